From an optimization exercise on the open Yosys and OpenROAD flow, aimed at small area; shortcuts taken in it are not production practice.
RTL that was checked went through simulation tests only; none was proved equivalent to the original.
Runs are listed by start time; runs that overlapped did not see each other's results, and the first one shown may already differ from the original design.
Some runs may be left out. An edit can pass the tests and still lose a function that they never use.
For runs 5 to 7, only the layout was checked, not whether the RTL still works.
Power is estimated from default activity; no workload was simulated.

`flow/config.mk`:
```
export PLATFORM = sky130hd
export DESIGN_NAME = mtm_Alu
export DESIGN_NICKNAME = mtm_Alu
export VERILOG_FILES = /design/flow/design.v
export SDC_FILE = /design/flow/constraint.sdc
export NUM_CORES = 4
export LEC_CHECK = 0
export CAP_MARGIN = 20
export CORE_MARGIN = 2
export CORE_UTILIZATION = 40
export PLACE_DENSITY = 0.6
export SLEW_MARGIN = 20
```
`flow/design.v`:
```
module mtm_Alu_deserializer (
  input wire clk,
  input wire rst_n,
  input wire sin,
  output reg [31:0] A,
  output reg [31:0] B,
  output reg [7:0] CTL
);
localparam IDLE = 2'd0;
localparam LOAD = 2'd1;
localparam DATA_ERR = 2'd2;
localparam STOP = 2'd3;
reg [7:0] bit_counter;
reg [1:0] state;
reg [98:0] OUT;
reg [7:0] bit_counter_v;
reg [1:0] state_v;
reg [3:0] CRC_v;
reg [98:0] OUT_v;
reg [7:0] CTL_v;
reg [31:0] A_v;
reg [31:0] B_v;
always @(posedge clk) begin
  state_v = state;
  bit_counter_v = bit_counter;
  CRC_v = 4'b0000;
  OUT_v = OUT;
  CTL_v = CTL;
  A_v = A;
  B_v = B;
  if (!rst_n) begin
    state_v = IDLE;
    bit_counter_v = 0;
    CTL_v = 8'b11111111;
    OUT_v = 99'b111111111111111111111111111111111111111111111111111111111111111111111111111111111111111111111111111;
  end
  else begin
    case(state_v)
      IDLE: begin
        if (sin == 0) begin
          bit_counter_v = 97;
          state_v = LOAD;
          OUT_v = {OUT_v,sin};
        end
        else begin
          state_v = IDLE;
        end
      end
      LOAD: begin
        if (bit_counter_v % 11 == 10 && sin == 1) begin
          state_v = LOAD;
        end
        else if (bit_counter_v == 9 && sin == 0) begin
          state_v = DATA_ERR;
          bit_counter_v = 9;
          CTL_v = 8'b11001001;
        end
        else if (bit_counter_v != 9 && bit_counter_v % 11 == 9 && sin == 1) begin
          state_v = DATA_ERR;
          bit_counter_v = 9;
          CTL_v = 8'b11001001;
        end
        else if (bit_counter_v % 11 == 0 && sin == 0) begin
          state_v = DATA_ERR;
          bit_counter_v = 0;
          CTL_v = 8'b11001001;
        end
        else if (bit_counter_v == 0 && sin == 1) begin
          OUT_v = {OUT_v,sin};
          CRC_v = nextCRC4_D68({OUT_v[96:89],OUT_v[85:78],OUT_v[74:67],OUT_v[63:56],OUT_v[52:45],OUT_v[41:34],OUT_v[30:23],OUT_v[19:12],1'b1,OUT_v[7:5]},4'b0000);
          bit_counter_v = 2;
          if (CRC_v == OUT_v[4:1]) begin
            A_v = {OUT_v[96:89],OUT_v[85:78],OUT_v[74:67],OUT_v[63:56]};
            B_v = {OUT_v[52:45],OUT_v[41:34],OUT_v[30:23],OUT_v[19:12]};
            CTL_v = OUT_v[8:1];
            state_v = STOP;
          end
          else begin
            CTL_v = 8'b10100101;
            state_v = DATA_ERR;
          end
        end
        else begin
          OUT_v = {OUT_v,sin};
          bit_counter_v = bit_counter_v - 1;
        end
      end
      DATA_ERR: begin
        if (bit_counter_v > 0) begin
          bit_counter_v = bit_counter_v - 1;
        end
        else begin
          state_v = IDLE;
          CTL_v = 8'b11111111;
        end
      end
      STOP: begin
        if (bit_counter_v > 0) begin
          bit_counter_v = bit_counter_v - 1;
        end
        else begin
          A_v = 32'b11111111111111111111111111111111;
          B_v = 32'b11111111111111111111111111111111;
          CTL_v = 32'b11111111;
          state_v = IDLE;
        end
      end
      endcase
    end
  state <= state_v;
  bit_counter <= bit_counter_v;
  OUT <= OUT_v;
  CTL <= CTL_v;
  A <= A_v;
  B <= B_v;
end
function [3:0] nextCRC4_D68;
  input [67:0] Data;
  input [3:0] crc;
  reg [67:0] d;
  reg [3:0] c;
  reg [3:0] newcrc;
begin
  d = Data;
  c = crc;
  newcrc[0] = d[66] ^ d[64] ^ d[63] ^ d[60] ^ d[56] ^ d[55] ^ d[54] ^ d[53] ^ d[51] ^ d[49] ^ d[48] ^ d[45] ^ d[41] ^ d[40] ^ d[39] ^ d[38] ^ d[36] ^ d[34] ^ d[33] ^ d[30] ^ d[26] ^ d[25] ^ d[24] ^ d[23] ^ d[21] ^ d[19] ^ d[18] ^ d[15] ^ d[11] ^ d[10] ^ d[9] ^ d[8] ^ d[6] ^ d[4] ^ d[3] ^ d[0] ^ c[0] ^ c[2];
  newcrc[1] = d[67] ^ d[66] ^ d[65] ^ d[63] ^ d[61] ^ d[60] ^ d[57] ^ d[53] ^ d[52] ^ d[51] ^ d[50] ^ d[48] ^ d[46] ^ d[45] ^ d[42] ^ d[38] ^ d[37] ^ d[36] ^ d[35] ^ d[33] ^ d[31] ^ d[30] ^ d[27] ^ d[23] ^ d[22] ^ d[21] ^ d[20] ^ d[18] ^ d[16] ^ d[15] ^ d[12] ^ d[8] ^ d[7] ^ d[6] ^ d[5] ^ d[3] ^ d[1] ^ d[0] ^ c[1] ^ c[2] ^ c[3];
  newcrc[2] = d[67] ^ d[66] ^ d[64] ^ d[62] ^ d[61] ^ d[58] ^ d[54] ^ d[53] ^ d[52] ^ d[51] ^ d[49] ^ d[47] ^ d[46] ^ d[43] ^ d[39] ^ d[38] ^ d[37] ^ d[36] ^ d[34] ^ d[32] ^ d[31] ^ d[28] ^ d[24] ^ d[23] ^ d[22] ^ d[21] ^ d[19] ^ d[17] ^ d[16] ^ d[13] ^ d[9] ^ d[8] ^ d[7] ^ d[6] ^ d[4] ^ d[2] ^ d[1] ^ c[0] ^ c[2] ^ c[3];
  newcrc[3] = d[67] ^ d[65] ^ d[63] ^ d[62] ^ d[59] ^ d[55] ^ d[54] ^ d[53] ^ d[52] ^ d[50] ^ d[48] ^ d[47] ^ d[44] ^ d[40] ^ d[39] ^ d[38] ^ d[37] ^ d[35] ^ d[33] ^ d[32] ^ d[29] ^ d[25] ^ d[24] ^ d[23] ^ d[22] ^ d[20] ^ d[18] ^ d[17] ^ d[14] ^ d[10] ^ d[9] ^ d[8] ^ d[7] ^ d[5] ^ d[3] ^ d[2] ^ c[1] ^ c[3];
  nextCRC4_D68 = newcrc;
end
endfunction
    endmodule
module mtm_Alu_core(
  input wire clk,
  input wire rst_n,
  input wire [31:0] A,
  input wire [31:0] B,
  input wire [7:0] CTL,
  output reg [31:0] C,
  output reg [7:0] CTL_out
  );
wire [2:0] OP;
assign OP = CTL[6:4];
localparam  AND = 3'b000;
localparam OR = 3'b001;
localparam ADD = 3'b100;
localparam SUB = 3'b101;
reg cr,of,zr,neg;
reg cr_v,of_v,zr_v,neg_v;
reg [31:0] C_v;
reg [7:0] CTL_out_v;
always @(posedge clk) begin
  cr_v = cr; of_v = of; zr_v = zr; neg_v = neg;
  C_v = C;
  CTL_out_v = CTL_out;
  if (!rst_n) begin
    cr_v = 0; of_v = 0; zr_v = 0; neg_v = 0;
    CTL_out_v = 8'b11111111;
    C_v = 0;
  end
  else if (CTL[7] == 0) begin
    case(OP)
      AND: begin
        C_v = A & B;
        CTL_out_v = {1'b0,cr_v,of_v,zr_v,neg_v,nextCRC3_D36({C_v,1'b0,cr_v,of_v,zr_v,neg_v},4'b0000)};
      end
      OR: begin
        C_v = A | B;
        CTL_out_v = {1'b0,cr_v,of_v,zr_v,neg_v,nextCRC3_D36({C_v,1'b0,cr_v,of_v,zr_v,neg_v},4'b0000)};
      end
      ADD: begin
        {cr_v,C_v} = A + B;
        zr_v = (C_v == 0);
        of_v = ((A[31] == 0 && B[31] == 0 && C_v[31] == 1) || (A[31] == 1 && B[31] == 1 && C_v[31] == 0));
        neg_v = (C_v[31] == 1);
        CTL_out_v = {1'b0,cr_v,of_v,zr_v,neg_v,nextCRC3_D36({C_v,1'b0,cr_v,of_v,zr_v,neg_v},4'b0000)};
      end
      SUB: begin
        {cr_v,C_v} = A - B;
        zr_v = (C_v == 0);
        of_v = ((A[31] == 0 && B[31] == 0 && C_v[31] == 1) || (A[31] == 1 && B[31] == 1 && C_v[31] == 0));
        neg_v = (A < B);
        CTL_out_v = {1'b0,cr_v,of_v,zr_v,neg_v,nextCRC3_D36({C_v,1'b0,cr_v,of_v,zr_v,neg_v},4'b0000)};
      end
      default: begin
        CTL_out_v = 8'b10010011;
      end
    endcase
    end
    else if( CTL == 8'b10100101 || CTL == 8'b11001001) begin
      CTL_out_v = CTL;
    end
    else begin
    cr_v = 0;  
    of_v = 0;
    zr_v = 0;
    neg_v = 0;
    CTL_out_v = 8'b11111111;
    end
  cr <= cr_v; of <= of_v; zr <= zr_v; neg <= neg_v;
  C <= C_v;
  CTL_out <= CTL_out_v;
end
function [2:0] nextCRC3_D36;
  input [35:0] Data;
  input [2:0] crc;
  reg [35:0] d;
  reg [2:0] c;
  reg [2:0] newcrc;
begin
  d = Data;
  c = crc;
  newcrc[0] = d[35] ^ d[32] ^ d[31] ^ d[30] ^ d[28] ^ d[25] ^ d[24] ^ d[23] ^ d[21] ^ d[18] ^ d[17] ^ d[16] ^ d[14] ^ d[11] ^ d[10] ^ d[9] ^ d[7] ^ d[4] ^ d[3] ^ d[2] ^ d[0] ^ c[2];
  newcrc[1] = d[35] ^ d[33] ^ d[30] ^ d[29] ^ d[28] ^ d[26] ^ d[23] ^ d[22] ^ d[21] ^ d[19] ^ d[16] ^ d[15] ^ d[14] ^ d[12] ^ d[9] ^ d[8] ^ d[7] ^ d[5] ^ d[2] ^ d[1] ^ d[0] ^ c[0] ^ c[2];
  newcrc[2] = d[34] ^ d[31] ^ d[30] ^ d[29] ^ d[27] ^ d[24] ^ d[23] ^ d[22] ^ d[20] ^ d[17] ^ d[16] ^ d[15] ^ d[13] ^ d[10] ^ d[9] ^ d[8] ^ d[6] ^ d[3] ^ d[2] ^ d[1] ^ c[1];
  nextCRC3_D36 = newcrc;
end
endfunction
endmodule
module mtm_Alu_serializer(
  input  wire clk,    
  input  wire rst_n,
  input wire [31:0] C,
  input wire [7:0] CTL_out,
  output reg sout
  );
  localparam IDLE = 4'd0;   
  localparam SERIAL_C = 4'd1;
  localparam SERIAL_CTL = 4'd2;
  localparam BEGIN = 4'd3;  
  localparam BEGIN_2 = 4'd4;   
  localparam FINISH = 4'd5;    
  localparam NEXT = 4'd6;
  reg [7:0] bit_counter;
  reg [7:0] byte_counter;
  reg [2:0] state;
  reg [31:0] C_nxt;
  reg [7:0] CTL_nxt;
  reg [7:0] bit_counter_v;
  reg [7:0] byte_counter_v;
  reg [2:0] state_v;
  reg [31:0] C_nxt_v;
  reg [7:0] CTL_nxt_v;
  reg sout_v;
  always @(posedge clk) begin
    bit_counter_v = bit_counter;
    byte_counter_v = byte_counter;
    state_v = state;
    C_nxt_v = C_nxt;
    CTL_nxt_v = CTL_nxt;
    sout_v = sout;
    if (!rst_n) begin
      state_v = IDLE;
      bit_counter_v = 0;
      byte_counter_v = 0;
      CTL_nxt_v = 0;
      C_nxt_v = 0;
      sout_v = 1;
    end
    else begin
      case(state_v)
        IDLE: begin
          if (CTL_out[7] == 0) begin
            state_v = BEGIN;
            C_nxt_v = C;
            CTL_nxt_v = CTL_out;
            byte_counter_v = 5;
            bit_counter_v = 31;
          end
          else if (CTL_out[7:0] == 8'b11001001 || CTL_out[7:0] == 8'b10010011 || CTL_out[7:0] == 8'b10100101) begin
            state_v = BEGIN;
            C_nxt_v = C;
            CTL_nxt_v = CTL_out;
            byte_counter_v = 1;
          end
          else begin
            sout_v = 1;
          end
        end
        BEGIN: begin
          state_v = BEGIN_2;
          sout_v = 0;
          end
        BEGIN_2: begin
          if (byte_counter_v > 1) begin
            sout_v = 0;
            state_v = SERIAL_C;
          end
          else begin
            sout_v = 1;
            state_v = SERIAL_CTL;
            bit_counter_v = 7;
          end
        end
        SERIAL_C: begin
          if ((bit_counter_v+1)% 8 == 1) begin
            sout_v = C_nxt_v[bit_counter_v];
            state_v = FINISH;
            byte_counter_v = byte_counter_v - 1;
            bit_counter_v = bit_counter_v - 1;
          end
          else begin
            sout_v = C_nxt_v[bit_counter_v];
            bit_counter_v = bit_counter_v - 1;
          end
        end
        SERIAL_CTL: begin
          if (bit_counter_v == 0) begin
            sout_v = CTL_nxt_v[bit_counter_v];
            state_v = FINISH;
            byte_counter_v = byte_counter_v - 1;
          end
          else begin
            sout_v = CTL_nxt_v[bit_counter_v];
            bit_counter_v = bit_counter_v - 1;
          end
        end
        FINISH: begin
          sout_v = 1;
          if (byte_counter_v == 0) begin
            state_v = IDLE;
            end
            else
          state_v = BEGIN;
          end
      endcase
    end
    bit_counter <= bit_counter_v;
    byte_counter <= byte_counter_v;
    state <= state_v;
    C_nxt <= C_nxt_v;
    CTL_nxt <= CTL_nxt_v;
    sout <= sout_v;
  end
endmodule
module mtm_Alu (
    input  wire clk,    
    input  wire rst_n,  
    input  wire sin,    
    output wire sout    
);
wire [31:0] A;
wire [31:0] B;
wire [31:0] C;
wire [7:0] CTL;
wire [7:0] CTL_out;
mtm_Alu_deserializer u_mtm_Alu_deserializer(
  .clk    (clk),
  .rst_n  (rst_n),
  .sin (sin),
  .A (A),
  .B  (B),
  .CTL(CTL)
);
mtm_Alu_core u_mtm_Alu_core(
  .clk    (clk),
  .rst_n  (rst_n),
  .A (A),
  .B  (B),
  .CTL(CTL),
  .C(C),
  .CTL_out(CTL_out)
);
mtm_Alu_serializer u_mtm_Alu_serializer(
  .clk(clk),
  .rst_n(rst_n),
  .C(C),
  .CTL_out(CTL_out),
  .sout(sout)
);
endmodule
```
`flow/constraint.sdc`:
```
create_clock -name core_clock -period 10.0 [get_ports {clk}]
set_input_delay 2.0000 -clock core_clock [delete_from_list [all_inputs] [get_ports {clk}]]
set_output_delay 2.0000 -clock core_clock [all_outputs]
set_load 0.01 [all_outputs]
```
`flow/run.sh`:
```
#!/bin/bash
# synth_recipe.tcl (not shown) runs the flow's synth.tcl, then flattens the netlist and writes it again
# the make line also repeats each setting of config.mk as NAME=value (left out here)
make -C /OpenROAD-flow-scripts/flow DESIGN_CONFIG=/design/flow/config.mk WORK_HOME=/design/flow/orfs CLKGATE_MAP_FILE= SYNTH_SCRIPT=/design/flow/synth_recipe.tcl finish
```
==> impl_metrics.env, run 1 <==
export IMPL_row_count=82
export IMPL_r2r_end="u_mtm_Alu_deserializer.OUT[16]$_SDFFE_PN1P_"
export IMPL_status="timing/DRC/antenna clean"
export IMPL_yosys_area_share_simple_pct=18.0
export IMPL_reg2reg_from="u_mtm_Alu_deserializer.bit_counter[5]$_SDFFE_PN0P_"
export IMPL_end_kind="flip-flop"
export IMPL_grt_first_pass_wirelength_um=91100
export IMPL_cts_buffer_depth=3
export IMPL_mostFrequentLayoutCells="nand2_1, xnor2_1, dfxtp_1, a21oi_1, nor2_1"
export IMPL_grt_max_degree=105
export IMPL_cts_resized=0
export IMPL_avgSynthCellArea_um2=8.57
export IMPL_die_area_um2=52200
export IMPL_synthXorXnorAreaFrac_pct=13.0
export IMPL_yosys_area_share_adder_pct=6.91
export IMPL_cts_hold_buf=0
export IMPL_cts_tree="built"
export IMPL_first_pass_iters=7
export IMPL_syn_to_final_growth_pct=7.37
export IMPL_max_freq_mhz=109
export IMPL_synth_top_family_by_area="simple AND/OR/NAND/NOR gates"
export IMPL_worstMarginPinSlew_ns=1.12
export IMPL_ios=4
export IMPL_r2r_slack_ns=0.85
export IMPL_crit_slowest_cell="dfxtp_1"
export IMPL_min_period_ns=9.15
export IMPL_slew_violations=0
export IMPL_cts_made_buffers=31
export IMPL_ir_worst_vdd_mv=0.201
export IMPL_holdPathStages=2
export IMPL_track_usage_pct=21.7
export IMPL_yosysWarnings=3
export IMPL_clock_sinks=282
export IMPL_final_nets=2378
export IMPL_hold_viol_final=0
export IMPL_ys_seq_area_share_pct=31.2
export IMPL_port_buffers=3
export IMPL_die_w_um=228
export IMPL_drive_above_1_share_pct=6.12
export IMPL_worst_path_largest_cell_delay_ns=0.78
export IMPL_finalWorstSetupSlack_ns=0.854
export IMPL_initial_core_util_pct=40.3
export IMPL_clock_skew_final_ns=0.0139
export IMPL_cp_arrival_ns=9.56
export IMPL_cts_clk_slew_worst_paths_ns=0.06
export IMPL_n_fill_cell=4937
export IMPL_drc_errors=0
export IMPL_startpoint_type="flip-flop"
export IMPL_min_path_type="flip-flop to flip-flop"
export IMPL_vias=16600
export IMPL_root_buffer="clkbuf_16"
export IMPL_final_setup_viol_count=0
export IMPL_drt_iter0_drc=1320
export IMPL_synth_cell_type_count=91
export IMPL_synthesis_area_um2=20100
export IMPL_synth_nets=2463
export IMPL_critPathKind="flip-flop to flip-flop"
export IMPL_layout_commonest_cell="nand2_1"
export IMPL_synth_ff_type="dfxtp_1"
export IMPL_holdPathEnd="u_mtm_Alu_serializer.CTL_nxt[6]$_SDFFE_PN0P_"
export IMPL_timing_final_crit_share_pct=91.5
export IMPL_final_cell_count_no_fill=2962
export IMPL_p_leak_nw=8.11
export IMPL_required_ns=10.41
export IMPL_power_density_nw_per_um2=222
export IMPL_post_drt_wl_per_cell_um=19.4
export IMPL_netlist_instances=2350
export IMPL_min_from="u_mtm_Alu_serializer.CTL_nxt[6]$_SDFFE_PN0P_"
export IMPL_via_per_inst=5.59
export IMPL_ant_nets=0
export IMPL_synthMuxAreaShare_pct=9.68
export IMPL_p_total_mw=4.80
export IMPL_regArea_um2=6290
export IMPL_dp_cells=2904
export IMPL_coreArea_um2=50000
export IMPL_maxCapViolCount=0
export IMPL_maxSlewHeadroom_pct=25.4
export IMPL_gp_congestion=1.02
export IMPL_synth_compound_area_share_pct=15.7
export IMPL_overflow=0
export IMPL_dp_slack_ns=0.998
export IMPL_dp_hpwl_um=44200
export IMPL_fin_tns_setup_ns=0
export IMPL_rsz0062_at_grt="no"
export IMPL_grt_pass1_vias=15700
export IMPL_synth_edf_count=64
export IMPL_crit_top_cell="ha_1"
export IMPL_die_h_um=228
export IMPL_wirelength_um=57600
export IMPL_multi_input_area_um2=12800
export IMPL_synth_seq_cells=282
export IMPL_worst_path_max_fanout=47
export IMPL_synthArstFlopShare_pct=0
export IMPL_postCtsSetupBuffers=0
export IMPL_worstRegToRegCells=28
export IMPL_htree_levels=1
export IMPL_antenna_found_initial=0
export IMPL_clock_latency_ns=0.59
## through the flow
| stage | instance area (µm²) | util (%) | hold slack (ns) |
|---|---|---|---|
| 2_1_floorplan | 20100 | - | 0.429 |
| 5_1_grt | 21600 | 43.3 | 0.468 |
| 3_5_place_dp | 20600 | 41.3 | 0.442 |
| 4_1_cts | 21600 | 43.3 | 0.451 |
| 6_report | 21600 | 43.3 | 0.449 |
| 3_3_place_gp | 20600 | 41.2 | 0.441 |
## logic make-up (layout without fill, tap and decap cells)
family          count (synthesis)  in the layout
compound gates                482            482
xor+xnor                      292            292
fa+ha+maj                     110            110
buf+inv                       274            213
flops                         282            282
mux                           159            159
other cells                     0              1
simple gates                  751            751
## per-layer routing
metal,vias to the layer above,GRT usage [%],wire (µm)
li1,8013,-,-
met1,7941,30.0,26400
met2,493,35.6,26400
met3,111,2.32,2780
met4,0,6.80,2010
met5,-,0,0
## worst max path at each step
stage,startpoint,end
after floorplan,u_mtm_Alu_deserializer.bit_counter[5]$_SDFFE_PN0P_,u_mtm_Alu_deserializer.A[0]$_SDFFCE_PP1P_
after global placement,u_mtm_Alu_deserializer.bit_counter[5]$_SDFFE_PN0P_,u_mtm_Alu_deserializer.A[5]$_SDFFCE_PP1P_
after detailed placement,u_mtm_Alu_deserializer.bit_counter[5]$_SDFFE_PN0P_,u_mtm_Alu_deserializer.B[7]$_SDFFCE_PP1P_
after CTS,u_mtm_Alu_deserializer.bit_counter[5]$_SDFFE_PN0P_,u_mtm_Alu_deserializer.B[4]$_SDFFCE_PP1P_
after global routing,u_mtm_Alu_deserializer.bit_counter[6]$_SDFFE_PN0P_,u_mtm_Alu_deserializer.OUT[16]$_SDFFE_PN1P_
final,u_mtm_Alu_deserializer.bit_counter[5]$_SDFFE_PN0P_,u_mtm_Alu_deserializer.OUT[16]$_SDFFE_PN1P_
## critical path, delay by kind of cell (launching register included)
kind | cells | cell delay, ns
buffers and inverters | 3 | 0.73
xor gates and xnor gates | 1 | 0.27
muxes | 3 | 0.76
adders and majority gates | 3 | 0.83
AOI/OAI and AO/OA | 11 | 3.51
DFF | 1 | 0.78
and+or+nand+nor | 7 | 2.07
## cell type report
type,count,share of cell area [%]
diodes,1,0.0116
clock buffers,41,3.90
clock inverters,16,0.718
inverters,137,2.38
multi-input cells,1794,59.2
flip-flops and latches,282,29.1
well taps,672,3.89
repair buffers,19,0.799
## synthesized netlist by cell type, types with 7 or more instances
| cell type | number | share of area (%) |
|---|---|---|
| o211ai_1 | 14 | 0.52 |
| a21oi_1 | 170 | 4.2 |
| xnor2_1 | 239 | 10 |
| o21bai_1 | 17 | 0.63 |
| a21o_1 | 14 | 0.52 |
| nor2_1 | 146 | 2.7 |
| mux2_2 | 16 | 0.89 |
| nand4_1 | 14 | 0.43 |
| o31ai_1 | 9 | 0.34 |
| ha_1 | 108 | 6.7 |
| or4_1 | 10 | 0.37 |
| o22ai_1 | 7 | 0.22 |
| a2111oi_0 | 8 | 0.35 |
| nand2b_1 | 87 | 2.7 |
| or2_2 | 7 | 0.22 |
| nand2_1 | 284 | 5.3 |
| edfxtp_1 | 64 | 9.5 |
| nor3b_1 | 7 | 0.26 |
| xor2_1 | 48 | 2.1 |
| mux4_2 | 27 | 3.0 |
| dfxtp_1 | 218 | 22 |
| nand3b_1 | 8 | 0.30 |
| a211o_1 | 8 | 0.35 |
| a31oi_1 | 14 | 0.43 |
| a22oi_1 | 8 | 0.30 |
| and3_1 | 11 | 0.34 |
| buf_1 | 10 | 0.19 |
| nand3_1 | 28 | 0.70 |
| o21ai_0 | 76 | 1.9 |
| nor3_1 | 51 | 1.3 |
| nor2b_1 | 35 | 1.1 |
| inv_1 | 135 | 2.5 |
| a211oi_1 | 42 | 1.6 |
| buf_2 | 8 | 0.20 |
| a221oi_1 | 8 | 0.35 |
| clkbuf_1 | 112 | 2.1 |
| o21a_1 | 10 | 0.37 |
| or3_1 | 14 | 0.43 |
| nor4_1 | 16 | 0.50 |
| mux2i_1 | 116 | 5.8 |
| and2_1 | 9 | 0.28 |
## flip-flops by register name, summed over array words and instances (netlist names)
name / cells
u_mtm_Alu_deserializer.OUT: 96
u_mtm_Alu_core.C: 32
u_mtm_Alu_deserializer.A: 32
u_mtm_Alu_deserializer.B: 32
u_mtm_Alu_serializer.C_nxt: 32
u_mtm_Alu_core.CTL_out: 8
u_mtm_Alu_deserializer.CTL: 8
u_mtm_Alu_deserializer.bit_counter: 8
u_mtm_Alu_serializer.CTL_nxt: 8
u_mtm_Alu_serializer.bit_counter: 8
u_mtm_Alu_serializer.byte_counter: 8
u_mtm_Alu_serializer.state: 3
u_mtm_Alu_deserializer.state: 2
u_mtm_Alu_core.cr: 1
u_mtm_Alu_core.neg: 1
u_mtm_Alu_core.of: 1
u_mtm_Alu_core.zr: 1
u_mtm_Alu_serializer.sout: 1
## power breakdown
group / switching [mW] / internal, mW
logic: 1.37 / 0.953
clock network: 0.475 / 0.647
registers: 0.136 / 1.22
==> run 2: changes to the inputs <==
==> flow/design.v (replaced) <==
module mtm_Alu_deserializer (
  input  wire        clk,
  input  wire        rst_n,
  input  wire        sin,
  output reg  [31:0] A,
  output reg  [2:0]  op,
  output wire        shift_b,
  output wire        load_c,
  output reg  [2:0]  kind
);
localparam IDLE = 2'd0;
localparam LOAD = 2'd1;
localparam DERR = 2'd2;
localparam STOP = 2'd3;
reg [1:0] state;
reg [3:0] q;       
reg [3:0] k;       
reg [3:0] crc;
reg       msb;
reg       echo;
wire payload = (state == LOAD) && (q >= 4'd2) && (q <= 4'd9);
wire ctlpkt  = (k == 4'd8);
assign shift_b = payload && (k[3:2] == 2'b01);
assign load_c  = (state == LOAD) && ctlpkt && (q == 4'd10);
wire d  = (ctlpkt && q == 4'd2) ? 1'b1 : sin;
wire fb = crc[3] ^ d;
always @(*) begin
  kind = 3'd0;
  if (state == DERR)
    kind = 3'd2;
  else if (state == STOP) begin
    if (crc != 4'd0)
      kind = 3'd3;
    else if (!msb)
      kind = (op[1] == 1'b0) ? 3'd1 : 3'd4;
    else if (echo)
      kind = op[2] ? 3'd2 : 3'd3;
  end
end
always @(posedge clk) begin
  if (!rst_n) begin
    state <= IDLE;
  end
  else begin
    case (state)
      IDLE: begin
        if (!sin) begin
          state <= LOAD;
          q <= 4'd1;
          k <= 4'd0;
          crc <= 4'd0;
        end
      end
      LOAD: begin
        if (q == 4'd0) begin
          if (!sin) q <= 4'd1;
        end
        else if (q == 4'd1) begin
          if (sin != ctlpkt) begin
            state <= DERR;
            q <= 4'd9;
          end
          else
            q <= 4'd2;
        end
        else if (q == 4'd10) begin
          if (!sin) begin
            state <= DERR;
            q <= 4'd0;
          end
          else if (ctlpkt) begin
            state <= STOP;
            q <= 4'd2;
          end
          else begin
            q <= 4'd0;
            k <= k + 4'd1;
          end
        end
        else begin
          q <= q + 4'd1;
          crc <= {crc[2], crc[1], crc[0] ^ fb, fb};
          if (k[3:2] == 2'b00)
            A <= {A[30:0], sin};
          if (ctlpkt) begin
            if (q == 4'd2) msb <= sin;
            if (q >= 4'd3 && q <= 4'd5) op <= {op[1:0], sin};
            if (q == 4'd6)
              echo <= msb && ((op == 3'b010 && crc == 4'b0101) ||
                              (op == 3'b100 && crc == 4'b1001));
          end
        end
      end
      default: begin
        if (q != 4'd0)
          q <= q - 4'd1;
        else
          state <= IDLE;
      end
    endcase
  end
end
endmodule
module mtm_Alu_core(
  input  wire        clk,
  input  wire        sin,
  input  wire [31:0] A,
  input  wire [2:0]  op,
  input  wire        shift_b,
  input  wire        load_c,
  input  wire        shift_c,
  output reg  [31:0] B,
  output reg         cr,
  output reg         of,
  output reg         zr,
  output reg         neg
);
wire        arith = op[2];
wire        sub   = op[0];
wire [32:0] sum   = {1'b0, A} + {1'b0, sub ? ~B : B} + {32'd0, sub};
wire [31:0] C     = arith ? sum[31:0] : (sub ? (A | B) : (A & B));
wire        bw    = sum[32] ^ sub;
always @(posedge clk) begin
  if (load_c) begin
    B   <= C;
    cr  <= arith && bw;
    of  <= arith && (A[31] == B[31]) && (sum[31] != A[31]);
    neg <= arith && (sub ? bw : sum[31]);
    zr  <= arith;
  end
  else begin
    if (shift_b || shift_c)
      B <= {B[30:0], sin};
    if (shift_c && B[31])
      zr <= 1'b0;
  end
end
endmodule
module mtm_Alu_serializer(
  input  wire       clk,
  input  wire       rst_n,
  input  wire [2:0] kind,
  input  wire       cbit,
  input  wire       cr,
  input  wire       of,
  input  wire       zr,
  input  wire       neg,
  output wire       shift_c,
  output reg        sout
);
reg       busy;
reg [3:0] sq;      
reg [2:0] sk;      
reg [2:0] code;
reg [2:0] crc;
reg       se;      
wire dbit = busy && (sq >= 4'd2) && (sq <= 4'd9);
assign shift_c = dbit && !sk[2];
reg [7:0] ctl;
always @(*) begin
  case (code)
    3'd2:    ctl = 8'b11001001;
    3'd3:    ctl = 8'b10100101;
    3'd4:    ctl = 8'b10010011;
    default: ctl = {1'b0, cr, of, zr, neg, crc[2], crc[2], crc[2]};
  endcase
end
reg bitv;
always @(*) begin
  if (!sk[2])
    bitv = cbit;
  else
    bitv = ctl[4'd9 - sq];
end
wire fb = crc[2] ^ bitv;
always @(posedge clk) begin
  if (!rst_n) begin
    busy <= 1'b0;
    se   <= 1'b1;
    sout <= 1'b1;
  end
  else begin
    sout <= se;
    if (!busy) begin
      se <= 1'b1;
      if (kind != 3'd0) begin
        busy <= 1'b1;
        sq   <= 4'd0;
        sk   <= (kind == 3'd1) ? 3'd0 : 3'd4;
        code <= kind;
        crc  <= 3'd0;
      end
    end
    else if (sq == 4'd0) begin
      se <= 1'b0;
      sq <= 4'd1;
    end
    else if (sq == 4'd1) begin
      se <= sk[2];
      sq <= 4'd2;
    end
    else if (sq == 4'd10) begin
      se <= 1'b1;
      if (sk[2])
        busy <= 1'b0;
      else begin
        sk <= sk + 3'd1;
        sq <= 4'd0;
      end
    end
    else begin
      se <= bitv;
      sq <= sq + 4'd1;
      if (sk != 3'd0 || sq != 4'd2)
        crc <= {crc[1], crc[0] ^ fb, fb};
    end
  end
end
endmodule
module mtm_Alu (
    input  wire clk,    
    input  wire rst_n,  
    input  wire sin,    
    output wire sout    
);
wire [31:0] A;
wire [31:0] B;
wire [2:0]  op;
wire        shift_b;
wire        load_c;
wire [2:0]  kind;
wire        shift_c;
wire        cr, of, zr, neg;
mtm_Alu_deserializer u_mtm_Alu_deserializer(
  .clk    (clk),
  .rst_n  (rst_n),
  .sin    (sin),
  .A      (A),
  .op     (op),
  .shift_b(shift_b),
  .load_c (load_c),
  .kind   (kind)
);
mtm_Alu_core u_mtm_Alu_core(
  .clk    (clk),
  .sin    (sin),
  .A      (A),
  .op     (op),
  .shift_b(shift_b),
  .load_c (load_c),
  .shift_c(shift_c),
  .B      (B),
  .cr     (cr),
  .of     (of),
  .zr     (zr),
  .neg    (neg)
);
mtm_Alu_serializer u_mtm_Alu_serializer(
  .clk    (clk),
  .rst_n  (rst_n),
  .kind   (kind),
  .cbit   (B[31]),
  .cr     (cr),
  .of     (of),
  .zr     (zr),
  .neg    (neg),
  .shift_c(shift_c),
  .sout   (sout)
);
endmodule
==> impl_metrics.env, run 2 <==
export IMPL_status="timing/DRC/antenna clean"
export IMPL_cts_clk_slew_worst_paths_ns=0.07
export IMPL_reg2reg_from="u_mtm_Alu_deserializer.q[0]$_DFFE_PP_"
export IMPL_synthArstFlopShare_pct=0
export IMPL_syn_to_final_growth_pct=6.47
export IMPL_ir_worst_vdd_mv=0.0831
export IMPL_dp_hpwl_um=11600
export IMPL_slew_violations=0
export IMPL_synthesis_area_um2=7760
export IMPL_via_per_inst=5.48
export IMPL_final_setup_viol_count=0
export IMPL_first_pass_iters=5
export IMPL_grt_first_pass_wirelength_um=28100
export IMPL_drc_errors=0
export IMPL_netlist_instances=838
export IMPL_initial_core_util_pct=41.1
export IMPL_clock_latency_ns=0.36
export IMPL_overflow=0
export IMPL_synth_top_area_cell="edfxtp_1"
export IMPL_end_kind="flip-flop"
export IMPL_p_leak_nw=3.08
export IMPL_max_freq_mhz=269
export IMPL_fin_area_um2=8260
export IMPL_min_path_type="flip-flop to flip-flop"
export IMPL_clock_sinks=103
export IMPL_antenna_found_initial=0
export IMPL_timing_final_crit_share_pct=37.2
export IMPL_multi_input_area_um2=4440
export IMPL_postCtsSetupBuffers=0
export IMPL_reg_top3="u_mtm_Alu_core.B: 32 flops, u_mtm_Alu_deserializer.A: 32 flops"
export IMPL_htree_levels=3
export IMPL_synth_nets=889
export IMPL_regArea_um2=3040
export IMPL_n_fill_cell=1912
export IMPL_wirelength_um=16800
export IMPL_yosysWarnings=3
export IMPL_synth_cell_type_count=81
export IMPL_fin_tns_setup_ns=0
export IMPL_ys_seq_area_share_pct=39.2
export IMPL_cp_startpoint="u_mtm_Alu_deserializer.q[0]$_DFFE_PP_"
export IMPL_die_area_um2=20500
export IMPL_min_period_ns=3.72
export IMPL_drive_above_1_share_pct=5.35
export IMPL_drt_iter0_drc=413
export IMPL_layout_commonest_cell="edfxtp_1"
export IMPL_clock_skew_final_ns=0.00902
export IMPL_diodes=0
export IMPL_min_from="u_mtm_Alu_serializer.se$_SDFF_PN1_"
export IMPL_gp_congestion=0.840
export IMPL_yosysMostFrequentCell="edfxtp_1"
export IMPL_track_usage_pct=17.1
export IMPL_die_h_um=143
export IMPL_cp_arrival_ns=3.83
export IMPL_root_buffer="clkbuf_16"
export IMPL_finalWorstSetupSlack_ns=6.28
export IMPL_dpl_cell_area_um2=7990
export IMPL_mostFrequentLayoutCells="edfxtp_1, a21oi_1, nand2_1, nor2_1, o21ai_0"
export IMPL_met2_usage_pct=27.1
export IMPL_cts_resized=0
export IMPL_synth_seq_cells=103
export IMPL_ant_nets=0
export IMPL_cts_buffer_depth=2
export IMPL_yosysTopAreaCellShare_pct=37.9
export IMPL_worst_path_max_fanout=51
export IMPL_post_drt_wl_per_cell_um=15.5
export IMPL_cts_hold_buf=0
export IMPL_startpoint_type="flip-flop"
export IMPL_synth_ff_type="edfxtp_1"
export IMPL_final_nets=869
export IMPL_rsz0062_at_grt="no"
export IMPL_cts_tree="built"
export IMPL_worstMarginPinSlew_ns=0.906
export IMPL_dp_slack_ns=5.98
export IMPL_grt_use_met3_pct=2.01
export IMPL_maxSlewHeadroom_pct=39.6
export IMPL_critPathKind="flip-flop to flip-flop"
export IMPL_cts_made_buffers=9
export IMPL_use_met1_pct=24.4
export IMPL_synth_edf_count=98
export IMPL_required_ns=10.11
export IMPL_power_density_nw_per_um2=173
export IMPL_row_count=50
export IMPL_grt_pass1_vias=5594
export IMPL_coreArea_um2=18900
export IMPL_vias=5938
export IMPL_synthTopCellsByCount="edfxtp_1, a21oi_1, nand2_1"
export IMPL_ios=4
export IMPL_maxCapViolCount=0
export IMPL_port_buffers=3
export IMPL_die_w_um=143
export IMPL_grt_max_degree=68
export IMPL_avgSynthCellArea_um2=9.26
export IMPL_busiest_layer="met2"
export IMPL_ys_top_cells_by_area="edfxtp_1, ha_1, a21oi_1"
export IMPL_hold_viol_final=0
## run 2: cell count changes after synthesis, moves of 32 or more
| cell | change |
|---|---|
| nor2_1 | -78 |
| xnor2_1 | -224 |
| nor3_1 | -32 |
| mux2i_1 | -107 |
| clkbuf_1 | -86 |
| a21oi_1 | -80 |
| nand2b_1 | -81 |
| dfxtp_1 | -213 |
| edfxtp_1 | +34 |
| inv_1 | -106 |
| ha_1 | -61 |
| nand2_1 | -202 |
## run 2: final timing paths
path                                          end  slack [ns]  cells past startpoint
max reg2reg        u_mtm_Alu_core.B[27]$_DFFE_PP_        6.28                      8
min reg2reg  u_mtm_Alu_serializer.sout$_SDFF_PN1_        0.42                      1
min          u_mtm_Alu_serializer.sout$_SDFF_PN1_        0.42                      1
max                u_mtm_Alu_core.B[27]$_DFFE_PP_        6.28                      8
## run 2: cell type report
cell class,instances,area share [%]
timing repair buffer,9,0.909
clock buffer,11,2.82
multi-input combinational,666,53.8
clock inverter,5,0.409
sequential,103,36.8
inverter,29,1.32
tap,260,3.94
## run 2: worst max-delay path: stages (launching register included)
cell and delay (ns):
edfxtp_1 0.46, inv_1 0.16, ha_1 0.27, nand3b_1 0.28, or3_2 0.96, inv_1 0.68, nand2_1 0.38, nor2_1 0.19
a21oi_1 0.07
## run 2: routing by layer
metal,vias up,wire length (µm),share of wire (%)
li1,3048,-,-
met1,2808,8590,51
met2,64,7580,45
met3,18,365,2.2
met4,0,291,1.7
met5,-,0,0
## run 2: report_power, final
group / switching [mW] / internal, mW
combinational: 0.271 / 0.195
sequential: 0.0797 / 0.548
clock: 0.162 / 0.169
## run 2: through the flow
step	power [mW]	instances	util [%]	hold WS (ns)
after floorplan	0.994	838	-	0.386
after global placement	1.10	1067	42.3	0.394
after detailed placement	1.10	1067	42.3	0.406
after CTS	1.44	1083	43.7	0.423
after global routing	1.52	1083	43.7	0.448
final	1.43	1083	43.7	0.416
## run 2: cell families (layout without fill, tap and decap cells)
group           count (synthesis)  count (layout)  share of synthesized area (%)
simple gates                  262             262                           16.7
compound gates                275             275                           23.0
mux                            12              12                           1.63
flops                         103             103                           39.2
xor+xnor                       65              65                           7.51
buf+inv                        69              54                           3.61
fa+ha+maj                      52              52                           8.35
==> run 3: changes to the inputs <==
--- a/flow/design.v
+++ b/flow/design.v
@@ -7,3 +7,4 @@
   output wire        shift_b,
-  output wire        load_c,
+  output wire        alu_en,
+  output wire [1:0]  slice,
   output reg  [2:0]  kind
@@ -23,3 +24,4 @@
 assign shift_b = payload && (k[3:2] == 2'b01);
-assign load_c  = (state == LOAD) && ctlpkt && (q == 4'd10);
+assign alu_en  = payload && ctlpkt && (q >= 4'd6);
+assign slice   = {~q[1], q[0]};
 wire d  = (ctlpkt && q == 4'd2) ? 1'b1 : sin;
@@ -109,3 +111,4 @@
   input  wire        shift_b,
-  input  wire        load_c,
+  input  wire        alu_en,
+  input  wire [1:0]  slice,
   input  wire        shift_c,
@@ -117,14 +120,30 @@
 );
-wire        arith = op[2];
-wire        sub   = op[0];
-wire [32:0] sum   = {1'b0, A} + {1'b0, sub ? ~B : B} + {32'd0, sub};
-wire [31:0] C     = arith ? sum[31:0] : (sub ? (A | B) : (A & B));
-wire        bw    = sum[32] ^ sub;
+wire       arith = op[2];
+wire       inv   = op[2] & op[0];
+wire [7:0] a     = A[8*slice +: 8];
+wire [7:0] b     = B[8*slice +: 8];
+wire       cin   = (slice == 2'd0) ? inv : cr;
+wire [8:0] c;
+wire [7:0] s;
+wire [7:0] r;
+assign c[0] = cin;
+genvar i;
+generate
+  for (i = 0; i < 8; i = i + 1) begin : g_bit
+    wire bx = b[i] ^ inv;
+    assign s[i]   = a[i] ^ bx ^ c[i];
+    assign c[i+1] = (a[i] & bx) | (c[i] & (a[i] ^ bx));
+    assign r[i]   = arith ? s[i] : (op[0] ? (a[i] | b[i]) : (a[i] & b[i]));
+  end
+endgenerate
+wire last = (slice == 2'd3);
 always @(posedge clk) begin
-  if (load_c) begin
-    B   <= C;
-    cr  <= arith && bw;
-    of  <= arith && (A[31] == B[31]) && (sum[31] != A[31]);
-    neg <= arith && (sub ? bw : sum[31]);
-    zr  <= arith;
+  if (alu_en) begin
+    B[8*slice +: 8] <= r;
+    cr <= last ? (arith & (c[8] ^ inv)) : c[8];
+    if (last) begin
+      of  <= arith && (a[7] == b[7]) && (s[7] != a[7]);
+      neg <= arith && (inv ? ~c[8] : s[7]);
+      zr  <= arith;
+    end
   end
@@ -229,3 +248,4 @@
 wire        shift_b;
-wire        load_c;
+wire        alu_en;
+wire [1:0]  slice;
 wire [2:0]  kind;
@@ -240,3 +260,4 @@
   .shift_b(shift_b),
-  .load_c (load_c),
+  .alu_en (alu_en),
+  .slice  (slice),
   .kind   (kind)
@@ -249,3 +270,4 @@
   .shift_b(shift_b),
-  .load_c (load_c),
+  .alu_en (alu_en),
+  .slice  (slice),
   .shift_c(shift_c),
==> impl_metrics.env, run 3 <==
export IMPL_synth_edf_count=98
export IMPL_synth_cell_type_count=60
export IMPL_final_cell_count_no_fill=740
export IMPL_reg_top3="u_mtm_Alu_core.B: 32 flops, u_mtm_Alu_deserializer.A: 32 flops"
export IMPL_post_drt_wl_per_cell_um=17.5
export IMPL_cts_resized=0
export IMPL_die_w_um=127
export IMPL_clock_sinks=103
export IMPL_grt_first_pass_wirelength_um=21200
export IMPL_diodes=0
export IMPL_die_area_um2=16200
export IMPL_mostFrequentLayoutCells="edfxtp_1, nand2_1, a21oi_1, nor2_1, inv_1"
export IMPL_maxSlewHeadroom_pct=31.4
export IMPL_die_h_um=127
export IMPL_yosysMostFrequentCell="edfxtp_1"
export IMPL_cp_arrival_ns=5.79
export IMPL_synth_top_area_cell="edfxtp_1"
export IMPL_final_setup_viol_count=0
export IMPL_rsz0062_at_grt="no"
export IMPL_coreArea_um2=15000
export IMPL_synth_nets=583
export IMPL_track_usage_pct=16.7
export IMPL_drive_above_1_share_pct=9.96
export IMPL_cts_made_buffers=9
export IMPL_synthesis_area_um2=6080
export IMPL_end_kind="flip-flop"
export IMPL_min_period_ns=5.59
export IMPL_dp_cells=724
export IMPL_use_met1_pct=24.2
export IMPL_busiest_layer="met2"
export IMPL_avgSynthCellArea_um2=10.9
export IMPL_syn_to_final_growth_pct=7.04
export IMPL_ios=4
export IMPL_synthArstFlopShare_pct=0
export IMPL_antenna_found_initial=0
export IMPL_met2_usage_pct=25.3
export IMPL_layout_commonest_cell="edfxtp_1"
export IMPL_dp_slack_ns=4.49
export IMPL_first_pass_iters=5
export IMPL_timing_final_crit_share_pct=55.9
export IMPL_vias=4215
export IMPL_synth_seq_cells=103
export IMPL_cts_hold_buf=0
export IMPL_drc_errors=0
export IMPL_clock_latency_ns=0.36
export IMPL_critPathKind="flip-flop to flip-flop"
export IMPL_drt_iter0_drc=391
export IMPL_port_buffers=3
export IMPL_dp_hpwl_um=8900
export IMPL_startpoint_type="flip-flop"
export IMPL_overflow=0
export IMPL_maxCapViolCount=0
export IMPL_root_buffer="clkbuf_16"
export IMPL_cts_buffer_depth=2
export IMPL_synthTopCellsByCount="edfxtp_1, nand2_1, a21oi_1"
export IMPL_ant_nets=0
export IMPL_min_path_type="flip-flop to flip-flop"
export IMPL_ir_worst_vdd_mv=0.147
export IMPL_max_freq_mhz=179
export IMPL_netlist_instances=557
export IMPL_grt_pass1_vias=4017
export IMPL_ys_seq_area_share_pct=50.1
export IMPL_htree_levels=3
export IMPL_postCtsSetupBuffers=0
export IMPL_required_ns=10.20
export IMPL_grt_max_degree=69
export IMPL_final_nets=573
export IMPL_p_leak_nw=2.31
export IMPL_hold_viol_final=0
export IMPL_grt_use_met3_pct=2.30
export IMPL_synth_ff_type="edfxtp_1"
export IMPL_finalWorstSetupSlack_ns=4.41
export IMPL_cts_tree="built"
export IMPL_worst_path_max_fanout=17
export IMPL_initial_core_util_pct=40.4
export IMPL_status="timing/DRC/antenna clean"
export IMPL_slew_violations=0
export IMPL_n_fill_cell=1368
export IMPL_post_route_util_pct=43.3
export IMPL_yosysWarnings=3
export IMPL_via_per_inst=5.70
export IMPL_yosysTopAreaCellShare_pct=48.4
export IMPL_row_count=45
export IMPL_fin_tns_setup_ns=0
export IMPL_gp_congestion=0.874
export IMPL_power_density_nw_per_um2=251
export IMPL_worstMarginPinSlew_ns=1.00
export IMPL_clock_skew_final_ns=0.00891
export IMPL_cts_clk_slew_worst_paths_ns=0.07
export IMPL_ys_top_cells_by_area="edfxtp_1, mux4_2, a21oi_1"
export IMPL_wirelength_um=12900
==> run 3: cell count changes in the layout (fill, tap and decap cells not counted), sizes merged, moves of 17 or more <==
cell	change
ha	-32
o21ai	-31
xor2	-41
a21o	-17
nand2	-23
nor2	-26
a21oi	-44
==> run 3: layout make-up <==
class                      instances  area (µm²)  share of cell area [%]
clock buffer                       9         225                    3.46
inverter                          34         128                    1.96
sequential                       103        3040                    46.8
timing repair buffer              10        82.6                    1.27
tap                              188         235                    3.62
multi-input combinational        389        2750                    42.3
clock inverter                     7        40.0                   0.615
==> run 3: logic make-up after synthesis <==
logic type / after synthesis / synth area share [%]
xor+xnor: 20 / 3.11
simple gates: 179 / 14.2
fa+ha+maj: 24 / 5.91
mux: 19 / 6.50
compound gates: 147 / 15.3
buf+inv: 65 / 4.90
flops: 103 / 50.1
==> run 3: through the flow <==
stage          hold WS, ns  total power, mW  instance area (µm²)
2_1_floorplan        0.386             1.15                 6080
3_3_place_gp         0.405             1.29                 6240
3_5_place_dp         0.405             1.31                 6240
4_1_cts              0.435             1.64                 6510
5_1_grt              0.454             1.74                 6510
6_report             0.435             1.64                 6510
==> run 3: critical path: stages, from the launching register on <==
cell,delay [ns]
edfxtp_1,0.79
nand2_1,0.46
xnor2_1,0.27
fa_1,0.44
fa_1,0.39
fa_1,0.39
fa_1,0.40
fa_1,0.38
inv_1,0.08
fa_1,0.15
inv_1,0.05
fa_1,0.36
inv_1,0.09
fa_1,0.45
o21ai_0,0.44
a22oi_1,0.14
o21ai_0,0.16
==> run 3: final timing paths <==
kind                                           to                                    from  slack, ns  depth (start not counted)
min          u_mtm_Alu_serializer.sout$_SDFF_PN1_      u_mtm_Alu_serializer.se$_SDFF_PN1_       0.43                          1
min reg2reg  u_mtm_Alu_serializer.sout$_SDFF_PN1_      u_mtm_Alu_serializer.se$_SDFF_PN1_       0.43                          1
max reg2reg        u_mtm_Alu_core.B[31]$_DFFE_PP_  u_mtm_Alu_deserializer.op[2]$_DFFE_PP_       4.41                         16
max                u_mtm_Alu_core.B[31]$_DFFE_PP_  u_mtm_Alu_deserializer.op[2]$_DFFE_PP_       4.41                         16
==> run 3: power breakdown <==
| part | switching [mW] | leakage, nW | internal (mW) |
|---|---|---|---|
| Clock | 0.156 | 0.124 | 0.166 |
| Combinational | 0.426 | 1.24 | 0.277 |
| Sequential | 0.0637 | 0.940 | 0.547 |
| Total | 0.646 | 2.31 | 0.990 |
==> run 3: metal layers <==
metal | wire length (µm) | vias up
met3 | 596 | 15
met2 | 6030 | 118
met5 | 0 | -
met1 | 6100 | 2062
met4 | 208 | 0
li1 | - | 2020
==> run 4: changes to the inputs <==
--- a/flow/design.v
+++ b/flow/design.v
@@ -8,4 +8,5 @@
   output wire        alu_en,
-  output wire [1:0]  slice,
-  output reg  [2:0]  kind
+  output wire [2:0]  step,
+  output wire        req,
+  output reg  [1:0]  code
 );
@@ -16,7 +17,6 @@
 reg [1:0] state;
-reg [3:0] q;       
+reg [3:0] q;
 reg [3:0] k;       
 reg [3:0] crc;
-reg       msb;
-reg       echo;
+reg       msb;     
 wire payload = (state == LOAD) && (q >= 4'd2) && (q <= 4'd9);
@@ -24,18 +24,18 @@
 assign shift_b = payload && (k[3:2] == 2'b01);
-assign alu_en  = payload && ctlpkt && (q >= 4'd6);
-assign slice   = {~q[1], q[0]};
+assign alu_en  = ((state == LOAD) && ctlpkt && (q >= 4'd6)) || (state == STOP);
+assign step    = q[2:0];
 wire d  = (ctlpkt && q == 4'd2) ? 1'b1 : sin;
 wire fb = crc[3] ^ d;
+wire crc_ok = (crc == 4'd0);
+assign req = (state == DERR) ||
+             ((state == STOP) && !(crc_ok && msb && op == 3'b000));
 always @(*) begin
-  kind = 3'd0;
   if (state == DERR)
-    kind = 3'd2;
-  else if (state == STOP) begin
-    if (crc != 4'd0)
-      kind = 3'd3;
-    else if (!msb)
-      kind = (op[1] == 1'b0) ? 3'd1 : 3'd4;
-    else if (echo)
-      kind = op[2] ? 3'd2 : 3'd3;
-  end
+    code = 2'd1;
+  else if (!crc_ok)
+    code = 2'd2;
+  else if (!msb)
+    code = op[1] ? 2'd3 : 2'd0;
+  else
+    code = op[2] ? 2'd1 : 2'd2;
 end
@@ -62,3 +62,3 @@
             state <= DERR;
-            q <= 4'd9;
+            q <= 4'd4;
           end
@@ -70,3 +70,3 @@
             state <= DERR;
-            q <= 4'd0;
+            q <= 4'd13;
           end
@@ -74,3 +74,3 @@
             state <= STOP;
-            q <= 4'd2;
+            q <= 4'd11;
           end
@@ -89,5 +89,6 @@
             if (q >= 4'd3 && q <= 4'd5) op <= {op[1:0], sin};
-            if (q == 4'd6)
-              echo <= msb && ((op == 3'b010 && crc == 4'b0101) ||
-                              (op == 3'b100 && crc == 4'b1001));
+            if (q == 4'd6 && msb &&
+                !((op == 3'b010 && crc == 4'b0101) ||
+                  (op == 3'b100 && crc == 4'b1001)))
+              op <= 3'b000;
           end
@@ -96,6 +97,6 @@
       default: begin
-        if (q != 4'd0)
-          q <= q - 4'd1;
+        if (q == 4'd13)
+          state <= IDLE;
         else
-          state <= IDLE;
+          q <= q + 4'd1;
       end
@@ -112,3 +113,3 @@
   input  wire        alu_en,
-  input  wire [1:0]  slice,
+  input  wire [2:0]  step,
   input  wire        shift_c,
@@ -122,8 +123,11 @@
 wire       inv   = op[2] & op[0];
-wire [7:0] a     = A[8*slice +: 8];
-wire [7:0] b     = B[8*slice +: 8];
-wire       cin   = (slice == 2'd0) ? inv : cr;
-wire [8:0] c;
-wire [7:0] s;
-wire [7:0] r;
+wire [2:0] nib   = step + 3'd2;           
+wire [3:0] a     = A[4*nib +: 4];
+wire [3:0] b     = B[3:0];
+wire       first = (step == 3'd6);
+wire       last  = (step == 3'd5);
+wire       cin   = first ? inv : cr;
+wire [4:0] c;
+wire [3:0] s;
+wire [3:0] r;
 assign c[0] = cin;
@@ -131,6 +135,6 @@
 generate
-  for (i = 0; i < 8; i = i + 1) begin : g_bit
+  for (i = 0; i < 4; i = i + 1) begin : g_bit
     wire bx = b[i] ^ inv;
     assign s[i]   = a[i] ^ bx ^ c[i];
-    assign c[i+1] = (a[i] & bx) | (c[i] & (a[i] ^ bx));
+    assign c[i+1] = (a[i] & bx) | (a[i] & c[i]) | (bx & c[i]);
     assign r[i]   = arith ? s[i] : (op[0] ? (a[i] | b[i]) : (a[i] & b[i]));
@@ -138,10 +142,9 @@
 endgenerate
-wire last = (slice == 2'd3);
 always @(posedge clk) begin
   if (alu_en) begin
-    B[8*slice +: 8] <= r;
-    cr <= last ? (arith & (c[8] ^ inv)) : c[8];
+    B  <= {r, B[31:4]};
+    cr <= last ? (arith & (c[4] ^ inv)) : c[4];
     if (last) begin
-      of  <= arith && (a[7] == b[7]) && (s[7] != a[7]);
-      neg <= arith && (inv ? ~c[8] : s[7]);
+      of  <= arith && (a[3] == b[3]) && (s[3] != a[3]);
+      neg <= arith && (inv ? ~c[4] : s[3]);
       zr  <= arith;
@@ -160,3 +163,4 @@
   input  wire       rst_n,
-  input  wire [2:0] kind,
+  input  wire       req,
+  input  wire [1:0] code,
   input  wire       cbit,
@@ -169,30 +173,24 @@
 );
-reg       busy;
 reg [3:0] sq;      
-reg [2:0] sk;      
-reg [2:0] code;
+reg [2:0] sk;
 reg [2:0] crc;
 reg       se;      
-wire dbit = busy && (sq >= 4'd2) && (sq <= 4'd9);
-assign shift_c = dbit && !sk[2];
+wire idle  = (sk == 3'd7);
+wire dbit  = (sq >= 4'd2) && (sq <= 4'd9);
+assign shift_c = !sk[2] && dbit;
 reg [7:0] ctl;
 always @(*) begin
-  case (code)
-    3'd2:    ctl = 8'b11001001;
-    3'd3:    ctl = 8'b10100101;
-    3'd4:    ctl = 8'b10010011;
-    default: ctl = {1'b0, cr, of, zr, neg, crc[2], crc[2], crc[2]};
+  if (!sk[0])
+    ctl = {1'b0, cr, of, zr, neg, crc[2], crc[2], crc[2]};
+  else case (crc[1:0])
+    2'd1:    ctl = 8'b11001001;
+    2'd2:    ctl = 8'b10100101;
+    default: ctl = 8'b10010011;
   endcase
 end
-reg bitv;
-always @(*) begin
-  if (!sk[2])
-    bitv = cbit;
-  else
-    bitv = ctl[4'd9 - sq];
-end
-wire fb = crc[2] ^ bitv;
+wire bitv = sk[2] ? ctl[4'd9 - sq] : cbit;
+wire fb   = crc[2] ^ bitv;
 always @(posedge clk) begin
   if (!rst_n) begin
-    busy <= 1'b0;
+    sk   <= 3'd7;
     se   <= 1'b1;
@@ -202,10 +200,8 @@
     sout <= se;
-    if (!busy) begin
+    if (idle) begin
       se <= 1'b1;
-      if (kind != 3'd0) begin
-        busy <= 1'b1;
-        sq   <= 4'd0;
-        sk   <= (kind == 3'd1) ? 3'd0 : 3'd4;
-        code <= kind;
-        crc  <= 3'd0;
+      if (req) begin
+        sq  <= 4'd0;
+        sk  <= (code == 2'd0) ? 3'd0 : 3'd5;
+        crc <= {1'b0, code};
       end
@@ -222,8 +218,7 @@
       se <= 1'b1;
+      sq <= 4'd0;
       if (sk[2])
-        busy <= 1'b0;
-      else begin
+        sk <= 3'd7;
+      else
         sk <= sk + 3'd1;
-        sq <= 4'd0;
-      end
     end
@@ -232,3 +227,3 @@
       sq <= sq + 4'd1;
-      if (sk != 3'd0 || sq != 4'd2)
+      if ((sk != 3'd0 || sq != 4'd2) && !(sk == 3'd5))
         crc <= {crc[1], crc[0] ^ fb, fb};
@@ -249,4 +244,5 @@
 wire        alu_en;
-wire [1:0]  slice;
-wire [2:0]  kind;
+wire [2:0]  step;
+wire        req;
+wire [1:0]  code;
 wire        shift_c;
@@ -261,4 +257,5 @@
   .alu_en (alu_en),
-  .slice  (slice),
-  .kind   (kind)
+  .step   (step),
+  .req    (req),
+  .code   (code)
 );
@@ -271,3 +268,3 @@
   .alu_en (alu_en),
-  .slice  (slice),
+  .step   (step),
   .shift_c(shift_c),
@@ -282,3 +279,4 @@
   .rst_n  (rst_n),
-  .kind   (kind),
+  .req    (req),
+  .code   (code),
   .cbit   (B[31]),
==> impl_metrics.env, run 4 <==
export IMPL_synthMuxAreaShare_pct=5.86
export IMPL_clock_skew_final_ns=0.00834
export IMPL_crit_slowest_cell="edfxtp_1"
export IMPL_overflow=0
export IMPL_grt_max_degree=36
export IMPL_layout_commonest_cell="nand2_1"
export IMPL_synth_top_area_cell="edfxtp_1"
export IMPL_end_kind="flip-flop"
export IMPL_track_usage_pct=15.2
export IMPL_final_setup_viol_count=0
export IMPL_synth_cell_type_count=66
export IMPL_slew_violations=0
export IMPL_gp_congestion=0.829
export IMPL_synth_compound_area_share_pct=10.7
export IMPL_timing_final_crit_share_pct=40.0
export IMPL_busiest_layer="met2"
export IMPL_ys_seq_area_share_pct=53.4
export IMPL_use_met1_pct=21.7
export IMPL_status="timing/DRC/antenna clean"
export IMPL_clock_sinks=98
export IMPL_reg_top3="u_mtm_Alu_core.B: 32 flops, u_mtm_Alu_deserializer.A: 32 flops"
export IMPL_vias=3577
export IMPL_root_buffer="clkbuf_16"
export IMPL_drc_errors=0
export IMPL_clock_latency_ns=0.35
export IMPL_cts_resized=0
export IMPL_p_leak_nw=2.16
export IMPL_maxSlewHeadroom_pct=53.5
export IMPL_worst_path_largest_cell_delay_ns=0.75
export IMPL_yosysMostFrequentCell="nand2_1"
export IMPL_r2r_slack_ns=6.00
export IMPL_grt_pass1_vias=3442
export IMPL_crit_top_cell="fa_1"
export IMPL_cts_tree="built"
export IMPL_synthesis_area_um2=5380
export IMPL_max_freq_mhz=250
export IMPL_htree_levels=3
export IMPL_synthTopCellsByCount="nand2_1, edfxtp_1, nor2_1"
export IMPL_worst_path_max_fanout=22
export IMPL_cp_arrival_ns=4.18
export IMPL_hold_viol_final=0
export IMPL_drt_iter0_drc=168
export IMPL_met2_usage_pct=23.5
export IMPL_cts_hold_buf=0
export IMPL_crit_buf_inv=2
export IMPL_antenna_found_initial=0
export IMPL_drive_above_1_share_pct=7.14
export IMPL_ios=4
export IMPL_via_per_inst=5.37
export IMPL_min_path_type="flip-flop to flip-flop"
export IMPL_synthXorXnorAreaFrac_pct=2.12
export IMPL_power_density_nw_per_um2=213
export IMPL_final_nets=512
export IMPL_yosys_area_share_adder_pct=6.14
export IMPL_fin_tns_setup_ns=0
export IMPL_avgSynthCellArea_um2=10.8
export IMPL_synthArstFlopShare_pct=0
export IMPL_cts_made_buffers=9
export IMPL_wirelength_um=10200
export IMPL_critPathTopFamily="adder cells"
export IMPL_netlist_instances=496
export IMPL_rsz0062_at_grt="no"
export IMPL_coreArea_um2=13200
export IMPL_grt_first_pass_wirelength_um=17500
export IMPL_cp_cell_sequence="inv_1 -> ha_1 -> mux4_2 -> mux2_4 -> fa_1 -> fa_1 -> inv_1 -> fa_1 -> fa_1 -> xnor2_1 -> nor3b_1"
export IMPL_cts_clk_slew_worst_paths_ns=0.07
export IMPL_row_count=42
export IMPL_maxCapViolCount=0
export IMPL_syn_to_final_growth_pct=8.37
export IMPL_die_area_um2=14400
export IMPL_critPathKind="flip-flop to flip-flop"
export IMPL_cts_buffer_depth=2
export IMPL_dp_hpwl_um=7060
export IMPL_ys_top_cells_by_area="edfxtp_1, nand2_1, ha_1"
export IMPL_synth_nets=523
export IMPL_yosys_area_share_simple_pct=17.8
export IMPL_port_buffers=3
export IMPL_mostFrequentLayoutCells="nand2_1, edfxtp_1, nor2_1, a21oi_1"
export IMPL_ant_nets=0
export IMPL_diodes=0
export IMPL_yosysTopAreaCellShare_pct=50.8
export IMPL_startpoint_type="flip-flop"
export IMPL_yosysWarnings=3
export IMPL_synth_ff_type="edfxtp_1"
export IMPL_n_fill_cell=1234
export IMPL_worstMarginPinSlew_ns=0.698
export IMPL_synth_seq_cells=98
export IMPL_die_h_um=120
export IMPL_ir_worst_vdd_mv=0.110
export IMPL_postCtsSetupBuffers=0
export IMPL_initial_core_util_pct=40.8
export IMPL_first_pass_iters=5
export IMPL_post_drt_wl_per_cell_um=15.4
export IMPL_grt_use_met3_pct=2.28
export IMPL_synth_top_family_by_area="simple AND/OR/NAND/NOR gates"
export IMPL_hold_slack_ns=0.408
export IMPL_min_period_ns=4.00
export IMPL_die_w_um=120
export IMPL_synth_edf_count=91
export IMPL_required_ns=10.18
-- run 4: through the flow --
stage	utilization [%]	cell area, µm²	power, mW	instances	worst slack, ns
after detailed placement	41.9	5530	0.895	650	5.82
after floorplan	-	5380	0.825	496	5.22
final	44.2	5830	1.24	666	6.00
after global routing	44.2	5830	1.31	666	5.78
after global placement	41.9	5530	0.888	650	5.85
after CTS	44.2	5830	1.25	666	5.98
-- run 4: cells by family after synthesis --
logic type | Yosys count
multiplexers | 18
adder cells (fa/ha/maj) | 24
XOR/XNOR | 13
AND/OR/NAND/NOR | 205
buffers and inverters | 51
flip-flops | 98
AO/OA/AOI/OAI | 87
-- run 4: path summary, 6_finish.rpt --
kind                                          end                             startpoint  cells past startpoint
max                   u_mtm_Alu_core.of$_DFFE_PP_  u_mtm_Alu_deserializer.q[2]$_DFFE_PP_                     11
min          u_mtm_Alu_serializer.sout$_SDFF_PN1_     u_mtm_Alu_serializer.se$_SDFF_PP1_                      1
max reg2reg           u_mtm_Alu_core.of$_DFFE_PP_  u_mtm_Alu_deserializer.q[2]$_DFFE_PP_                     11
min reg2reg  u_mtm_Alu_serializer.sout$_SDFF_PN1_     u_mtm_Alu_serializer.se$_SDFF_PP1_                      1
-- run 4: routing by layer --
metal	share of wire, %	vias up
met4	1.6	0
met1	50	1741
li1	-	1780
met5	0	-
met3	2.4	10
met2	46	46
-- run 4: layout make-up --
type	count	area, µm²	area share, %
inverters	23	86.3	1.48
well taps	176	220	3.78
repair buffers	6	52.6	0.901
clock inverters	6	73.8	1.27
flip-flops and latches	98	2870	49.3
clock buffers	10	229	3.93
multi-input cells	347	2300	39.4
-- run 4: power breakdown --
| group | internal [mW] | total (mW) | switching (mW) | leakage (nW) |
|---|---|---|---|---|
| combinational | 0.143 | 0.324 | 0.181 | 1.12 |
| sequential | 0.505 | 0.562 | 0.0567 | 0.891 |
| clock | 0.198 | 0.356 | 0.158 | 0.142 |
| total | 0.846 | 1.24 | 0.396 | 2.16 |
-- run 4: worst register-to-register path, stage by stage, from the launching register on --
cell,delay [ns]
edfxtp_1,0.75
inv_1,0.10
ha_1,0.48
mux4_2,0.35
mux2_4,0.30
fa_1,0.44
fa_1,0.38
inv_1,0.08
fa_1,0.18
fa_1,0.46
xnor2_1,0.15
nor3b_1,0.18
==> run 5: changes to the inputs <==
--- a/flow/design.v
+++ b/flow/design.v
@@ -12,23 +12,21 @@
 );
-localparam IDLE = 2'd0;
-localparam LOAD = 2'd1;
-localparam DERR = 2'd2;
-localparam STOP = 2'd3;
-reg [1:0] state;
 reg [3:0] q;
-reg [3:0] k;       
+reg [3:0] k;
 reg [3:0] crc;
 reg       msb;     
-wire payload = (state == LOAD) && (q >= 4'd2) && (q <= 4'd9);
-wire ctlpkt  = (k == 4'd8);
+wire ctlpkt  = k[3] & ~k[0];                  
+wire derr    = k[3] & k[0] & ~k[1];           
+wire idle    = k[3] & k[1];                   
+wire inpkt   = ~k[3] | ctlpkt;                
+wire stop    = ctlpkt & q[3] & q[2] & ~(q[1] & q[0]);
+wire payload = inpkt & ~q[3];
 assign shift_b = payload && (k[3:2] == 2'b01);
-assign alu_en  = ((state == LOAD) && ctlpkt && (q >= 4'd6)) || (state == STOP);
+assign alu_en  = ctlpkt & ~(q[3] ^ q[2]);
 assign step    = q[2:0];
-wire d  = (ctlpkt && q == 4'd2) ? 1'b1 : sin;
+wire d  = (ctlpkt && q[2:0] == 3'd7) ? 1'b1 : sin;
 wire fb = crc[3] ^ d;
 wire crc_ok = (crc == 4'd0);
-assign req = (state == DERR) ||
-             ((state == STOP) && !(crc_ok && msb && op == 3'b000));
+assign req = derr || (stop && !(crc_ok && msb && op == 3'b000));
 always @(*) begin
-  if (state == DERR)
+  if (derr)
     code = 2'd1;
@@ -41,64 +39,54 @@
 end
+wire [3:0] qd = q - 4'd1;
 always @(posedge clk) begin
   if (!rst_n) begin
-    state <= IDLE;
+    k <= 4'd15;
+    q <= 4'd9;
+  end
+  else if (derr || stop) begin
+    if (q == {stop, stop, 2'b00}) begin
+      k <= 4'd15;
+      q <= 4'd9;
+    end
+    else
+      q <= qd;
+  end
+  else if (q == 4'd9) begin
+    if (!sin) begin
+      q <= qd;
+      k <= k + 4'd1;
+      if (idle) crc <= 4'd0;
+    end
+  end
+  else if (q == 4'd8) begin
+    if (sin != ctlpkt) begin
+      k <= 4'd9;
+      q <= 4'd9;
+    end
+    else
+      q <= qd;
+  end
+  else if (q == 4'd15) begin
+    if (!sin) begin
+      k <= 4'd9;
+      q <= 4'd0;
+    end
+    else if (ctlpkt)
+      q <= qd;
+    else
+      q <= 4'd9;
   end
   else begin
-    case (state)
-      IDLE: begin
-        if (!sin) begin
-          state <= LOAD;
-          q <= 4'd1;
-          k <= 4'd0;
-          crc <= 4'd0;
-        end
-      end
-      LOAD: begin
-        if (q == 4'd0) begin
-          if (!sin) q <= 4'd1;
-        end
-        else if (q == 4'd1) begin
-          if (sin != ctlpkt) begin
-            state <= DERR;
-            q <= 4'd4;
-          end
-          else
-            q <= 4'd2;
-        end
-        else if (q == 4'd10) begin
-          if (!sin) begin
-            state <= DERR;
-            q <= 4'd13;
-          end
-          else if (ctlpkt) begin
-            state <= STOP;
-            q <= 4'd11;
-          end
-          else begin
-            q <= 4'd0;
-            k <= k + 4'd1;
-          end
-        end
-        else begin
-          q <= q + 4'd1;
-          crc <= {crc[2], crc[1], crc[0] ^ fb, fb};
-          if (k[3:2] == 2'b00)
-            A <= {A[30:0], sin};
-          if (ctlpkt) begin
-            if (q == 4'd2) msb <= sin;
-            if (q >= 4'd3 && q <= 4'd5) op <= {op[1:0], sin};
-            if (q == 4'd6 && msb &&
-                !((op == 3'b010 && crc == 4'b0101) ||
-                  (op == 3'b100 && crc == 4'b1001)))
-              op <= 3'b000;
-          end
-        end
-      end
-      default: begin
-        if (q == 4'd13)
-          state <= IDLE;
-        else
-          q <= q + 4'd1;
-      end
-    endcase
+    q <= qd;
+    crc <= {crc[2], crc[1], crc[0] ^ fb, fb};
+    if (k[3:2] == 2'b00)
+      A <= {A[30:0], sin};
+    if (ctlpkt) begin
+      if (q[2:0] == 3'd7) msb <= sin;
+      if (q[2:0] == 3'd6 || q[2:0] == 3'd5 || q[2:0] == 3'd4) op <= {op[1:0], sin};
+      if (q[2:0] == 3'd3 && msb &&
+          !((op == 3'b010 && crc == 4'b0101) ||
+            (op == 3'b100 && crc == 4'b1001)))
+        op <= 3'b000;
+    end
   end
@@ -123,7 +111,7 @@
 wire       inv   = op[2] & op[0];
-wire [2:0] nib   = step + 3'd2;           
+wire [2:0] nib   = 3'd3 - step;
 wire [3:0] a     = A[4*nib +: 4];
 wire [3:0] b     = B[3:0];
-wire       first = (step == 3'd6);
-wire       last  = (step == 3'd5);
+wire       first = (step == 3'd3);
+wire       last  = (step == 3'd4);
 wire       cin   = first ? inv : cr;
@@ -173,3 +161,3 @@
 );
-reg [3:0] sq;      
+reg [3:0] sq;
 reg [2:0] sk;
@@ -177,4 +165,4 @@
 reg       se;      
-wire idle  = (sk == 3'd7);
-wire dbit  = (sq >= 4'd2) && (sq <= 4'd9);
+wire idle  = (sk[2:1] == 2'b11);
+wire dbit  = !sq[3];
 assign shift_c = !sk[2] && dbit;
@@ -190,3 +178,3 @@
 end
-wire bitv = sk[2] ? ctl[4'd9 - sq] : cbit;
+wire bitv = sk[2] ? ctl[sq[2:0]] : cbit;
 wire fb   = crc[2] ^ bitv;
@@ -203,3 +191,3 @@
       if (req) begin
-        sq  <= 4'd0;
+        sq  <= 4'd9;
         sk  <= (code == 2'd0) ? 3'd0 : 3'd5;
@@ -208,23 +196,21 @@
     end
-    else if (sq == 4'd0) begin
-      se <= 1'b0;
-      sq <= 4'd1;
-    end
-    else if (sq == 4'd1) begin
-      se <= sk[2];
-      sq <= 4'd2;
-    end
-    else if (sq == 4'd10) begin
-      se <= 1'b1;
-      sq <= 4'd0;
-      if (sk[2])
-        sk <= 3'd7;
-      else
-        sk <= sk + 3'd1;
-    end
     else begin
-      se <= bitv;
-      sq <= sq + 4'd1;
-      if ((sk != 3'd0 || sq != 4'd2) && !(sk == 3'd5))
-        crc <= {crc[1], crc[0] ^ fb, fb};
+      sq <= sq - 4'd1;
+      if (sq == 4'd9)
+        se <= 1'b0;
+      else if (sq == 4'd8)
+        se <= sk[2];
+      else if (sq == 4'd15) begin
+        se <= 1'b1;
+        sq <= 4'd9;
+        if (sk[2])
+          sk <= 3'd7;
+        else
+          sk <= sk + 3'd1;
+      end
+      else begin
+        se <= bitv;
+        if ((sk != 3'd0 || sq != 4'd7) && !(sk == 3'd5))
+          crc <= {crc[1], crc[0] ^ fb, fb};
+      end
     end
--- a/flow/config.mk
+++ b/flow/config.mk
@@ -10,2 +10,3 @@
 export CORE_UTILIZATION = 40
+export CTS_BUF_LIST = sky130_fd_sc_hd__clkbuf_8
 export PLACE_DENSITY = 0.6
==> impl_metrics.env, run 5 <==
export IMPL_cts_tree="built"
export IMPL_p_switching_mw=0.592
export IMPL_synth_top_family_by_area="simple AND/OR/NAND/NOR gates"
export IMPL_initial_core_util_pct=41.2
export IMPL_synthXorXnorAreaFrac_pct=1.51
export IMPL_p_sw_share_pct=38.1
export IMPL_fin_area_um2=5600
export IMPL_synth_edf_count=83
export IMPL_hold_viol_final=0
export IMPL_final_nets=444
export IMPL_root_buffer="clkbuf_8"
export IMPL_min_path_type="flip-flop to flip-flop"
export IMPL_n_fill_cell=1231
export IMPL_slew_violations=0
export IMPL_ys_top_cells_by_area="edfxtp_1, mux2_2, dfxtp_1"
export IMPL_layout_commonest_cell="edfxtp_1"
export IMPL_port_buffers=3
export IMPL_yosysTopAreaCellShare_pct=47.6
export IMPL_postCtsSetupBuffers=0
export IMPL_drive_above_1_share_pct=14.9
export IMPL_clock_latency_ns=0.36
export IMPL_antenna_found_initial=0
export IMPL_yosys_area_share_adder_pct=6.50
export IMPL_synth_seq_cells=96
export IMPL_fin_tns_setup_ns=0
export IMPL_diodes=0
export IMPL_ys_seq_area_share_pct=52.6
export IMPL_timing_final_crit_share_pct=39.6
export IMPL_max_freq_mhz=253
export IMPL_cts_made_buffers=9
export IMPL_ant_nets=0
export IMPL_power_density_nw_per_um2=278
export IMPL_die_w_um=118
export IMPL_cts_clk_slew_worst_paths_ns=0.10
export IMPL_clockPowerShare_pct=17.9
export IMPL_clock_skew_final_ns=0.0133
export IMPL_die_area_um2=14000
export IMPL_p_leak_nw=1.96
export IMPL_worstMarginPinSlew_ns=0.983
export IMPL_die_h_um=118
export IMPL_worst_path_largest_cell_delay_ns=0.96
export IMPL_ir_worst_vdd_mv=0.176
export IMPL_cts_buffer_depth=2
export IMPL_post_drt_wl_per_cell_um=17.0
export IMPL_grt_pass1_vias=3278
export IMPL_ios=4
export IMPL_synth_cell_type_count=71
export IMPL_synthTopCellsByCount="edfxtp_1, mux2_2, nor2_1"
export IMPL_drc_errors=0
export IMPL_required_ns=10.07
export IMPL_synth_top_area_cell="edfxtp_1"
export IMPL_end_kind="flip-flop"
export IMPL_synthesis_area_um2=5240
export IMPL_startpoint_type="flip-flop"
export IMPL_wirelength_um=10100
export IMPL_grt_first_pass_wirelength_um=16700
export IMPL_crit_slowest_cell="clkinv_1"
export IMPL_worst_path_max_fanout=32
export IMPL_via_per_inst=5.71
export IMPL_gp_congestion=0.858
export IMPL_clock_sinks=96
export IMPL_syn_to_final_growth_pct=6.88
export IMPL_maxCapViolCount=0
export IMPL_yosysWarnings=3
export IMPL_netlist_instances=425
export IMPL_coreArea_um2=12700
export IMPL_drt_iter0_drc=222
export IMPL_avgSynthCellArea_um2=12.3
export IMPL_overflow=0
export IMPL_yosys_area_share_simple_pct=12.2
export IMPL_dp_hpwl_um=7040
export IMPL_final_setup_viol_count=0
export IMPL_cts_hold_buf=0
export IMPL_pwr_share_comb_pct=40.9
export IMPL_mostFrequentLayoutCells="edfxtp_1, mux2_2, nor2_1, nand2_1, o21ai_0"
export IMPL_cts_resized=0
export IMPL_cp_cell_sequence="inv_2 -> ha_1 -> nand2_1 -> clkinv_1 -> a311o_1 -> buf_4"
export IMPL_maxSlewHeadroom_pct=34.0
export IMPL_vias=3393
export IMPL_synth_nets=451
export IMPL_p_int_mw=0.961
export IMPL_reg_top3="u_mtm_Alu_core.B: 32 flops, u_mtm_Alu_deserializer.A: 32 flops"
export IMPL_synth_ff_type="edfxtp_1"
export IMPL_row_count=41
export IMPL_min_period_ns=3.96
export IMPL_cp_arrival_ns=4.03
export IMPL_status="timing/DRC/antenna clean"
export IMPL_first_pass_iters=6
export IMPL_seqPwrFrac_pct=41.2
export IMPL_yosysMostFrequentCell="edfxtp_1"
export IMPL_synth_compound_area_share_pct=11.7
export IMPL_grt_max_degree=33
export IMPL_rsz0062_at_grt="no"
export IMPL_dpl_cell_area_um2=5380
export IMPL_synthArstFlopShare_pct=0
export IMPL_synthMuxAreaShare_pct=11.6
export IMPL_htree_levels=3
export IMPL_track_usage_pct=14.8
export IMPL_critPathKind="flip-flop to flip-flop"
run 5: logic make-up after synthesis:
| logic type | Yosys count |
|---|---|
| mux | 43 |
| xor+xnor | 9 |
| simple gates | 119 |
| fa+ha+maj | 25 |
| flops | 96 |
| buf+inv | 44 |
| compound gates | 89 |
run 5: cell type report:
type / count / area (µm²) / share of cell area, %
sequential: 96 / 2750 / 49.2
clock buffer: 9 / 124 / 2.21
multi-input combinational: 285 / 2290 / 40.8
clock inverter: 6 / 91.3 / 1.63
inverter: 20 / 75.1 / 1.34
timing repair buffer: 6 / 52.6 / 0.939
tap: 172 / 215 / 3.85
run 5: critical path, delay by kind of cell, from the launching register on:
| family | cells | cell delay [ns] |
|---|---|---|
| AND/OR/NAND/NOR | 1 | 0.46 |
| flip-flops | 1 | 0.69 |
| adder cells (fa/ha/maj) | 1 | 0.38 |
| AO/OA/AOI/OAI | 1 | 0.64 |
| buffers and inverters | 3 | 1.47 |
run 5: metrics by stage:
step	setup WS, ns	total power [mW]	utilization (%)	hold slack, ns	instances
2_1_floorplan	5.04	1.13	-	0.386	425
3_3_place_gp	6.03	1.26	42.3	0.394	579
3_5_place_dp	5.96	1.28	42.3	0.407	579
4_1_cts	6.25	1.56	44.0	0.428	594
5_1_grt	5.71	1.67	44.0	0.457	594
6_report	6.04	1.55	44.0	0.426	594
run 5: worst paths after layout:
kind,start,endpoint,slack [ns],cells past startpoint
worst max-delay path,u_mtm_Alu_deserializer.q[2]$_SDFFE_PN0N_,u_mtm_Alu_core.B[31]$_DFFE_PP_,6.04,6
worst min-delay path,u_mtm_Alu_serializer.se$_SDFF_PP1_,u_mtm_Alu_serializer.sout$_SDFF_PN1_,0.43,1
worst max register to register,u_mtm_Alu_deserializer.q[2]$_SDFFE_PN0N_,u_mtm_Alu_core.B[31]$_DFFE_PP_,6.04,6
worst min register to register,u_mtm_Alu_serializer.se$_SDFF_PP1_,u_mtm_Alu_serializer.sout$_SDFF_PN1_,0.43,1
run 5: power groups by stage:
stage / registers, mW / clock network (mW) / logic [mW]
final: 0.639 / 0.279 / 0.635
after global routing: 0.654 / 0.299 / 0.716
after CTS: 0.639 / 0.285 / 0.633
after detailed placement: 0.648 / 0 / 0.630
after global placement: 0.646 / 0 / 0.618
after floorplan: 0.590 / 0 / 0.541
run 5: metal layers:
layer  routed length, µm  GRT usage (%)
met1                4900           20.7
met3                 332           2.51
met4                 144           4.76
met2                4710           23.5
met5                   0              0
==> run 6: changes to the inputs <==
--- a/flow/design.v
+++ b/flow/design.v
@@ -111,4 +111,15 @@
 wire       inv   = op[2] & op[0];
-wire [2:0] nib   = 3'd3 - step;
-wire [3:0] a     = A[4*nib +: 4];
+reg  [3:0] a;
+always @(*) begin
+  case (step)
+    3'd3:    a = A[3:0];
+    3'd2:    a = A[7:4];
+    3'd1:    a = A[11:8];
+    3'd0:    a = A[15:12];
+    3'd7:    a = A[19:16];
+    3'd6:    a = A[23:20];
+    3'd5:    a = A[27:24];
+    default: a = A[31:28];
+  endcase
+end
 wire [3:0] b     = B[3:0];
--- a/flow/config.mk
+++ b/flow/config.mk
@@ -10,3 +10,3 @@
 export CORE_UTILIZATION = 40
-export CTS_BUF_LIST = sky130_fd_sc_hd__clkbuf_8
+export CTS_BUF_LIST = sky130_fd_sc_hd__clkbuf_2 sky130_fd_sc_hd__clkbuf_4 sky130_fd_sc_hd__clkbuf_8
 export PLACE_DENSITY = 0.6
==> impl_metrics.env, run 6 <==
export IMPL_drive_above_1_share_pct=7.26
export IMPL_critPathKind="flip-flop to flip-flop"
export IMPL_max_freq_mhz=246
export IMPL_rsz0062_at_grt="no"
export IMPL_end_kind="flip-flop"
export IMPL_die_w_um=117
export IMPL_synthMuxAreaShare_pct=1.31
export IMPL_avgSynthCellArea_um2=10.6
export IMPL_ios=4
export IMPL_ir_worst_vdd_mv=0.143
export IMPL_post_drt_wl_per_cell_um=16.1
export IMPL_mostFrequentLayoutCells="nand2_1, edfxtp_1, o21ai_0, a21oi_1, ha_1"
export IMPL_yosys_area_share_adder_pct=6.62
export IMPL_timing_final_crit_share_pct=40.6
export IMPL_yosys_area_share_simple_pct=17.7
export IMPL_cts_resized=0
export IMPL_port_buffers=3
export IMPL_row_count=41
export IMPL_synthTopCellsByCount="nand2_1, edfxtp_1, o21ai_0"
export IMPL_track_usage_pct=15.6
export IMPL_min_period_ns=4.06
export IMPL_synth_edf_count=83
export IMPL_worstMarginPinSlew_ns=0.759
export IMPL_synth_compound_area_share_pct=15.3
export IMPL_netlist_instances=487
export IMPL_synthesis_area_um2=5140
export IMPL_ys_top_cells_by_area="edfxtp_1, nand2_1, dfxtp_1"
export IMPL_maxSlewHeadroom_pct=49.4
export IMPL_pwr_share_comb_pct=39.8
export IMPL_fin_tns_setup_ns=0
export IMPL_yosysMostFrequentCell="nand2_1"
export IMPL_diodes=0
export IMPL_postCtsSetupBuffers=0
export IMPL_hold_slack_ns=0.432
export IMPL_antenna_found_initial=0
export IMPL_dp_hpwl_um=7170
export IMPL_coreArea_um2=12600
export IMPL_synth_top_area_cell="edfxtp_1"
export IMPL_synth_cell_type_count=65
export IMPL_cts_buffer_depth=2
export IMPL_reg_top3="u_mtm_Alu_core.B: 32 flops, u_mtm_Alu_deserializer.A: 32 flops"
export IMPL_ant_nets=0
export IMPL_clock_sinks=96
export IMPL_cts_tree="built"
export IMPL_drc_errors=0
export IMPL_p_sw_share_pct=39.8
export IMPL_yosysTopAreaCellShare_pct=48.5
export IMPL_p_leak_nw=2.02
export IMPL_hold_viol_final=0
export IMPL_dpl_cell_area_um2=5300
export IMPL_synthXorXnorAreaFrac_pct=1.87
export IMPL_p_int_mw=0.883
export IMPL_via_per_inst=5.58
export IMPL_ys_seq_area_share_pct=53.5
export IMPL_vias=3651
export IMPL_cp_arrival_ns=4.21
export IMPL_synthArstFlopShare_pct=0
export IMPL_p_total_mw=1.47
export IMPL_synth_top_family_by_area="simple AND/OR/NAND/NOR gates"
export IMPL_maxCapViolCount=0
export IMPL_overflow=0
export IMPL_power_density_nw_per_um2=267
export IMPL_required_ns=10.15
export IMPL_worst_path_max_fanout=15
export IMPL_drt_iter0_drc=215
export IMPL_final_setup_viol_count=0
export IMPL_initial_core_util_pct=40.9
export IMPL_grt_pass1_vias=3452
export IMPL_slew_violations=0
export IMPL_status="timing/DRC/antenna clean"
export IMPL_gp_congestion=0.856
export IMPL_synth_seq_cells=96
export IMPL_p_switching_mw=0.584
export IMPL_n_fill_cell=1202
export IMPL_regArea_um2=2750
export IMPL_wirelength_um=10500
export IMPL_syn_to_final_growth_pct=6.86
export IMPL_final_nets=503
export IMPL_cts_clk_slew_worst_paths_ns=0.10
export IMPL_grt_first_pass_wirelength_um=17400
export IMPL_yosysWarnings=3
export IMPL_seqPwrFrac_pct=43.0
export IMPL_die_area_um2=13800
export IMPL_synth_ff_type="edfxtp_1"
export IMPL_layout_commonest_cell="nand2_1"
export IMPL_synth_nets=513
export IMPL_clockPowerShare_pct=17.2
export IMPL_first_pass_iters=6
export IMPL_cts_made_buffers=9
export IMPL_cts_hold_buf=0
export IMPL_clock_skew_final_ns=0.00893
export IMPL_grt_max_degree=36
export IMPL_fin_area_um2=5500
export IMPL_root_buffer="clkbuf_8"
export IMPL_startpoint_type="flip-flop"
export IMPL_die_h_um=117
export IMPL_min_path_type="flip-flop to flip-flop"
export IMPL_clock_latency_ns=0.38
export IMPL_htree_levels=3
export IMPL_multi_input_area_um2=2200
## run 6: cell types whose count changed after synthesis, sizes merged, moves of 5 or more
cell    before  now
a222oi       2    7
a22oi        1    8
clkbuf      11   20
nor2        24   16
nor2b        4   10
a21oi       15   21
buf         13    8
mux2        31    3
nand3       14    8
mux4         8    0
nand2       23   99
## run 6: area by class of cell
class / instances / share of cell area, %
Clock inverter: 7 / 1.23
Tap cell: 172 / 3.92
Timing Repair Buffer: 7 / 1.09
Sequential cell: 96 / 50.1
Multi-Input combinational cell: 344 / 40.1
Inverter: 19 / 1.30
Clock buffer: 9 / 2.25
## run 6: per-layer routing
metal  GRT usage (%)  up-vias  wire length (µm)
li1                -     1769                 -
met1            21.2     1777              4910
met2            24.1       88              4950
met3            3.84       17               441
met4            6.10        0               243
met5               0        -                 0
## run 6: kinds of logic after synthesis
family	after synthesis
buf+inv	47
xor+xnor	11
simple gates	190
flops	96
mux	6
compound gates	112
fa+ha+maj	25
## run 6: critical path, stage by stage (launching register included)
cell and delay [ns]:
dfxtp_1 0.41, inv_1 0.14, ha_1 0.42, a2111oi_2 0.59
a221o_1 0.28, inv_1 0.07, fa_1 0.43, fa_1 0.38
inv_1 0.08, fa_1 0.16, inv_1 0.05, fa_1 0.42
nand4_1 0.12, o21ai_0 0.09, a21o_1 0.19
## run 6: worst paths after layout
| kind | slack [ns] | cells after the start | end | from |
|---|---|---|---|---|
| setup / recovery | 5.94 | 14 | u_mtm_Alu_core.cr$_DFFE_PP_ | u_mtm_Alu_deserializer.q[0]$_SDFFE_PN1N_ |
| hold / removal | 0.43 | 1 | u_mtm_Alu_serializer.sout$_SDFF_PN1_ | u_mtm_Alu_serializer.se$_SDFF_PP1_ |
| setup reg to reg | 5.94 | 14 | u_mtm_Alu_core.cr$_DFFE_PP_ | u_mtm_Alu_deserializer.q[0]$_SDFFE_PN1N_ |
| hold reg to reg | 0.43 | 1 | u_mtm_Alu_serializer.sout$_SDFF_PN1_ | u_mtm_Alu_serializer.se$_SDFF_PP1_ |
## run 6: stage by stage
stage / worst slack [ns] / util [%] / instances
5_1_grt: 5.53 / 43.7 / 654
3_3_place_gp: 6.03 / 42.2 / 638
2_1_floorplan: 4.93 / - / 487
6_report: 5.94 / 43.7 / 654
3_5_place_dp: 5.93 / 42.2 / 638
4_1_cts: 5.90 / 43.7 / 654
## run 6: power by group through the flow
stage | Clock (mW) | Combinational [mW] | Sequential [mW]
final | 0.253 | 0.584 | 0.631
after global routing | 0.275 | 0.667 | 0.644
after CTS | 0.260 | 0.586 | 0.631
after detailed placement | 0 | 0.582 | 0.640
after global placement | 0 | 0.567 | 0.637
after floorplan | 0 | 0.490 | 0.590
==> run 7: changes to the inputs <==
--- a/flow/config.mk
+++ b/flow/config.mk
@@ -10,3 +10,5 @@
 export CORE_UTILIZATION = 40
-export CTS_BUF_LIST = sky130_fd_sc_hd__clkbuf_2 sky130_fd_sc_hd__clkbuf_4 sky130_fd_sc_hd__clkbuf_8
+export CTS_BUF_LIST = sky130_fd_sc_hd__clkbuf_8
+export CTS_CLUSTER_DIAMETER = 200
+export CTS_CLUSTER_SIZE = 30
 export PLACE_DENSITY = 0.6
==> impl_metrics.env, run 7 <==
export IMPL_coreArea_um2=12600
export IMPL_synth_cell_type_count=65
export IMPL_min_path_type="flip-flop to flip-flop"
export IMPL_cts_hold_buf=0
export IMPL_clockPowerShare_pct=17.2
export IMPL_holdPathEnd="u_mtm_Alu_serializer.sout$_SDFF_PN1_"
export IMPL_synthesis_area_um2=5140
export IMPL_gp_congestion=0.856
export IMPL_startpoint_type="flip-flop"
export IMPL_post_drt_wl_per_cell_um=16.1
export IMPL_first_pass_iters=6
export IMPL_root_buffer="clkbuf_8"
export IMPL_ys_top_cells_by_area="edfxtp_1, nand2_1, dfxtp_1"
export IMPL_end_kind="flip-flop"
export IMPL_status="timing/DRC/antenna clean"
export IMPL_synth_nets=513
export IMPL_syn_to_final_growth_pct=6.86
export IMPL_p_leak_nw=2.02
export IMPL_p_total_mw=1.47
export IMPL_holdPathStages=1
export IMPL_ys_seq_area_share_pct=53.5
export IMPL_r2r_slack_ns=5.94
export IMPL_synth_ff_type="edfxtp_1"
export IMPL_reg_top3="u_mtm_Alu_core.B: 32 flops, u_mtm_Alu_deserializer.A: 32 flops"
export IMPL_drive_above_1_share_pct=7.26
export IMPL_cp_arrival_ns=4.21
export IMPL_maxSlewHeadroom_pct=49.4
export IMPL_worst_path_largest_cell_delay_ns=0.59
export IMPL_yosysWarnings=3
export IMPL_final_setup_viol_count=0
export IMPL_ios=4
export IMPL_worstMarginPinSlew_ns=0.759
export IMPL_final_nets=503
export IMPL_postCtsSetupBuffers=0
export IMPL_mostFrequentLayoutCells="nand2_1, edfxtp_1, o21ai_0, a21oi_1, ha_1"
export IMPL_timing_final_crit_share_pct=40.6
export IMPL_p_int_mw=0.883
export IMPL_p_sw_share_pct=39.8
export IMPL_layout_commonest_cell="nand2_1"
export IMPL_htree_levels=3
export IMPL_cts_buffer_depth=2
export IMPL_rsz0062_at_grt="no"
export IMPL_synthTopCellsByCount="nand2_1, edfxtp_1, o21ai_0"
export IMPL_port_buffers=3
export IMPL_grt_pass1_vias=3452
export IMPL_via_per_inst=5.58
export IMPL_die_area_um2=13800
export IMPL_synthArstFlopShare_pct=0
export IMPL_max_freq_mhz=246
export IMPL_clock_sinks=96
export IMPL_power_density_nw_per_um2=267
export IMPL_p_switching_mw=0.584
export IMPL_worstRegToRegCells=14
export IMPL_cts_tree="built"
export IMPL_clock_skew_final_ns=0.00893
export IMPL_pwr_share_comb_pct=39.8
export IMPL_diodes=0
export IMPL_yosysMostFrequentCell="nand2_1"
export IMPL_synth_edf_count=83
export IMPL_synth_seq_cells=96
export IMPL_die_h_um=117
export IMPL_row_count=41
export IMPL_vias=3651
export IMPL_track_usage_pct=15.6
export IMPL_drc_errors=0
export IMPL_grt_first_pass_wirelength_um=17400
export IMPL_initial_core_util_pct=40.9
export IMPL_wirelength_um=10500
export IMPL_fin_tns_setup_ns=0
export IMPL_avgSynthCellArea_um2=10.6
export IMPL_die_w_um=117
export IMPL_grt_max_degree=36
export IMPL_cts_clk_slew_worst_paths_ns=0.10
export IMPL_synth_top_area_cell="edfxtp_1"
export IMPL_cts_resized=0
export IMPL_clock_latency_ns=0.38
export IMPL_ir_worst_vdd_mv=0.143
export IMPL_dp_hpwl_um=7170
export IMPL_worst_path_max_fanout=15
export IMPL_required_ns=10.15
export IMPL_crit_buf_inv=4
export IMPL_critPathKind="flip-flop to flip-flop"
export IMPL_seqPwrFrac_pct=43.0
export IMPL_critPathTopFamily="adder cells"
export IMPL_slew_violations=0
export IMPL_antenna_found_initial=0
export IMPL_drt_iter0_drc=215
export IMPL_overflow=0
export IMPL_crit_slowest_cell="a2111oi_2"
export IMPL_hold_viol_final=0
export IMPL_maxCapViolCount=0
export IMPL_netlist_instances=487
export IMPL_min_period_ns=4.06
export IMPL_yosysTopAreaCellShare_pct=48.5
export IMPL_min_from="u_mtm_Alu_serializer.se$_SDFF_PP1_"
export IMPL_cts_made_buffers=9
export IMPL_ant_nets=0
export IMPL_r2r_end="u_mtm_Alu_core.cr$_DFFE_PP_"
export IMPL_reg2reg_from="u_mtm_Alu_deserializer.q[0]$_SDFFE_PN1N_"
export IMPL_cp_cell_sequence="inv_1 -> ha_1 -> a2111oi_2 -> a221o_1 -> inv_1 -> fa_1 -> fa_1 -> inv_1 -> fa_1 -> inv_1 -> fa_1 -> nand4_1 -> o21ai_0 -> a21o_1"
[run 7: stage by stage]
step,utilization [%],std cells,hold slack (ns),setup slack (ns),area [µm²]
finish,43.7,654,0.432,5.94,5500
global route,43.7,654,0.470,5.53,5500
CTS,43.7,654,0.433,5.90,5500
detailed placement,42.2,638,0.392,5.93,5300
global placement,42.2,638,0.395,6.03,5300
floorplan,-,487,0.386,4.93,5140
[run 7: cell families (layout without fill, tap and decap cells)]
logic type	Yosys count	in the layout	synth area share, %
mux	6	6	1.31
fa+ha+maj	25	25	6.62
xor+xnor	11	11	1.87
flops	96	96	53.5
simple gates	190	190	17.7
buf+inv	47	42	3.70
compound gates	112	112	15.3
[run 7: routing by layer]
layer / vias up / track usage (%) / part of all wire [%]
met5: - / 0 / 0
met4: 0 / 6.10 / 2.3
met3: 17 / 3.84 / 4.2
met2: 88 / 24.1 / 47
met1: 1777 / 21.2 / 47
li1: 1769 / - / -
[run 7: how the worst max path moves through the flow]
stage,from,to,cells after the start
finish,u_mtm_Alu_deserializer.q[0]$_SDFFE_PN1N_,u_mtm_Alu_core.cr$_DFFE_PP_,14
floorplan,rst_n,u_mtm_Alu_deserializer.A[0]$_DFFE_PP_,3
global route,u_mtm_Alu_deserializer.q[0]$_SDFFE_PN1N_,u_mtm_Alu_core.B[31]$_DFFE_PP_,14
CTS,u_mtm_Alu_deserializer.q[0]$_SDFFE_PN1N_,u_mtm_Alu_core.cr$_DFFE_PP_,14
detailed placement,u_mtm_Alu_deserializer.q[0]$_SDFFE_PN1N_,u_mtm_Alu_core.cr$_DFFE_PP_,14
global placement,u_mtm_Alu_deserializer.q[2]$_SDFFE_PN0N_,u_mtm_Alu_core.neg$_DFFE_PP_,12
[run 7: area by class of cell]
cell class              instances  area (µm²)
clock inverters                 7        67.6
repair buffers                  7        60.1
fillers                      1202        7070
well taps                     172         215
flip-flops and latches         96        2750
inverters                      19        71.3
multi-input cells             344        2200
clock buffers                   9         124
[run 7: power groups by stage]
stage	Clock (mW)	Combinational (mW)	Sequential, mW
floorplan	0	0.490	0.590
global placement	0	0.567	0.637
detailed placement	0	0.582	0.640
CTS	0.260	0.586	0.631
global route	0.275	0.667	0.644
finish	0.253	0.584	0.631
==> run 8: changes to the inputs <==
--- a/flow/design.v
+++ b/flow/design.v
@@ -10,3 +10,3 @@
   output wire        req,
-  output reg  [1:0]  code
+  output reg  [2:0]  code
 );
@@ -30,10 +30,5 @@
 always @(*) begin
-  if (derr)
-    code = 2'd1;
-  else if (!crc_ok)
-    code = 2'd2;
-  else if (!msb)
-    code = op[1] ? 2'd3 : 2'd0;
-  else
-    code = op[2] ? 2'd1 : 2'd2;
+  code[2] = derr | (crc_ok & msb & op[2]);
+  code[1] = ~derr & (~crc_ok | (msb & ~op[2]));
+  code[0] = ~derr & crc_ok & ~msb & op[1];
 end
@@ -163,3 +158,3 @@
   input  wire       req,
-  input  wire [1:0] code,
+  input  wire [2:0] code,
   input  wire       cbit,
@@ -183,7 +178,4 @@
     ctl = {1'b0, cr, of, zr, neg, crc[2], crc[2], crc[2]};
-  else case (crc[1:0])
-    2'd1:    ctl = 8'b11001001;
-    2'd2:    ctl = 8'b10100101;
-    default: ctl = 8'b10010011;
-  endcase
+  else
+    ctl = {1'b1, crc, crc, 1'b1};
 end
@@ -203,4 +195,4 @@
         sq  <= 4'd9;
-        sk  <= (code == 2'd0) ? 3'd0 : 3'd5;
-        crc <= {1'b0, code};
+        sk  <= (code == 3'd0) ? 3'd0 : 3'd5;
+        crc <= code;
       end
@@ -243,3 +235,3 @@
 wire        req;
-wire [1:0]  code;
+wire [2:0]  code;
 wire        shift_c;
--- a/flow/config.mk
+++ b/flow/config.mk
@@ -11,4 +11,2 @@
 export CTS_BUF_LIST = sky130_fd_sc_hd__clkbuf_8
-export CTS_CLUSTER_DIAMETER = 200
-export CTS_CLUSTER_SIZE = 30
 export PLACE_DENSITY = 0.6
==> impl_metrics.env, run 8 <==
export IMPL_drc_errors=0
export IMPL_coreArea_um2=12000
export IMPL_maxCapViolCount=0
export IMPL_critPathKind="flip-flop to flip-flop"
export IMPL_grt_first_pass_wirelength_um=16800
export IMPL_synth_ff_type="edfxtp_1"
export IMPL_track_usage_pct=16.2
export IMPL_slew_violations=0
export IMPL_postCtsSetupBuffers=0
export IMPL_die_area_um2=13200
export IMPL_diodes=0
export IMPL_worstRegToRegCells=15
export IMPL_cts_resized=0
export IMPL_vias=3449
export IMPL_drt_iter0_drc=283
export IMPL_ant_nets=0
export IMPL_via_per_inst=5.56
export IMPL_reg2reg_from="u_mtm_Alu_deserializer.q[0]$_SDFFE_PN1N_"
export IMPL_min_period_ns=3.95
export IMPL_r2r_slack_ns=6.05
export IMPL_worst_path_largest_cell_delay_ns=0.60
export IMPL_maxSlewHeadroom_pct=37.5
export IMPL_p_int_mw=0.850
export IMPL_first_pass_iters=5
export IMPL_startpoint_type="flip-flop"
export IMPL_timing_final_crit_share_pct=39.5
export IMPL_drive_above_1_share_pct=5.92
export IMPL_mostFrequentLayoutCells="nand2_1, edfxtp_1, nor2_1, a21oi_1, inv_1"
export IMPL_seqPwrFrac_pct=41.9
export IMPL_synth_edf_count=83
export IMPL_cp_cell_sequence="inv_1 -> ha_1 -> a2111oi_2 -> nand2_1 -> nand2_1 -> inv_1 -> fa_1 -> fa_1 -> inv_1 -> fa_1 -> inv_1 -> fa_1 -> nand4_1 -> o21ai_0 -> a21o_1"
export IMPL_synth_seq_cells=96
export IMPL_max_freq_mhz=253
export IMPL_ys_seq_area_share_pct=55.9
export IMPL_synth_cell_type_count=60
export IMPL_root_buffer="clkbuf_8"
export IMPL_synthArstFlopShare_pct=0
export IMPL_pwr_share_comb_pct=40.2
export IMPL_synthesis_area_um2=4920
export IMPL_clock_skew_final_ns=0.0110
export IMPL_r2r_end="u_mtm_Alu_core.cr$_DFFE_PP_"
export IMPL_clockPowerShare_pct=18.0
export IMPL_ir_worst_vdd_mv=0.126
export IMPL_crit_slowest_cell="a2111oi_2"
export IMPL_yosysTopAreaCellShare_pct=50.6
export IMPL_syn_to_final_growth_pct=6.86
export IMPL_p_sw_share_pct=38.8
export IMPL_min_from="u_mtm_Alu_serializer.se$_SDFF_PP1_"
export IMPL_cts_clk_slew_worst_paths_ns=0.09
export IMPL_fin_tns_setup_ns=0
export IMPL_die_w_um=115
export IMPL_ys_top_cells_by_area="edfxtp_1, nand2_1, dfxtp_1"
export IMPL_dp_hpwl_um=6770
export IMPL_crit_buf_inv=4
export IMPL_rsz0062_at_grt="no"
export IMPL_ios=4
export IMPL_cp_arrival_ns=4.09
export IMPL_final_setup_viol_count=0
export IMPL_hold_slack_ns=0.445
export IMPL_holdPathStages=1
export IMPL_port_buffers=3
export IMPL_antenna_found_initial=0
export IMPL_cts_buffer_depth=2
export IMPL_synth_top_area_cell="edfxtp_1"
export IMPL_worst_path_max_fanout=15
export IMPL_avgSynthCellArea_um2=10.4
export IMPL_grt_pass1_vias=3393
export IMPL_p_leak_nw=1.94
export IMPL_post_drt_wl_per_cell_um=16.1
export IMPL_overflow=0
export IMPL_grt_max_degree=36
export IMPL_reg_top3="u_mtm_Alu_core.B: 32 flops, u_mtm_Alu_deserializer.A: 32 flops"
export IMPL_status="timing/DRC/antenna clean"
export IMPL_synthTopCellsByCount="nand2_1, edfxtp_1, nor2_1"
export IMPL_hold_viol_final=0
export IMPL_cts_tree="built"
export IMPL_clock_latency_ns=0.38
export IMPL_htree_levels=3
export IMPL_die_h_um=115
export IMPL_min_path_type="flip-flop to flip-flop"
export IMPL_p_switching_mw=0.540
export IMPL_end_kind="flip-flop"
export IMPL_holdPathEnd="u_mtm_Alu_serializer.sout$_SDFF_PN1_"
export IMPL_row_count=40
export IMPL_cts_hold_buf=0
export IMPL_gp_congestion=0.894
export IMPL_final_nets=492
export IMPL_netlist_instances=472
export IMPL_required_ns=10.14
export IMPL_cts_made_buffers=9
export IMPL_power_density_nw_per_um2=264
export IMPL_yosysWarnings=3
export IMPL_yosysMostFrequentCell="nand2_1"
export IMPL_layout_commonest_cell="nand2_1"
export IMPL_wirelength_um=9950
export IMPL_synth_nets=495
export IMPL_initial_core_util_pct=41.0
export IMPL_clock_sinks=96
export IMPL_critPathTopFamily="adder cells"
export IMPL_worstMarginPinSlew_ns=0.931
[run 8: cell types whose count changed after synthesis, sizes merged, moves of 5 or more]
cell / previous run / this run
clkbuf: 20 / 14
nor2b: 10 / 5
nor2: 16 / 27
nand2: 99 / 119
[run 8: metrics by stage]
step / instance area (µm²) / utilization [%] / power [mW] / std cells / setup WS, ns
CTS: 5260 / 43.8 / 1.40 / 620 / 6.02
finish: 5260 / 43.8 / 1.39 / 620 / 6.05
global route: 5260 / 43.8 / 1.50 / 620 / 5.66
detailed placement: 5070 / 42.3 / 1.15 / 605 / 6.06
floorplan: 4920 / - / 1.02 / 472 / 4.91
global placement: 5070 / 42.3 / 1.13 / 605 / 6.11
[run 8: layer usage]
metal | share of wire, % | wire (µm) | track usage [%]
met1 | 49 | 4850 | 23.6
met4 | 1.6 | 163 | 7.07
met3 | 4.7 | 472 | 2.90
met2 | 45 | 4470 | 23.7
met5 | 0 | 0 | 0
[run 8: worst max path at each step]
| stage | slack, ns | end | cells past startpoint | start |
|---|---|---|---|---|
| finish | 6.05 | u_mtm_Alu_core.cr$_DFFE_PP_ | 15 | u_mtm_Alu_deserializer.q[0]$_SDFFE_PN1N_ |
| global route | 5.66 | u_mtm_Alu_core.cr$_DFFE_PP_ | 15 | u_mtm_Alu_deserializer.q[0]$_SDFFE_PN1N_ |
| CTS | 6.02 | u_mtm_Alu_core.cr$_DFFE_PP_ | 15 | u_mtm_Alu_deserializer.q[0]$_SDFFE_PN1N_ |
| detailed placement | 6.06 | u_mtm_Alu_core.cr$_DFFE_PP_ | 15 | u_mtm_Alu_deserializer.q[0]$_SDFFE_PN1N_ |
| global placement | 6.11 | u_mtm_Alu_deserializer.A[16]$_DFFE_PP_ | 4 | rst_n |
| floorplan | 4.91 | u_mtm_Alu_deserializer.A[0]$_DFFE_PP_ | 3 | rst_n |
[run 8: layout make-up]
class	instances	area, µm²
fillers	1172	6750
clock buffers	9	124
inverters	21	78.8
repair buffers	6	52.6
clock inverters	6	61.3
multi-input cells	335	2010
flip-flops and latches	96	2750
well taps	147	184
[run 8: power groups by stage]
stage	sequential, mW	combinational (mW)	clock, mW
final	0.582	0.558	0.250
after global routing	0.591	0.637	0.274
after CTS	0.582	0.559	0.255
after detailed placement	0.591	0.556	0
after global placement	0.589	0.546	0
after floorplan	0.562	0.454	0
[run 8: logic make-up after synthesis]
family          Yosys count  share of synthesized area [%]
buf+inv                  41                           3.41
compound gates           94                           13.2
simple gates            204                           18.3
flops                    96                           55.9
mux                       3                          0.864
fa+ha+maj                22                           6.15
xor+xnor                 12                           2.14
==> run 9: changes to the inputs <==
--- a/flow/config.mk
+++ b/flow/config.mk
@@ -7,7 +7,7 @@
 export LEC_CHECK = 0
-export CAP_MARGIN = 20
+export CAP_MARGIN = 0
 export CORE_MARGIN = 2
-export CORE_UTILIZATION = 40
+export CORE_UTILIZATION = 60
 export CTS_BUF_LIST = sky130_fd_sc_hd__clkbuf_8
-export PLACE_DENSITY = 0.6
-export SLEW_MARGIN = 20
+export PLACE_DENSITY = 0.75
+export SLEW_MARGIN = 0
==> impl_metrics.env, run 9 <==
export IMPL_ys_top_cells_by_area="edfxtp_1, nand2_1, dfxtp_1"
export IMPL_critical_path_depth=15
export IMPL_clock_sinks=96
export IMPL_antenna_found_initial=0
export IMPL_reg_top3="u_mtm_Alu_core.B: 32 flops, u_mtm_Alu_deserializer.A: 32 flops"
export IMPL_yosysWarnings=3
export IMPL_wirelength_um=9380
export IMPL_drt_iter0_drc=308
export IMPL_hold_slack_ns=0.427
export IMPL_dp_hpwl_um=6400
export IMPL_slew_violations=0
export IMPL_crit_slowest_cell="a2111oi_2"
export IMPL_finalWorstSetupSlack_ns=6.06
export IMPL_grt_pass1_vias=3172
export IMPL_status="timing/DRC/antenna clean"
export IMPL_cts_made_buffers=9
export IMPL_end_kind="flip-flop"
export IMPL_min_path_type="flip-flop to flip-flop"
export IMPL_mostFrequentLayoutCells="nand2_1, edfxtp_1, nor2_1, inv_1, a21oi_1"
export IMPL_cp_arrival_ns=4.03
export IMPL_syn_to_final_growth_pct=5.80
export IMPL_p_int_mw=0.829
export IMPL_fin_tns_setup_ns=0
export IMPL_grt_first_pass_wirelength_um=15700
export IMPL_p_switching_mw=0.542
export IMPL_die_area_um2=8940
export IMPL_die_h_um=94.6
export IMPL_pwr_share_comb_pct=40.4
export IMPL_synth_seq_cells=96
export IMPL_synth_cell_type_count=60
export IMPL_postCtsSetupBuffers=0
export IMPL_rsz0062_at_grt="no"
export IMPL_drive_above_1_share_pct=6.32
export IMPL_maxSlewHeadroom_pct=57.8
export IMPL_via_per_inst=5.99
export IMPL_ios=4
export IMPL_cts_hold_buf=0
export IMPL_ys_seq_area_share_pct=55.9
export IMPL_holdPathStages=1
export IMPL_overflow=0
export IMPL_hold_viol_final=0
export IMPL_endpoint="u_mtm_Alu_core.B[31]$_DFFE_PP_"
export IMPL_layout_commonest_cell="nand2_1"
export IMPL_worstMarginPinSlew_ns=0.633
export IMPL_synthesis_area_um2=4920
export IMPL_seqPwrFrac_pct=42.4
export IMPL_p_sw_share_pct=39.5
export IMPL_initial_core_util_pct=60.8
export IMPL_ant_nets=0
export IMPL_diodes=0
export IMPL_min_period_ns=3.94
export IMPL_post_drt_wl_per_cell_um=16.2
export IMPL_timing_final_crit_share_pct=39.4
export IMPL_critPathKind="flip-flop to flip-flop"
export IMPL_worst_path_largest_cell_delay_ns=0.60
export IMPL_cts_clk_slew_worst_paths_ns=0.10
export IMPL_cp_cell_sequence="inv_1 -> ha_1 -> a2111oi_2 -> nand2_1 -> nand2_1 -> inv_1 -> fa_1 -> fa_1 -> inv_1 -> fa_1 -> inv_1 -> fa_1 -> nand2_1 -> o21ai_0 -> o21ai_0"
export IMPL_reg2reg_from="u_mtm_Alu_deserializer.q[0]$_SDFFE_PN1N_"
export IMPL_synth_nets=495
export IMPL_avgSynthCellArea_um2=10.4
export IMPL_maxCapViolCount=0
export IMPL_cp_startpoint="u_mtm_Alu_deserializer.q[0]$_SDFFE_PN1N_"
export IMPL_synth_top_area_cell="edfxtp_1"
export IMPL_power_density_nw_per_um2=263
export IMPL_worst_path_max_fanout=15
export IMPL_root_buffer="clkbuf_8"
export IMPL_clock_latency_ns=0.37
export IMPL_cts_buffer_depth=2
export IMPL_first_pass_iters=5
export IMPL_vias=3476
export IMPL_post_route_util_pct=64.3
export IMPL_synth_ff_type="edfxtp_1"
export IMPL_clock_skew_final_ns=0.0128
export IMPL_r2r_end="u_mtm_Alu_core.B[31]$_DFFE_PP_"
export IMPL_worstRegToRegCells=15
export IMPL_gp_congestion=0.865
export IMPL_r2r_slack_ns=6.06
export IMPL_yosysTopAreaCellShare_pct=50.6
export IMPL_port_buffers=3
export IMPL_n_fill_cell=659
export IMPL_synthArstFlopShare_pct=0
export IMPL_final_nets=493
export IMPL_synth_edf_count=83
export IMPL_startpoint_type="flip-flop"
export IMPL_dp_slack_ns=6.08
export IMPL_track_usage_pct=22.7
export IMPL_cts_tree="built"
export IMPL_drc_errors=0
export IMPL_yosysMostFrequentCell="nand2_1"
export IMPL_p_leak_nw=1.95
export IMPL_die_w_um=94.6
export IMPL_crit_buf_inv=4
export IMPL_clockPowerShare_pct=17.1
export IMPL_netlist_instances=472
export IMPL_ir_worst_vdd_mv=0.219
export IMPL_coreArea_um2=8090
export IMPL_required_ns=10.10
export IMPL_synthTopCellsByCount="nand2_1, edfxtp_1, nor2_1"
export IMPL_row_count=33
export IMPL_grt_max_degree=37
export IMPL_max_freq_mhz=254
export IMPL_critPathTopFamily="adder cells"
export IMPL_cts_resized=0
export IMPL_final_setup_viol_count=0
export IMPL_htree_levels=3
-- run 9: changes by cell type in the layout (fill, tap and decap cells not counted), sizes merged --
cell / delta
bufinv: -1
inv: +4
buf: +1
clkinvlp: -1
clkinv: -1
-- run 9: metal layers --
layer	part of all wire, %	track usage [%]
met5	0	0
met4	1.3	7.61
met3	5.6	3.51
met2	46	33.8
met1	47	34.5
-- run 9: per-stage QoR --
| step | area (µm²) | cells | power [mW] |
|---|---|---|---|
| finish | 5210 | 580 | 1.37 |
| global route | 5210 | 580 | 1.47 |
| CTS | 5210 | 580 | 1.37 |
| detailed placement | 5030 | 564 | 1.14 |
| global placement | 5030 | 564 | 1.12 |
| floorplan | 4920 | 472 | 1.02 |
-- run 9: how the worst min path moves through the flow --
stage,from,endpoint,slack (ns)
2_1_floorplan,u_mtm_Alu_serializer.se$_SDFF_PP1_,u_mtm_Alu_serializer.sout$_SDFF_PN1_,0.39
6_report,u_mtm_Alu_serializer.se$_SDFF_PP1_,u_mtm_Alu_serializer.sout$_SDFF_PN1_,0.43
3_5_place_dp,u_mtm_Alu_serializer.se$_SDFF_PP1_,u_mtm_Alu_serializer.sout$_SDFF_PN1_,0.41
5_1_grt,u_mtm_Alu_serializer.se$_SDFF_PP1_,u_mtm_Alu_serializer.sout$_SDFF_PN1_,0.46
4_1_cts,u_mtm_Alu_serializer.se$_SDFF_PP1_,u_mtm_Alu_serializer.sout$_SDFF_PN1_,0.43
3_3_place_gp,u_mtm_Alu_serializer.se$_SDFF_PP1_,u_mtm_Alu_serializer.sout$_SDFF_PN1_,0.40
-- run 9: power groups by stage --
stage	combinational [mW]	sequential, mW	clock, mW
after floorplan	0.454	0.562	0
after global placement	0.536	0.586	0
after detailed placement	0.549	0.589	0
after CTS	0.553	0.580	0.239
after global routing	0.628	0.589	0.255
final	0.554	0.581	0.235
-- run 9: final cells by class --
cell class	instances	area, µm²	area share, %
Sequential cell	96	2750	52.9
Multi-Input combinational cell	335	2010	38.5
Tap cell	105	131	2.52
Clock buffer	9	124	2.38
Inverter	21	78.8	1.51
Timing Repair Buffer	7	60.1	1.15
Clock inverter	7	53.8	1.03
-- run 9: logic make-up (layout without fill, tap and decap cells) --
logic type	after synthesis	in the layout	synth area share, %
buf+inv	41	44	3.41
compound gates	94	94	13.2
mux	3	3	0.864
simple gates	204	204	18.3
fa+ha+maj	22	22	6.15
xor+xnor	12	12	2.14
flops	96	96	55.9
==> run 10: changes to the inputs <==
==> flow/flow/run.sh (new file) <==
#!/bin/bash
set -e
export CTS_ARGS="-sink_clustering_enable -repair_clock_nets -dont_use_dummy_load -buf_list sky130_fd_sc_hd__clkbuf_8"
cat standard.sh > standard_sh_copy.log
bash standard.sh > standard.log 2>&1
==> flow/standard.sh (new file) <==
#!/bin/bash
# synth_recipe.tcl (not shown) runs the flow's synth.tcl, then flattens the netlist and writes it again
# the make line also repeats each setting of config.mk as NAME=value (left out here)
make -C /OpenROAD-flow-scripts/flow DESIGN_CONFIG=/design/flow/config.mk WORK_HOME=/design/flow/orfs CLKGATE_MAP_FILE= SYNTH_SCRIPT=/design/flow/synth_recipe.tcl "${@:-finish}"
--- a/flow/config.mk
+++ b/flow/config.mk
@@ -7,7 +7,7 @@
 export LEC_CHECK = 0
-export CAP_MARGIN = 0
+export CAP_MARGIN = 20
 export CORE_MARGIN = 2
-export CORE_UTILIZATION = 60
+export CORE_UTILIZATION = 40
 export CTS_BUF_LIST = sky130_fd_sc_hd__clkbuf_8
-export PLACE_DENSITY = 0.75
-export SLEW_MARGIN = 0
+export PLACE_DENSITY = 0.6
+export SLEW_MARGIN = 20
removed: flow/run.sh
==> impl_metrics.env, run 10 <==
export IMPL_final_setup_viol_count=0
export IMPL_initial_core_util_pct=41.0
export IMPL_yosysWarnings=3
export IMPL_worst_path_max_fanout=15
export IMPL_clock_sinks=96
export IMPL_worstMarginPinSlew_ns=0.930
export IMPL_synthTopCellsByCount="nand2_1, edfxtp_1, nor2_1"
export IMPL_netlist_instances=472
export IMPL_n_fill_cell=1176
export IMPL_rsz0062_at_grt="no"
export IMPL_diodes=0
export IMPL_maxSlewHeadroom_pct=37.6
export IMPL_hold_viol_final=0
export IMPL_drt_iter0_drc=317
export IMPL_synthesis_area_um2=4920
export IMPL_postCtsSetupBuffers=0
export IMPL_cp_cell_sequence="inv_1 -> ha_1 -> a2111oi_2 -> nand2_1 -> nand2_1 -> inv_1 -> fa_1 -> fa_1 -> inv_1 -> fa_1 -> inv_1 -> fa_1 -> nand4_1 -> o21ai_0 -> a21o_1"
export IMPL_clock_skew_final_ns=0.0204
export IMPL_final_nets=492
export IMPL_coreArea_um2=12000
export IMPL_max_freq_mhz=252
export IMPL_required_ns=10.12
export IMPL_syn_to_final_growth_pct=5.62
export IMPL_cts_resized=0
export IMPL_fin_tns_setup_ns=0
export IMPL_cts_tree="built"
export IMPL_synth_cell_type_count=60
export IMPL_first_pass_iters=5
export IMPL_antenna_found_initial=0
export IMPL_startpoint_type="flip-flop"
export IMPL_min_period_ns=3.97
export IMPL_grt_first_pass_wirelength_um=16700
export IMPL_cts_clk_slew_worst_paths_ns=0.08
export IMPL_synth_seq_cells=96
export IMPL_cp_arrival_ns=4.09
export IMPL_row_count=40
export IMPL_ir_worst_vdd_mv=0.127
export IMPL_cts_buffer_depth=2
export IMPL_timing_final_crit_share_pct=39.7
export IMPL_ios=4
export IMPL_synthArstFlopShare_pct=0
export IMPL_reg_top3="u_mtm_Alu_core.B: 32 flops, u_mtm_Alu_deserializer.A: 32 flops"
export IMPL_maxCapViolCount=0
export IMPL_ys_seq_area_share_pct=55.9
export IMPL_layout_commonest_cell="nand2_1"
export IMPL_track_usage_pct=16.2
export IMPL_synth_edf_count=83
export IMPL_end_kind="flip-flop"
export IMPL_drc_errors=0
export IMPL_r2r_slack_ns=6.03
export IMPL_power_density_nw_per_um2=258
export IMPL_dp_hpwl_um=6770
export IMPL_p_total_mw=1.34
export IMPL_synth_top_area_cell="edfxtp_1"
export IMPL_clock_latency_ns=0.38
export IMPL_yosysTopAreaCellShare_pct=50.6
export IMPL_htree_levels=3
export IMPL_grt_max_degree=36
export IMPL_die_area_um2=13200
export IMPL_cts_hold_buf=0
export IMPL_status="timing/DRC/antenna clean"
export IMPL_ant_nets=0
export IMPL_wirelength_um=9970
export IMPL_vias=3427
export IMPL_worst_path_largest_cell_delay_ns=0.60
export IMPL_post_drt_wl_per_cell_um=16.2
export IMPL_min_path_type="flip-flop to flip-flop"
export IMPL_gp_congestion=0.894
export IMPL_ys_top_cells_by_area="edfxtp_1, nand2_1, dfxtp_1"
export IMPL_slew_violations=0
export IMPL_avgSynthCellArea_um2=10.4
export IMPL_cts_made_buffers=9
export IMPL_die_h_um=115
export IMPL_synth_ff_type="edfxtp_1"
export IMPL_drive_above_1_share_pct=4.93
export IMPL_die_w_um=115
export IMPL_hold_slack_ns=0.440
export IMPL_mostFrequentLayoutCells="nand2_1, edfxtp_1, nor2_1, a21oi_1, inv_1"
export IMPL_via_per_inst=5.58
export IMPL_p_leak_nw=1.92
export IMPL_yosysMostFrequentCell="nand2_1"
export IMPL_overflow=0
export IMPL_synth_nets=495
export IMPL_critPathKind="flip-flop to flip-flop"
export IMPL_port_buffers=3
export IMPL_root_buffer="clkbuf_8"
export IMPL_grt_pass1_vias=3392
export IMPL_crit_slowest_cell="a2111oi_2"
export IMPL_post_route_util_pct=43.3
[run 10: metal layers]
metal  part of all wire, %  track usage (%)  vias to the layer above  wire length, µm
met2                    45             23.8                       92             4520
met4                   1.7             7.07                        0              170
met5                     0                0                        -                0
met1                    48             23.4                     1651             4770
met3                   5.0             3.11                       11              500
li1                      -                -                     1673                -
[run 10: where the power goes]
group | switching (mW) | internal, mW
Clock | 0.122 | 0.0809
Combinational | 0.340 | 0.219
Sequential | 0.0640 | 0.518
Total | 0.526 | 0.818
[run 10: cells by family (layout without fill, tap and decap cells)]
group | Yosys count | in the layout | share of synthesized area (%)
AOI/OAI and AO/OA | 94 | 94 | 13.2
xor gates and xnor gates | 12 | 12 | 2.14
adders and majority gates | 22 | 22 | 6.15
buffers and inverters | 41 | 36 | 3.41
DFF | 96 | 96 | 55.9
muxes | 3 | 3 | 0.864
and+or+nand+nor | 204 | 204 | 18.3
[run 10: worst paths after layout]
path / endpoint / start / cells after the start
max: u_mtm_Alu_core.cr$_DFFE_PP_ / u_mtm_Alu_deserializer.q[0]$_SDFFE_PN1N_ / 15
min: u_mtm_Alu_serializer.sout$_SDFF_PN1_ / u_mtm_Alu_serializer.se$_SDFF_PP1_ / 1
max reg2reg: u_mtm_Alu_core.cr$_DFFE_PP_ / u_mtm_Alu_deserializer.q[0]$_SDFFE_PN1N_ / 15
min reg2reg: u_mtm_Alu_serializer.sout$_SDFF_PN1_ / u_mtm_Alu_serializer.se$_SDFF_PP1_ / 1
[run 10: through the flow]
step | cells | cell area, µm² | worst slack (ns)
after floorplan | 472 | 4920 | 4.91
after global placement | 605 | 5070 | 6.11
after detailed placement | 605 | 5070 | 6.06
after CTS | 614 | 5200 | 6.02
after global routing | 614 | 5200 | 5.66
final | 614 | 5200 | 6.03
[run 10: layout make-up]
| type | instances | area [µm²] | share of cell area (%) |
|---|---|---|---|
| clock buffers | 9 | 124 | 2.38 |
| flip-flops and latches | 96 | 2750 | 52.9 |
| well taps | 147 | 184 | 3.54 |
| multi-input cells | 335 | 2010 | 38.6 |
| repair buffers | 6 | 52.6 | 1.01 |
| inverters | 21 | 78.8 | 1.52 |
[run 10: worst max-delay path: cells and delay by family, from the launching register on]
| family | cells | cell delay, ns |
|---|---|---|
| AOI/OAI and AO/OA | 3 | 0.89 |
| adders and majority gates | 5 | 1.79 |
| buffers and inverters | 4 | 0.30 |
| DFF | 1 | 0.41 |
| and+or+nand+nor | 3 | 0.31 |
==> run 11: changes to the inputs <==
==> flow/flow/run.sh (replaced) <==
#!/bin/bash
# The standard layout flow (standard.sh) with two changes: clock tree
# synthesis adds no dummy loads for balancing, and the port buffers are
# the smallest buffer cell. The flow's output goes to standard.log.
set -e
export CTS_ARGS="-sink_clustering_enable -repair_clock_nets -dont_use_dummy_load -buf_list sky130_fd_sc_hd__clkbuf_8"
export BUFFER_PORTS_ARGS="-buffer_cell sky130_fd_sc_hd__buf_1"
bash standard.sh > standard.log 2>&1
--- a/flow/config.mk
+++ b/flow/config.mk
@@ -11,2 +11,3 @@
 export CTS_BUF_LIST = sky130_fd_sc_hd__clkbuf_8
+export GPL_TIMING_DRIVEN = 0
 export PLACE_DENSITY = 0.6
==> impl_metrics.env, run 11 <==
export IMPL_track_usage_pct=16.2
export IMPL_cts_hold_buf=0
export IMPL_reg_top3="u_mtm_Alu_core.B: 32 flops, u_mtm_Alu_deserializer.A: 32 flops"
export IMPL_final_nets=512
export IMPL_ios=4
export IMPL_synth_ff_type="edfxtp_1"
export IMPL_cts_clk_slew_worst_paths_ns=0.08
export IMPL_final_setup_viol_count=0
export IMPL_ys_seq_area_share_pct=55.9
export IMPL_netlist_instances=472
export IMPL_startpoint_type="flip-flop"
export IMPL_synth_edf_count=83
export IMPL_synth_top_family_by_area="simple AND/OR/NAND/NOR gates"
export IMPL_die_area_um2=13200
export IMPL_post_drt_wl_per_cell_um=15.6
export IMPL_min_path_type="flip-flop to flip-flop"
export IMPL_die_w_um=115
export IMPL_post_route_util_pct=43.9
export IMPL_cp_arrival_ns=4.00
export IMPL_diodes=0
export IMPL_r2r_slack_ns=6.11
export IMPL_ant_nets=0
export IMPL_coreArea_um2=12000
export IMPL_drc_errors=0
export IMPL_yosys_area_share_adder_pct=6.15
export IMPL_synthArstFlopShare_pct=0
export IMPL_root_buffer="clkbuf_8"
export IMPL_status="timing/DRC/antenna clean"
export IMPL_mostFrequentLayoutCells="nand2_1, edfxtp_1, nor2_1, a21oi_1, inv_1"
export IMPL_reg2reg_from="u_mtm_Alu_deserializer.q[0]$_SDFFE_PN1N_"
export IMPL_rsz0062_at_grt="no"
export IMPL_avgSynthCellArea_um2=10.4
export IMPL_grt_pass1_vias=3411
export IMPL_grt_max_degree=33
export IMPL_clock_latency_ns=0.37
export IMPL_synthTopCellsByCount="nand2_1, edfxtp_1, nor2_1"
export IMPL_cts_resized=0
export IMPL_ir_worst_vdd_mv=0.116
export IMPL_timing_final_crit_share_pct=38.9
export IMPL_grt_first_pass_wirelength_um=16900
export IMPL_min_from="u_mtm_Alu_serializer.se$_SDFF_PP1_"
export IMPL_min_period_ns=3.89
export IMPL_die_h_um=115
export IMPL_synthesis_area_um2=4920
export IMPL_synth_nets=495
export IMPL_syn_to_final_growth_pct=7.14
export IMPL_worstMarginPinSlew_ns=0.733
export IMPL_wirelength_um=9900
export IMPL_synth_seq_cells=96
export IMPL_gp_congestion=0.879
export IMPL_synthXorXnorAreaFrac_pct=2.14
export IMPL_htree_levels=3
export IMPL_cts_buffer_depth=2
export IMPL_power_density_nw_per_um2=256
export IMPL_initial_core_util_pct=41.0
export IMPL_clock_sinks=96
export IMPL_fin_tns_setup_ns=0
export IMPL_holdPathStages=1
export IMPL_end_kind="flip-flop"
export IMPL_via_per_inst=5.51
export IMPL_dp_hpwl_um=7190
export IMPL_synth_compound_area_share_pct=13.2
export IMPL_r2r_end="u_mtm_Alu_core.cr$_DFFE_PP_"
export IMPL_antenna_found_initial=0
export IMPL_worst_path_max_fanout=10
export IMPL_synthMuxAreaShare_pct=0.864
export IMPL_synth_top_area_cell="edfxtp_1"
export IMPL_postCtsSetupBuffers=0
export IMPL_first_pass_iters=4
export IMPL_maxSlewHeadroom_pct=51.1
export IMPL_drt_iter0_drc=169
export IMPL_yosys_area_share_simple_pct=18.3
export IMPL_slew_violations=0
export IMPL_drive_above_1_share_pct=6.16
export IMPL_maxCapViolCount=0
export IMPL_synth_cell_type_count=60
export IMPL_row_count=40
export IMPL_clock_skew_final_ns=0.0353
export IMPL_yosysTopAreaCellShare_pct=50.6
export IMPL_yosysMostFrequentCell="nand2_1"
export IMPL_holdPathEnd="u_mtm_Alu_serializer.sout$_SDFF_PN1_"
export IMPL_vias=3496
export IMPL_required_ns=10.10
export IMPL_max_freq_mhz=257
export IMPL_p_leak_nw=1.96
export IMPL_port_buffers=3
export IMPL_hold_viol_final=0
export IMPL_layout_commonest_cell="nand2_1"
export IMPL_overflow=0
export IMPL_cp_startpoint="u_mtm_Alu_deserializer.q[0]$_SDFFE_PN1N_"
export IMPL_critPathKind="flip-flop to flip-flop"
export IMPL_yosysWarnings=3
export IMPL_cts_tree="built"
export IMPL_worstRegToRegCells=17
export IMPL_ys_top_cells_by_area="edfxtp_1, nand2_1, dfxtp_1"
export IMPL_cts_made_buffers=9
run 11: critical path, cell delays in order (launching register included):
cell	delay, ns
dfxtp_1	0.35
inv_1	0.14
ha_1	0.33
clkbuf_1	0.43
a22oi_1	0.13
nand3_1	0.12
nand2_1	0.08
nand2_1	0.11
inv_1	0.07
fa_1	0.43
fa_1	0.37
inv_1	0.08
fa_1	0.15
inv_1	0.05
fa_1	0.42
nand4_1	0.11
o21ai_0	0.09
a21o_1	0.20
run 11: through the flow:
stage / hold WS [ns] / area [µm²] / power (mW) / setup slack, ns / cells
after detailed placement: 0.402 / 5150 / 1.15 / 5.88 / 625
after CTS: 0.422 / 5270 / 1.36 / 6.09 / 634
after global routing: 0.446 / 5270 / 1.46 / 5.85 / 634
final: 0.420 / 5270 / 1.35 / 6.11 / 634
after floorplan: 0.386 / 4920 / 1.02 / 4.91 / 472
after global placement: 0.392 / 5120 / 1.14 / 3.63 / 622
run 11: area by class of cell:
type	count	area, µm²
multi-input combinational	335	2010
clock buffer	9	124
fill	1182	6740
sequential	96	2750
buffer	20	88.8
tap	147	184
timing repair buffer	6	37.5
inverter	21	78.8
run 11: worst max-delay path by stage:
stage,to,slack [ns],depth (start not counted)
3_5_place_dp,u_mtm_Alu_deserializer.A[0]$_DFFE_PP_,5.88,6
3_3_place_gp,u_mtm_Alu_deserializer.A[24]$_DFFE_PP_,3.63,4
2_1_floorplan,u_mtm_Alu_deserializer.A[0]$_DFFE_PP_,4.91,3
6_report,u_mtm_Alu_core.cr$_DFFE_PP_,6.11,17
5_1_grt,u_mtm_Alu_core.B[31]$_DFFE_PP_,5.85,17
4_1_cts,u_mtm_Alu_core.B[31]$_DFFE_PP_,6.09,17
run 11: kinds of logic (layout without fill, tap and decap cells):
logic type	Yosys count	in the layout
buffers and inverters	41	56
AOI/OAI and AO/OA	94	94
adders and majority gates	22	22
DFF	96	96
and+or+nand+nor	204	204
muxes	3	3
xor gates and xnor gates	12	12
run 11: power by group:
part	total (mW)	switching, mW	internal, mW
registers	0.570	0.0511	0.519
logic	0.579	0.355	0.224
clock network	0.201	0.120	0.0810
run 11: routing by layer:
| metal | GRT usage [%] | routed length [µm] | share of wire (%) | vias to the layer above |
|---|---|---|---|---|
| met4 | 6.02 | 104 | 1.1 | 0 |
| met3 | 2.06 | 278 | 2.8 | 7 |
| met2 | 25.6 | 4670 | 47 | 49 |
| met1 | 22.8 | 4840 | 49 | 1716 |
| li1 | - | - | - | 1724 |
| met5 | 0 | 0 | 0 | - |
==> run 12: changes to the inputs <==
--- a/flow/config.mk
+++ b/flow/config.mk
@@ -11,3 +11,2 @@
 export CTS_BUF_LIST = sky130_fd_sc_hd__clkbuf_8
-export GPL_TIMING_DRIVEN = 0
 export PLACE_DENSITY = 0.6
==> impl_metrics.env, run 12 <==
export IMPL_min_period_ns=3.91
export IMPL_final_setup_viol_count=0
export IMPL_synthesis_area_um2=4920
export IMPL_root_buffer="clkbuf_8"
export IMPL_antenna_found_initial=0
export IMPL_synth_cell_type_count=60
export IMPL_yosysMostFrequentCell="nand2_1"
export IMPL_grt_pass1_vias=3249
export IMPL_reg_top3="u_mtm_Alu_core.B: 32 flops, u_mtm_Alu_deserializer.A: 32 flops"
export IMPL_cts_made_buffers=9
export IMPL_track_usage_pct=15.9
export IMPL_dp_hpwl_um=6690
export IMPL_synth_edf_count=83
export IMPL_cts_clk_slew_worst_paths_ns=0.08
export IMPL_hold_viol_final=0
export IMPL_final_nets=493
export IMPL_synthArstFlopShare_pct=0
export IMPL_grt_first_pass_wirelength_um=16400
export IMPL_postCtsSetupBuffers=0
export IMPL_grt_max_degree=37
export IMPL_synthMuxAreaShare_pct=0.864
export IMPL_synth_seq_cells=96
export IMPL_wirelength_um=9830
export IMPL_startpoint_type="flip-flop"
export IMPL_synth_top_family_by_area="simple AND/OR/NAND/NOR gates"
export IMPL_cts_buffer_depth=2
export IMPL_synth_compound_area_share_pct=13.2
export IMPL_timing_final_crit_share_pct=39.1
export IMPL_vias=3401
export IMPL_die_h_um=115
export IMPL_synthXorXnorAreaFrac_pct=2.14
export IMPL_yosysWarnings=3
export IMPL_critPathKind="flip-flop to flip-flop"
export IMPL_die_area_um2=13200
export IMPL_rsz0062_at_grt="no"
export IMPL_yosysTopAreaCellShare_pct=50.6
export IMPL_row_count=40
export IMPL_yosys_area_share_adder_pct=6.15
export IMPL_overflow=0
export IMPL_synth_ff_type="edfxtp_1"
export IMPL_mostFrequentLayoutCells="nand2_1, edfxtp_1, nor2_1, a21oi_1, inv_1"
export IMPL_avgSynthCellArea_um2=10.4
export IMPL_ios=4
export IMPL_syn_to_final_growth_pct=5.39
export IMPL_ant_nets=0
export IMPL_cts_hold_buf=0
export IMPL_end_kind="flip-flop"
export IMPL_netlist_instances=472
export IMPL_clock_skew_final_ns=0.0254
export IMPL_coreArea_um2=12000
export IMPL_ir_worst_vdd_mv=0.150
export IMPL_slew_violations=0
export IMPL_cts_resized=0
export IMPL_fin_tns_setup_ns=0
export IMPL_maxCapViolCount=0
export IMPL_holdPathStages=1
export IMPL_required_ns=10.13
export IMPL_drive_above_1_share_pct=5.13
export IMPL_crit_buf_inv=4
export IMPL_synth_top_area_cell="edfxtp_1"
export IMPL_drt_iter0_drc=231
export IMPL_diodes=0
export IMPL_yosys_area_share_simple_pct=18.3
export IMPL_p_leak_nw=1.92
export IMPL_clock_sinks=96
export IMPL_drc_errors=0
export IMPL_synthTopCellsByCount="nand2_1, edfxtp_1, nor2_1"
export IMPL_crit_slowest_cell="a2111oi_2"
export IMPL_cts_tree="built"
export IMPL_initial_core_util_pct=41.0
export IMPL_critical_path_depth=15
export IMPL_port_buffers=3
export IMPL_power_density_nw_per_um2=257
export IMPL_min_path_type="flip-flop to flip-flop"
export IMPL_worst_path_max_fanout=15
export IMPL_worst_path_largest_cell_delay_ns=0.60
export IMPL_max_freq_mhz=256
export IMPL_cp_arrival_ns=4.04
export IMPL_post_drt_wl_per_cell_um=16.0
export IMPL_worstMarginPinSlew_ns=0.714
export IMPL_n_fill_cell=1170
export IMPL_ys_seq_area_share_pct=55.9
export IMPL_die_w_um=115
export IMPL_worstRegToRegCells=15
export IMPL_htree_levels=3
export IMPL_first_pass_iters=5
export IMPL_clock_latency_ns=0.38
export IMPL_layout_commonest_cell="nand2_1"
export IMPL_gp_congestion=0.851
export IMPL_maxSlewHeadroom_pct=52.4
export IMPL_cp_cell_sequence="inv_1 -> ha_1 -> a2111oi_2 -> nand2_1 -> nand2_1 -> inv_1 -> fa_1 -> fa_1 -> inv_1 -> fa_1 -> inv_1 -> fa_1 -> nand4_1 -> o21ai_0 -> a21o_1"
export IMPL_ys_top_cells_by_area="edfxtp_1, nand2_1, dfxtp_1"
export IMPL_via_per_inst=5.53
export IMPL_p_total_mw=1.33
export IMPL_critPathTopFamily="adder cells"
export IMPL_status="timing/DRC/antenna clean"
export IMPL_synth_nets=495
==> run 12: cell counts after synthesis <==
No cell type changed its count.
==> run 12: through the flow <==
step	setup WS, ns	utilization, %	instance area (µm²)	hold WS [ns]	std cells
after global routing	5.71	43.2	5190	0.466	615
after CTS	6.08	43.2	5190	0.419	615
after global placement	6.19	42.2	5060	0.394	606
after detailed placement	6.09	42.2	5060	0.398	606
final	6.09	43.2	5190	0.417	615
after floorplan	4.91	-	4920	0.386	472
==> run 12: metal layers <==
metal	vias to the layer above	wire length, µm	track usage (%)
li1	1680	-	-
met2	78	4550	24.3
met3	10	413	4.38
met5	-	0	0
met1	1633	4710	21.9
met4	0	158	5.46
==> run 12: power breakdown <==
group | switching (mW) | total (mW) | internal, mW
clock network | 0.120 | 0.201 | 0.0808
registers | 0.0620 | 0.580 | 0.518
logic | 0.335 | 0.553 | 0.218
==> run 12: cells by family (layout without fill, tap and decap cells) <==
| logic type | after synthesis | in the layout |
|---|---|---|
| AND/OR/NAND/NOR | 204 | 204 |
| flip-flops | 96 | 96 |
| AO/OA/AOI/OAI | 94 | 94 |
| buffers and inverters | 41 | 37 |
| adder cells (fa/ha/maj) | 22 | 22 |
| XOR/XNOR | 12 | 12 |
| multiplexers | 3 | 3 |
==> run 12: final timing paths <==
kind	slack, ns	start	endpoint
setup / recovery	6.09	u_mtm_Alu_deserializer.q[0]$_SDFFE_PN1N_	u_mtm_Alu_core.cr$_DFFE_PP_
hold / removal	0.42	u_mtm_Alu_serializer.se$_SDFF_PP1_	u_mtm_Alu_serializer.sout$_SDFF_PN1_
setup reg to reg	6.09	u_mtm_Alu_deserializer.q[0]$_SDFFE_PN1N_	u_mtm_Alu_core.cr$_DFFE_PP_
hold reg to reg	0.42	u_mtm_Alu_serializer.se$_SDFF_PP1_	u_mtm_Alu_serializer.sout$_SDFF_PN1_
==> run 12: area by class of cell <==
class | instances | area, µm² | area share [%]
inverter | 21 | 78.8 | 1.52
timing repair buffer | 7 | 41.3 | 0.796
sequential | 96 | 2750 | 53.1
multi-input combinational | 335 | 2010 | 38.7
clock buffer | 9 | 124 | 2.39
tap | 147 | 184 | 3.55

-- separate check: timing with driven ports --
Ports are ideal in the flow. The routed layouts listed here were re-timed in OpenROAD.
Step 1: set_driving_cell puts a clkbuf_16 on clk and a buf_2 on each other input, an assumption about the parent block.
Step 2 moves the port delays by t, midway between the first and last clock arrival at a register: inputs arrive t later, outputs are due t later. That takes back most of the time a late clock gives input paths.
a / b / c = ideal / step 1 / step 2; a / b = the first two.
| run | t, ns | slack for setup (ns) | worst setup path at the end | worst data-port slew with drivers (ns) |
|---|---|---|---|---|
| run 1 | 0.633 | 0.854 / 0.854 / 0.854 | register to register | 0.03 |
| run 2 | 0.392 | 6.281 / 6.281 / 5.911 | input to register | 0.03 |
| run 3 | 0.390 | 4.409 / 4.409 / 4.409 | register to register | 0.03 |
| run 4 | 0.384 | 6.001 / 6.001 / 5.824 | input to register | 0.03 |
| run 5 | 0.388 | 6.040 / 6.040 / 5.945 | input to register | 0.03 |
| run 6 | 0.414 | 5.936 / 5.936 / 5.936 | register to register | 0.03 |
| run 7 | 0.414 | 5.936 / 5.936 / 5.936 | register to register | 0.03 |
| run 8 | 0.403 | 6.052 / 6.052 / 6.052 | register to register | 0.03 |
| run 9 | 0.391 | 6.063 / 6.063 / 6.063 | register to register | 0.03 |
| run 10 | 0.398 | 6.031 / 6.031 / 6.031 | register to register | 0.03 |
| run 11 | 0.389 | 6.107 / 6.107 / 5.870 | input to register | 0.03 |
| run 12 | 0.397 | 6.089 / 6.089 / 6.089 | register to register | 0.03 |
After both steps every run listed still meets setup and hold. The setup slack of run 2, which loses most, moves by 0.000 ns with the drivers and by -0.370 ns with both steps.
